Source: an optimization exercise on an open RTL-to-GDS flow (aim: small area). Production flows keep margins and buffers that such runs may drop.
Where RTL was checked, it was by simulation tests only, not by an equivalence proof against the original.
The runs stand in the order in which they began. Some may have run side by side, so a run need not build on the results above it, and the first need not be the original design.
Some runs may be left out. An edit can pass the tests and still lose a function that they never use.
The RTL of run 1 was laid out without a check of its function.
The flow treats the clock pin as an ideal source, which a real chip does not have.

==> design.v <==
`timescale 1ns/1ps
module ride_fsm #(
  parameter int DEBOUNCE_CYCLES = 3,
  parameter int PERSIST_CYCLES  = 5,
  parameter int SHUTDOWN_TIMEOUT= 20
)(
  input  logic clk,
  input  logic rst_n,
  input  logic vibration_raw,
  input  logic queue_raw,
  input  logic brake_raw,
  input  logic restraint_raw,
  input  logic mask_vibration,
  input  logic mask_queue,
  input  logic mask_brake,
  input  logic mask_restraint,
  output logic [1:0] state,
  output logic alarm,
  output logic [2:0] fault_code
);
  typedef enum logic [1:0] {S_NORMAL=2'd0,S_WARNING=2'd1,S_FAULT=2'd2,S_SHUTDOWN=2'd3} state_t;
  state_t cur_state, nxt_state;
  logic vibration_db, queue_db, brake_db, restraint_db;
  integer cnt_vib, cnt_queue, cnt_brake, cnt_rest;
  always_ff @(posedge clk or negedge rst_n) begin
    if (!rst_n) begin
      vibration_db<=0; queue_db<=0; brake_db<=0; restraint_db<=0;
      cnt_vib<=0; cnt_queue<=0; cnt_brake<=0; cnt_rest<=0;
      cur_state<=S_NORMAL;
    end else begin
      if (vibration_raw==vibration_db) cnt_vib<=0;
      else if (cnt_vib+1>=DEBOUNCE_CYCLES) begin vibration_db<=vibration_raw; cnt_vib<=0; end
      else cnt_vib<=cnt_vib+1;
      if (queue_raw==queue_db) cnt_queue<=0;
      else if (cnt_queue+1>=DEBOUNCE_CYCLES) begin queue_db<=queue_raw; cnt_queue<=0; end
      else cnt_queue<=cnt_queue+1;
      if (brake_raw==brake_db) cnt_brake<=0;
      else if (cnt_brake+1>=DEBOUNCE_CYCLES) begin brake_db<=brake_raw; cnt_brake<=0; end
      else cnt_brake<=cnt_brake+1;
      if (restraint_raw==restraint_db) cnt_rest<=0;
      else if (cnt_rest+1>=DEBOUNCE_CYCLES) begin restraint_db<=restraint_raw; cnt_rest<=0; end
      else cnt_rest<=cnt_rest+1;
      cur_state<=nxt_state;
    end
  end
  logic vib,que,brk,res;
  always_comb begin
    vib = vibration_db & ~mask_vibration;
    que = queue_db & ~mask_queue;
    brk = brake_db & ~mask_brake;
    res = restraint_db & ~mask_restraint;
  end
  always_comb begin
    if (res)      fault_code=3'd1;
    else if (brk) fault_code=3'd2;
    else if (vib) fault_code=3'd3;
    else if (que) fault_code=3'd4;
    else          fault_code=3'd0;
  end
  logic any_flag;
  assign any_flag = res|brk|vib|que;
  integer persist_cnt;
  always_ff @(posedge clk or negedge rst_n) begin
    if (!rst_n) persist_cnt<=0;
    else if (cur_state==S_WARNING || cur_state==S_FAULT) begin
      if (any_flag) persist_cnt<=persist_cnt+1;
      else persist_cnt<=0;
    end else if (cur_state==S_NORMAL && any_flag) persist_cnt<=1;
    else persist_cnt<=0;
  end
  always_comb begin
    nxt_state=cur_state;
    unique case(cur_state)
      S_NORMAL:  if(any_flag) nxt_state=S_WARNING;
      S_WARNING: begin
        if(res||brk) nxt_state=S_FAULT;
        else if(persist_cnt>=PERSIST_CYCLES) nxt_state=S_FAULT;
        else if(!any_flag) nxt_state=S_NORMAL;
      end
      S_FAULT: begin
        if(persist_cnt>=SHUTDOWN_TIMEOUT || res) nxt_state=S_SHUTDOWN;
        else if(!any_flag) nxt_state=S_WARNING;
      end
      S_SHUTDOWN: nxt_state=S_SHUTDOWN;
    endcase
  end
  assign state=cur_state;
  assign alarm=(cur_state!=S_NORMAL);
endmodule
==> run.sh <==
#!/bin/bash
# synth_recipe.tcl (not shown) runs the flow's synth.tcl, then flattens the netlist and writes it again
# the make line also repeats each setting of config.mk as NAME=value (left out here)
make -C /OpenROAD-flow-scripts/flow DESIGN_CONFIG=/design/flow/config.mk WORK_HOME=/design/flow/orfs CLKGATE_MAP_FILE= SYNTH_SCRIPT=/design/flow/synth_recipe.tcl finish
==> config.mk <==
export PLATFORM = sky130hd
export DESIGN_NAME = ride_fsm
export DESIGN_NICKNAME = ride_fsm
export VERILOG_FILES = /design/flow/design.v
export SDC_FILE = /design/flow/constraint.sdc
export NUM_CORES = 4
export LEC_CHECK = 0
export CAP_MARGIN = 20
export CORE_MARGIN = 2
export CORE_UTILIZATION = 40
export SLEW_MARGIN = 20
==> constraint.sdc <==
create_clock -name core_clock -period 5.0 [get_ports {clk}]
set_input_delay 1.0000 -clock core_clock [delete_from_list [all_inputs] [get_ports {clk}]]
set_output_delay 1.0000 -clock core_clock [all_outputs]
set_load 0.01 [all_outputs]
==> impl_results.rst, run 1 <==
.. list-table::
   :header-rows: 1

   * - Metric
     - Value
   * - Post-Route Setup TNS
     - 0 ns
   * - GRT Overall Usage
     - between 10% and 20%
   * - Height of the chip
     - ~160 um
   * - Mean Syn Cell Area
     - between 8 and 9 sq um
   * - Post-cts repair resize count
     - 0
   * - Share of synthesized cell area in full adder, half adder and majority cells
     - under 10%
   * - Fin. Hold Viols
     - 0
   * - Insertion delay of the later-clocked pin in the worst-skew pair
     - 0.44 ns
   * - Syn_nets
     - 1190
   * - Reg-to-Reg Start
     - cnt_rest[0]$_DFF_PN0_
   * - Unrepaired setup endpoints after global routing
     - false
   * - Endpoint of the worst-slack reg-to-reg timing path
     - cnt_rest[5]$_DFF_PN0_
   * - Starting density of the core
     - 40.88%
   * - Async set-or-reset flop fraction in the synthesized netlist
     - 100.0%
   * - Biggest fanout along the worst timing path
     - 3
   * - Final global-route overflow total
     - 0
   * - Drt total wl
     - ~23000 um
   * - Number of remaining DRC errors
     - 0
   * - Count of final setup violators
     - 0
   * - Final nets
     - 1177
   * - Number of antenna violations at the first check in global routing
     - 0
   * - H-tree depth reported by CTS
     - 4
   * - Sequential element share of the synthesized area
     - about two fifths
   * - Synthesized-area fraction occupied by xor and xnor cells
     - 13.32%
   * - Clk slew on worst S/H paths
     - 0.06 ns
   * - Port buffer count
     - 15
   * - Synth-to-layout area growth
     - 9.538%
   * - Most frequently used flop master after synthesis
     - dfrtp_1
   * - HPWL after detailed placement
     - 15540 um
   * - Layout cells sized above 1
     - about 7%
   * - Register bit count reported by yosys
     - 166
   * - Buffer count from post-CTS setup fixing
     - 0
   * - Crit path launch
     - mask_brake
   * - Count of standard-cell rows
     - 58
   * - Capturing element type of the critical path
     - primary output
   * - Run status
     - no timing/DRC/antenna violations
   * - TritonCTS clock tree
     - done
   * - Number of antenna cells inserted
     - 0
   * - Clock Tree Buf Depth
     - 2
   * - Largest family of logic cells by synthesized area
     - simple AND/OR/NAND/NOR gates
   * - Worst slack at placement
     - 1.274 ns
   * - Final setup margin
     - 1.297 ns
   * - Critical path data required time
     - 4.00 ns
   * - Leading cell types by total area after synthesis
     - dfrtp_1 40%, xor2_1 6.7%, xnor2_1 6.6%
   * - CTS Root Buffer Type
     - clkbuf_16
   * - Clock buffer count from CTS
     - 17
   * - Relative slew slack
     - 36.52%
   * - Simple-Gate Fraction of Synth Area
     - 32.24%
   * - Die area
     - 27110 sq um
   * - Multiplexer share of the synthesized area
     - 1.757%
   * - Netlist cell types
     - between 70 and 80
   * - Pins over their slew limit
     - 0
   * - Weighted congestion reported at the end of routability-driven placement
     - just over 0.8
   * - Vias
     - 8223
   * - Hold Path Stages
     - 1
   * - Hold Crit Endpoint
     - cnt_vib[0]$_DFF_PN0_
   * - Final critical-path share of the clock period
     - 74.07%
   * - Placed standard-cell area
     - 10710 sq um
   * - Startpoint-to-endpoint class of the critical path
     - input pin to primary output
   * - Hold path startpoint
     - cnt_vib[0]$_DFF_PN0_
   * - Pin count of the biggest net entering global routing
     - 99
   * - Synthesized-area fraction occupied by ao, oa, aoi and oai cells
     - 6.811%
   * - Count of max-cap constraint violations
     - 0
   * - Slew at the pin closest to its max-slew limit
     - about 0.94 ns
   * - CTS Sinks
     - 166
   * - DR pass1 iterations
     - 5
   * - Startpoint types
     - input pin
   * - Ports
     - 16
   * - Biggest area consumer among synthesized cells
     - dfrtp_1
   * - Die X
     - roughly 160 um
   * - Global-route wire length before repair
     - a little under 40000 um
   * - Class of the most critical hold timing path
     - flip-flop to flip-flop
   * - Worst path arrival time
     - 2.70 ns
   * - Cell count after synthesis
     - 1164
   * - Timing-limited maximum frequency
     - approximately 270 MHz
   * - Number of enable flip-flop cells after synthesis
     - 0
   * - Depth of the worst register-to-register path
     - 10
   * - Number of vias per cell
     - about 5.5
   * - Clk_skew
     - 0.01563 ns
   * - Crit path time final
     - roughly 3.7 ns
   * - Area of the core region
     - 25250 sq um
   * - Area share of the largest cell type after synthesis
     - 40.24%
   * - Initial DRC count
     - 422
   * - Ranking of synthesized cells by instance count
     - 172 x nor2_1, 166 x dfrtp_1, 89 x nand2_1
   * - Mapped cell area
     - 10320 sq um
   * - Routed WL per cell
     - 15.10 um
   * - Final standard cell area without fillers
     - 11310 sq um
   * - Number of buffers inserted by hold repair at cts
     - 0
   * - Cell with the most instances after synthesis
     - nor2_1
   * - Antenna viol nets, final
     - 0
   * - Yosys warns
     - 1
   * - Number of global-route vias before repair
     - 8005
   * - Slack of the worst reg-to-reg path
     - about 1.6 ns
==> placed cells by master, fill, tap and decap left out, drive strengths merged, types with 31 or more instances in the layout <==
master  instances
xor2           79
and3           31
nor4           36
xnor2          78
nor2          188
nand3          80
dfrtp         166
nor3           55
nand2          90
nand4          56
inv            35
==> registers in the layout, indices dropped and copies added (netlist names) <==
name / flops
brake_db: 1
cnt_brake: 32
cnt_queue: 32
cnt_rest: 32
cnt_vib: 32
cur_state: 2
persist_cnt: 32
queue_db: 1
restraint_db: 1
vibration_db: 1
==> worst max-delay path: stages <==
cell and delay (ns):
clkdlybuf4s50_1 0.40, nor2b_1 0.47, inv_1 0.12, a21oi_1 0.17
clkdlybuf4s50_1 0.55
==> kinds of logic after synthesis <==
| family | Yosys count |
|---|---|
| flip-flops | 166 |
| multiplexers | 17 |
| adder cells (fa/ha/maj) | 16 |
| XOR/XNOR | 157 |
| AO/OA/AOI/OAI | 97 |
| AND/OR/NAND/NOR | 626 |
| buffers and inverters | 85 |
==> per-layer routing <==
metal / wire [um] / vias to the layer above / GRT usage, %
li1: - / 4104 / -
met1: 10840 / 3935 / 24.48
met2: 10390 / 148 / 28.36
met3: 890 / 36 / 3.491
met4: 421 / 0 / 5.850
met5: 0 / - / 0
==> worst max-delay path by stage <==
stage                                    to  slack [ns]  cells after the start
detailed placement            fault_code[1]        1.27                      5
finish                        fault_code[1]        1.30                      5
global route                  fault_code[1]        1.09                      5
CTS                           fault_code[1]        1.27                      5
global placement              fault_code[1]        1.27                      5
floorplan           cnt_queue[27]$_DFF_PN0_        2.21                     11
==> layout make-up <==
cell class | instances | area (sq um)
multi-input combinational | 913 | 5809
clock buffer | 18 | 429.2
inverter | 32 | 120.1
clock inverter | 13 | 173.9
tap | 330 | 412.9
timing repair buffer | 21 | 209.0
sequential | 166 | 4154
fill | 2450 | 13950
==> per-stage QoR <==
step           util, %  std cells  hold slack (ns)
2_1_floorplan        -       1164           0.4868
3_3_place_gp     42.39       1462           0.5214
3_5_place_dp     42.39       1462           0.5379
4_1_cts          44.78       1493           0.5485
5_1_grt          44.78       1493           0.5788
6_report         44.78       1493           0.5384
Power of run 1 is not shown: the default activity estimate is doubtful for this run.
==> run 2, diff against run 1 <==
==> design.v (replaced) <==
`timescale 1ns/1ps
module ride_fsm #(
  parameter int DEBOUNCE_CYCLES = 3,
  parameter int PERSIST_CYCLES  = 5,
  parameter int SHUTDOWN_TIMEOUT= 20
)(
  input  logic clk,
  input  logic rst_n,
  input  logic vibration_raw,
  input  logic queue_raw,
  input  logic brake_raw,
  input  logic restraint_raw,
  input  logic mask_vibration,
  input  logic mask_queue,
  input  logic mask_brake,
  input  logic mask_restraint,
  output logic [1:0] state,
  output logic alarm,
  output logic [2:0] fault_code
);
  logic [3:0] raw, db, r1, r2, nxt_db;
  assign raw = {queue_raw, vibration_raw, brake_raw, restraint_raw};
  always_comb
    for (int i = 0; i < 4; i++)
      nxt_db[i] = (raw[i] & r1[i] & r2[i]) | (db[i] & (raw[i] | r1[i] | r2[i]));
  always_ff @(posedge clk or negedge rst_n) begin
    if (!rst_n) begin
      db <= 4'b0;
      r1 <= 4'b0;
    end else begin
      db <= nxt_db;
      r1 <= raw;
    end
  end
  always_ff @(posedge clk) r2 <= r1;
  logic res, brk, vib, que, any_flag;
  assign res = db[0] & ~mask_restraint;
  assign brk = db[1] & ~mask_brake;
  assign vib = db[2] & ~mask_vibration;
  assign que = db[3] & ~mask_queue;
  assign any_flag = res | brk | vib | que;
  always_comb begin
    if (res)      fault_code = 3'd1;
    else if (brk) fault_code = 3'd2;
    else if (vib) fault_code = 3'd3;
    else if (que) fault_code = 3'd4;
    else          fault_code = 3'd0;
  end
  logic [1:0] cur_state, nxt_state;
  logic [4:0] pc;
  logic p_ge5, p_ge20;
  assign p_ge5  = pc[4];
  assign p_ge20 = pc[3] & ~pc[2] & ~pc[1] & ~pc[0];
  always_ff @(posedge clk) begin
    if (!any_flag)                 pc <= 5'd0;
    else if (cur_state == 2'd0)    pc <= 5'd1;
    else                           pc <= {pc[3:0], ~(pc[4] ^ pc[1])};
  end
  always_comb begin
    nxt_state = cur_state;
    case (cur_state)
      2'd0: if (any_flag) nxt_state = 2'd1;
      2'd1: begin
        if (res || brk)     nxt_state = 2'd2;
        else if (p_ge5)     nxt_state = 2'd2;
        else if (!any_flag) nxt_state = 2'd0;
      end
      2'd2: begin
        if (p_ge20 || res)  nxt_state = 2'd3;
        else if (!any_flag) nxt_state = 2'd1;
      end
      default: nxt_state = 2'd3;
    endcase
  end
  always_ff @(posedge clk or negedge rst_n)
    if (!rst_n) cur_state <= 2'd0;
    else        cur_state <= nxt_state;
  assign state = cur_state;
  assign alarm = (cur_state != 2'd0);
endmodule
--- a/config.mk
+++ b/config.mk
@@ -5,7 +5,8 @@
 export SDC_FILE = /design/flow/constraint.sdc
 export NUM_CORES = 4
 export LEC_CHECK = 0
+export ABC_AREA = 1
 export CAP_MARGIN = 20
 export CORE_MARGIN = 2
-export CORE_UTILIZATION = 40
+export CORE_UTILIZATION = 70
 export SLEW_MARGIN = 20
==> run 2 against run 1 <==
  * Wire length down 93%
  * Sequential cell count shrank 147
  * Global-route usage is 10 points higher
==> impl_results.rst, run 2 <==
.. list-table::
   :header-rows: 1

   * - Metric
     - Value
   * - Run status
     - no timing/DRC/antenna violations
   * - Register bank with the most flops
     - pc
   * - Global-route wire length before repair
     - 2559 um (-94%)
   * - Number of flip-flops under the largest register name
     - 5
   * - Final global-route overflow total
     - 0 (unchanged)
   * - H-tree depth reported by CTS
     - 1 (-3)
   * - Clk_skew
     - 0.001953 ns (-0.01368 ns)
   * - CTS Sinks
     - 19 (-89%)
   * - Antenna viol nets, final
     - 0 (unchanged)
   * - Insertion delay of the later-clocked pin in the worst-skew pair
     - 0.29 ns (-0.15 ns)
   * - Most common cell on crit path
     - clkdlybuf4s50_1
   * - Vias
     - 640 (-92%)
   * - Number of buffers inserted by hold repair at cts
     - 0 (unchanged)
   * - Number of enable flip-flop cells after synthesis
     - 0 (unchanged)
   * - Final critical-path share of the clock period
     - 69.09% (-5.0 points)
   * - Final standard cell area without fillers
     - 977.2 sq um (-91%)
   * - Post-cts repair resize count
     - 0 (unchanged)
   * - Biggest fanout along the worst timing path
     - 4 (+1)
   * - Starting density of the core
     - 72.45% (+32 points)
   * - Number of antenna violations at the first check in global routing
     - 0 (unchanged)
   * - Leading cell types in the layout, fill and taps excluded
     - 17 x inv_1, 15 x clkdlybuf4s50_1, 10 x nand3_1, 10 x dfrtp_1, 9 x dfxtp_1
   * - HPWL after detailed placement
     - 1236 um (-92%)
   * - Number of antenna cells inserted
     - 0 (unchanged)
   * - Routed WL per cell
     - 13.58 um (-10%)
   * - Count of final setup violators
     - 0 (unchanged)
   * - TritonCTS clock tree
     - done
   * - Ranking of synthesized cells by instance count
     - 17 x inv_1, 10 x dfrtp_1, 10 x nand3_1
   * - Biggest area consumer among synthesized cells
     - dfrtp_1
   * - Placed standard-cell area
     - 950.9 sq um (-91%)
   * - Fin. Hold Viols
     - 0 (unchanged)
   * - Final nets
     - 118 (-90%)
   * - DR pass1 iterations
     - 4 (-1)
   * - Relative slew slack
     - 69.69% (+33 points)
   * - Count of max-cap constraint violations
     - 0 (unchanged)
   * - Most common library cell in the layout ignoring fill and taps
     - inv_1
   * - GRT Overall Usage
     - 28.28% (+10 points)
   * - Worst path arrival time
     - 2.45 ns (-0.25 ns)
   * - Synth-to-layout area growth
     - 24.76%
   * - Mean Syn Cell Area
     - 8.901 sq um (+0.35%)
   * - Cell with the most instances after synthesis
     - inv_1
   * - Netlist cell types
     - 17 (-77%)
   * - Syn_nets
     - 98 (-92%)
   * - Sequential element share of the synthesized area
     - 54.95% (+15 points)
   * - Most frequently used flop master after synthesis
     - dfrtp_1
   * - Slew at the pin closest to its max-slew limit
     - 0.4532 ns (-0.4917 ns)
   * - Yosys warns
     - 1 (unchanged)
   * - Fillers
     - 57 (-98%)
   * - Drt total wl
     - 1643 um (-93%)
   * - Capturing element type of the critical path
     - primary output
   * - Hold path startpoint
     - r1[1]$_DFF_PN0_
   * - Mapped cell area
     - 783.3 sq um (-92%)
   * - Die area
     - 1403 sq um (-95%)
   * - Die X
     - 37.45 um (-77%)
   * - Weighted congestion reported at the end of routability-driven placement
     - 0.7765 (-5.5%)
   * - CTS Root Buffer Type
     - clkbuf_4
   * - Pins over their slew limit
     - 0 (unchanged)
   * - Number of vias per cell
     - 5.289 (-4.0%)
   * - Clock Tree Buf Depth
     - 2 (unchanged)
   * - Pin count of the biggest net entering global routing
     - 11 (-89%)
   * - Buffer count from post-CTS setup fixing
     - 0 (unchanged)
   * - Post-Route Setup TNS
     - 0 ns (unchanged)
   * - Critical path data required time
     - 4.00 ns (about the same)
   * - Cells along the critical path
     - clkdlybuf4s50_1 > nor2_4 > inv_1 > a21oi_1 > clkdlybuf4s50_1
   * - Cell count after synthesis
     - 88 (-92%)
   * - Startpoint types
     - input pin
   * - Startpoint-to-endpoint class of the critical path
     - input pin to primary output
   * - Port buffer count
     - 15 (unchanged)
   * - Number of remaining DRC errors
     - 0 (unchanged)
   * - Clock buffer count from CTS
     - 3 (-14)
   * - Area of the core region
     - 1081 sq um (-96%)
   * - Leading cell types by total area after synthesis
     - dfrtp_1 32%, dfxtp_1 23%, inv_1 8.1%
   * - Crit path launch
     - mask_vibration
   * - Ports
     - 16 (unchanged)
   * - Clk slew on worst S/H paths
     - 0.10 ns (+0.04 ns)
   * - Number of global-route vias before repair
     - 612 (-92%)
   * - Height of the chip
     - 37.45 um (-77%)
   * - Register bit count reported by yosys
     - 19 (-89%)
   * - Unrepaired setup endpoints after global routing
     - false
   * - Count of standard-cell rows
     - 12 (-79%)
   * - Timing-limited maximum frequency
     - 289.5 MHz (+7.2%)
   * - Area of the multi-input gates
     - 285.3 sq um (-95%)
   * - FF+latch area
     - 430.4 sq um (-90%)
   * - Class of the most critical hold timing path
     - flip-flop to flip-flop
   * - Reg-to-Reg Start
     - cur_state[0]$_DFFE_PN0P_
   * - Crit path time final
     - 3.455 ns (-0.2488 ns)
   * - Async set-or-reset flop fraction in the synthesized netlist
     - 52.63% (-47 points)
   * - Initial DRC count
     - 11 (-97%)
   * - Layout cells sized above 1
     - 12.15% (+5.2 points)
   * - Slowest stage delay, CP
     - 0.56 ns (about the same)
   * - Max stage delay cell, worst path
     - clkdlybuf4s50_1
   * - Area share of the largest cell type after synthesis
     - 31.95% (-8.3 points)
==> run 2: final timing paths <==
check	cells after the start	to	slack, ns
min in group asynchronous	1	r1[0]$_DFF_PN0_	1.02
worst max-delay path	5	fault_code[1]	1.55
worst min-delay path	0	r2[1]$_DFF_P_	0.41
max in group asynchronous	1	db[3]$_DFF_PN0_	3.68
worst max register to register	5	pc[0]$_SDFF_PN0_	3.89
worst min register to register	0	r2[1]$_DFF_P_	0.41
==> run 2: critical path: cells and delay by family <==
family / cells / cell delay (ns)
AO/OA/AOI/OAI: 1 / 0.15
buffers and inverters: 3 / 1.07
AND/OR/NAND/NOR: 1 / 0.23
==> run 2: kinds of logic after synthesis <==
kind of cell | synth area share (%)
compound gates | 5.750
buf+inv | 8.626
flops | 54.95
simple gates | 30.67
==> run 2: metrics by stage <==
| stage | hold slack [ns] | util [%] | cells | setup WS, ns |
|---|---|---|---|---|
| 6_report | 0.4141 | 90.39 | 121 | 1.545 |
| 5_1_grt | 0.4258 | 90.39 | 121 | 1.455 |
| 4_1_cts | 0.4127 | 90.39 | 121 | 1.549 |
| 3_5_place_dp | 0.3906 | 87.96 | 117 | 1.548 |
| 3_3_place_gp | 0.3712 | 87.96 | 117 | 1.561 |
| 2_1_floorplan | 0.3683 | - | 88 | 2.436 |
==> run 2: layout make-up <==
cell class / instances / area share (%)
Clock buffer: 4 / 2.689
Sequential cell: 19 / 44.05
Tap cell: 14 / 1.793
Multi-Input combinational cell: 51 / 29.19
Inverter: 18 / 6.914
Timing Repair Buffer: 15 / 15.36
==> run 2: routing by layer <==
layer / wire, um / global-route usage (%) / up-vias
met1: 652 / 28.80 / 283
met2: 827 / 49.12 / 30
met5: 0 / 0 / -
li1: - / - / 317
met4: 75 / 20.54 / 0
met3: 88 / 7.738 / 10
Power of run 2 is not shown: the default activity estimate is doubtful for this run.
==> run 3, diff against run 2 <==
--- a/config.mk
+++ b/config.mk
@@ -5,8 +5,7 @@
 export SDC_FILE = /design/flow/constraint.sdc
 export NUM_CORES = 4
 export LEC_CHECK = 0
-export ABC_AREA = 1
 export CAP_MARGIN = 20
-export CORE_MARGIN = 2
-export CORE_UTILIZATION = 70
+export CORE_AREA = 2.3 2.72 57.5 59.84
+export DIE_AREA = 0 0 59.8 62.56
 export SLEW_MARGIN = 20
==> run 3 against run 2 <==
  * Still clean on timing, DRC and antenna
  * Die area rose to 2.7 times the previous value
  * Sequential cell count did not move
  * Clock skew increased by 0.011 ns
  * Count of clock-buffer cells in the layout shrank 1
  * Non-clock buffer count unchanged
  * Final area decreased by 5.9%
  * Via count shrank 21%
  * Critical path depth decreased by 1
  * Wire length is 20% lower
  * Global-route usage down 21 points
  * Critical path type unchanged
  * Largest cell class unchanged
  * Highest routed layer unchanged
==> impl_results.rst, run 3 <==
.. list-table::
   :header-rows: 1

   * - Metric
     - Value
   * - FF+latch area
     - 430.4 sq um (unchanged)
   * - Buffer count from post-CTS setup fixing
     - 0 (unchanged)
   * - Number of global-route vias before repair
     - 455 (-26%)
   * - Final nets
     - 91 (-23%)
   * - Dpl cells
     - 110 (-6.0%)
   * - Class of the most critical hold timing path
     - flip-flop to flip-flop
   * - Layout cells sized above 1
     - 11.25% (-0.90 points)
   * - Worst path arrival time
     - 2.54 ns (+0.09 ns)
   * - Count of final setup violators
     - 0 (unchanged)
   * - Final non-filler cell total
     - 114 (-5.8%)
   * - H-tree depth reported by CTS
     - 1 (unchanged)
   * - Timing-limited maximum frequency
     - 282.6 MHz (-2.4%)
   * - Reg-to-Reg Start
     - db[0]$_DFF_PN0_
   * - Leading cell types by total area after synthesis
     - dfrtp_1 36%, dfxtp_1 26%, o21ai_0 5.7%
   * - Startpoint types
     - input pin
   * - CTS Sinks
     - 19 (unchanged)
   * - Post-cts repair resize count
     - 0 (unchanged)
   * - Starting density of the core
     - 22.18% (-50 points)
   * - Drt total wl
     - 1316 um (-20%)
   * - Slowest stage delay, CP
     - 0.60 ns (+0.04 ns)
   * - Biggest fanout along the worst timing path
     - 5 (+1)
   * - Clk slew on worst S/H paths
     - 0.11 ns (about the same)
   * - Global-route wire length before repair
     - 2056 um (-20%)
   * - Synth-to-layout area growth
     - 31.48%
   * - Netlist cell types
     - 19 (+2)
   * - Number of antenna cells inserted
     - 0 (unchanged)
   * - Endpoint of the worst-slack reg-to-reg timing path
     - pc[4]$_SDFF_PP0_
   * - Most frequently used flop master after synthesis
     - dfrtp_1
   * - Capturing element type of the critical path
     - primary output
   * - Sequential element share of the synthesized area
     - 61.54% (+6.6 points)
   * - Number of flip-flops under the largest register name
     - 5 (unchanged)
   * - Number of buffers inserted by hold repair at cts
     - 0 (unchanged)
   * - Leading cell types in the layout, fill and taps excluded
     - 15 x clkdlybuf4s50_1, 10 x dfrtp_1, 9 x dfxtp_1, 8 x o21ai_0, 6 x a21oi_1
   * - Die area
     - 3741 sq um (+170%)
   * - Hold Crit Endpoint
     - r2[2]$_DFF_P_
   * - Crit path time final
     - 3.539 ns (+0.08443 ns)
   * - Mean Syn Cell Area
     - 11.47 sq um (+29%)
   * - Register bank with the most flops
     - pc
   * - Syn_nets
     - 71 (-28%)
   * - Most common library cell in the layout ignoring fill and taps
     - clkdlybuf4s50_1
   * - Final critical-path share of the clock period
     - 70.78% (+1.7 points)
   * - GRT Overall Usage
     - 7.683% (-21 points)
   * - HPWL after detailed placement
     - 1031 um (-17%)
   * - Slack of the worst reg-to-reg path
     - 3.63 ns (-0.26 ns)
   * - Number of enable flip-flop cells after synthesis
     - 0 (unchanged)
   * - Post-layout utilization of the core
     - 29.17% (-61 points)
   * - Yosys warns
     - 1 (unchanged)
   * - Ports
     - 16 (unchanged)
   * - Post-Route Setup TNS
     - 0 ns (unchanged)
   * - Number of remaining DRC errors
     - 0 (unchanged)
   * - Run status
     - no timing/DRC/antenna violations
   * - Cell with the most instances after synthesis
     - dfrtp_1
   * - Die X
     - 59.80 um (+60%)
   * - Number of antenna violations at the first check in global routing
     - 0 (unchanged)
   * - Ranking of synthesized cells by instance count
     - 10 x dfrtp_1, 9 x dfxtp_1, 8 x o21ai_0
   * - Critical path data required time
     - 4.00 ns (about the same)
   * - Port buffer count
     - 15 (unchanged)
   * - DR pass1 iterations
     - 4 (unchanged)
   * - Weighted congestion reported at the end of routability-driven placement
     - 0.6744 (-13%)
   * - Initial DRC count
     - 11 (unchanged)
   * - Biggest area consumer among synthesized cells
     - dfrtp_1
   * - Cell count after synthesis
     - 61 (-31%)
   * - Number of vias per cell
     - 4.447 (-16%)
   * - Height of the chip
     - 62.56 um (+67%)
   * - Count of max-cap constraint violations
     - 0 (unchanged)
   * - Unrepaired setup endpoints after global routing
     - false
   * - Depth of the worst register-to-register path
     - 4 (-1)
   * - TritonCTS clock tree
     - done
   * - Cells along the critical path
     - clkdlybuf4s50_1 > and2b_4 > nor4_1 > clkdlybuf4s50_1
   * - Insertion delay of the later-clocked pin in the worst-skew pair
     - 0.30 ns (about the same)
   * - Fin. Hold Viols
     - 0 (unchanged)
   * - Pins over their slew limit
     - 0 (unchanged)
   * - Vias
     - 507 (-21%)
   * - Final global-route overflow total
     - 0 (unchanged)
   * - Clk_skew
     - 0.01286 ns (+0.01091 ns)
   * - Slew at the pin closest to its max-slew limit
     - 0.4713 ns (+0.01806 ns)
   * - Area of the multi-input gates
     - 250.2 sq um (-12%)
   * - Clock Tree Buf Depth
     - 2 (unchanged)
   * - Area share of the largest cell type after synthesis
     - 35.78% (+3.8 points)
   * - Async set-or-reset flop fraction in the synthesized netlist
     - 52.63% (unchanged)
   * - Antenna viol nets, final
     - 0 (unchanged)
   * - Fillers
     - 329 (+480%)
   * - Routed WL per cell
     - 11.54 um (-15%)
   * - Max stage delay cell, worst path
     - clkdlybuf4s50_1
   * - Startpoint-to-endpoint class of the critical path
     - input pin to primary output
   * - Hold Path Stages
     - 0 (unchanged)
   * - CTS Root Buffer Type
     - clkbuf_4
   * - Pin count of the biggest net entering global routing
     - 12 (+1)
   * - Clock buffer count from CTS
     - 3 (unchanged)
   * - Area of the core region
     - 3153 sq um (+190%)
   * - Hold path startpoint
     - r1[2]$_DFF_PN0_
   * - Mapped cell area
     - 699.4 sq um (-11%)
   * - Count of standard-cell rows
     - 21 (+9)
   * - Relative slew slack
     - 68.48% (-1.2 points)
   * - Register bit count reported by yosys
     - 19 (unchanged)
   * - Most common cell on crit path
     - clkdlybuf4s50_1
-- run 3: cell count changes after synthesis, moves of 2 or more --
cell / change
inv_1: -12
nand3_1: -10
nand2_1: -8
o21ai_0: +8
and2_1: +4
nor2_1: -4
nor3_1: -4
nand2_4: -3
nand2b_1: +3
a21oi_1: -2
nand2_2: -2
nand4_1: -2
nor2b_4: +2
-- run 3: layout make-up --
class / instances / share of cell area, %
clock buffer: 3 / 2.449
timing repair buffer: 15 / 16.33
tap: 34 / 4.626
clock inverter: 1 / 0.5442
inverter: 5 / 2.041
multi-input combinational: 37 / 27.21
sequential: 19 / 46.80
-- run 3: how the worst max path moves through the flow --
stage,start,to,depth (start not counted)
2_1_floorplan,mask_brake,fault_code[2],2
3_3_place_gp,mask_brake,fault_code[2],4
3_5_place_dp,mask_brake,fault_code[2],4
4_1_cts,mask_brake,fault_code[2],4
5_1_grt,mask_brake,fault_code[2],4
6_report,mask_brake,fault_code[2],4
-- run 3: kinds of logic (layout without fill, tap and decap cells) --
family,Yosys count,count (layout),synth area share [%]
AOI/OAI and AO/OA,17,17,13.60
xor gates and xnor gates,1,1,1.252
buffers and inverters,5,24,2.684
DFF,19,19,61.54
and+or+nand+nor,19,19,20.93
-- run 3: critical path, delay by kind of cell --
family | cells | cell delay, ns
buffers and inverters | 2 | 1.05
and+or+nand+nor | 2 | 0.49
-- run 3: through the flow --
step | hold WS [ns] | setup WS, ns | instance area (sq um)
finish | 0.3781 | 1.461 | 919.6
global route | 0.3987 | 1.395 | 919.6
CTS | 0.3826 | 1.474 | 919.6
detailed placement | 0.3543 | 1.474 | 892.1
global placement | 0.3503 | 1.514 | 892.1
floorplan | 0.3472 | 2.401 | 699.4
-- run 3: per-layer routing --
| metal | share of wire (%) | track usage [%] | vias to the layer above | wire length, um |
|---|---|---|---|---|
| met5 | 0 | 0 | - | 0 |
| met4 | 0.76 | 2.500 | 0 | 10 |
| met3 | 9.1 | 4.969 | 2 | 120 |
| met2 | 43 | 9.103 | 20 | 564 |
| met1 | 47 | 11.04 | 235 | 620 |
| li1 | - | - | 250 | - |
Power of run 3 is not shown: the default activity estimate is doubtful for this run.
==> run 4, diff against run 3 <==
==> flow/run.sh (new file) <==
#!/bin/bash
# Own layout flow: the standard synthesis, then every combinational cell
# set to the smallest drive of its family, then the standard layout with
# buf_1 as the port buffer cell. Each tool's output goes to a log of its own.
set -euo pipefail
W=$(pwd)
R=$W/orfs/results/$FLOW_PLATFORM/ride_fsm/base
bash standard.sh synth > synth.log 2>&1
openroad -no_init -exit flow/downsize.tcl > downsize.log 2>&1
touch "$R/1_synth.sdc"
bash standard.sh "BUFFER_PORTS_ARGS=-buffer_cell sky130_fd_sc_hd__buf_1" finish > layout.log 2>&1
==> flow/downsize.tcl (new file) <==
# Set each combinational cell of the synthesized netlist to the smallest-area
# cell of its family (same name up to the drive suffix).
set R [pwd]/orfs/results/$::env(FLOW_PLATFORM)/ride_fsm/base
read_db $R/1_synth.odb
set db [ord::get_db]
set dont {probe lpflow}
set n 0
foreach inst [[ord::get_db_block] getInsts] {
  set m [$inst getMaster]
  set name [$m getName]
  if {![regexp {^(sky130_fd_sc_hd__)([a-z0-9]+)_([0-9]+)$} $name -> pre base drv]} continue
  if {[string match "df*" $base] || [string match "sdf*" $base] || [string match "edf*" $base] || [string match "dl*" $base]} continue
  set best $m
  set barea [expr {[$m getWidth] * [$m getHeight]}]
  foreach d {0 1 2 3 4 6 8 12 16} {
    set alt [$db findMaster "${pre}${base}_$d"]
    if {$alt eq "NULL"} continue
    set a [expr {[$alt getWidth] * [$alt getHeight]}]
    if {$a < $barea} { set best $alt; set barea $a }
  }
  if {$best ne $m} {
    puts "[$inst getName]: $name -> [$best getName]"
    $inst swapMaster $best
    incr n
  }
}
puts "downsized $n cells"
write_db $R/1_synth.odb
==> standard.sh (new file) <==
#!/bin/bash
# synth_recipe.tcl (not shown) runs the flow's synth.tcl, then flattens the netlist and writes it again
# the make line also repeats each setting of config.mk as NAME=value (left out here)
make -C /OpenROAD-flow-scripts/flow DESIGN_CONFIG=/design/flow/config.mk WORK_HOME=/design/flow/orfs CLKGATE_MAP_FILE= SYNTH_SCRIPT=/design/flow/synth_recipe.tcl "${@:-finish}"
removed: run.sh
==> run 4 against run 3 <==
  * Still clean
  * Synthesized cell count is the same
  * Synthesized area shrank 5.0%
  * Sequential cell count is the same
  * First-iteration DRC count grew 73%
  * Final area shrank 14%
  * Utilization shrank 4.1 points
  * Global-route usage is essentially flat
  * Critical endpoint unchanged
  * Largest cell class unchanged
==> impl_results.rst, run 4 <==
.. list-table::
   :header-rows: 1

   * - Metric
     - Value
   * - Run status
     - no timing/DRC/antenna violations
   * - Most common library cell in the layout ignoring fill and taps
     - buf_1
   * - Cell count after synthesis
     - 61 (unchanged)
   * - Initial DRC count
     - 19 (+8)
   * - Depth of the worst register-to-register path
     - 4 (unchanged)
   * - Crit path time final
     - 2.765 ns (-0.7739 ns)
   * - Starting density of the core
     - 21.07% (-1.1 points)
   * - Clk slew on worst S/H paths
     - 0.11 ns (about the same)
   * - Fillers
     - 353 (+7.3%)
   * - Post-Route Setup TNS
     - 0 ns (unchanged)
   * - Syn_nets
     - 71 (unchanged)
   * - Worst path arrival time
     - 1.77 ns (-0.77 ns)
   * - Weighted congestion reported at the end of routability-driven placement
     - 0.7258 (+7.6%)
   * - CTS Sinks
     - 19 (unchanged)
   * - Height of the chip
     - 62.56 um (unchanged)
   * - DR pass1 iterations
     - 4 (unchanged)
   * - Number of antenna cells inserted
     - 0 (unchanged)
   * - Leading cell types in the layout, fill and taps excluded
     - 15 x buf_1, 10 x dfrtp_1, 9 x dfxtp_1, 8 x o21ai_0, 6 x a21oi_1
   * - Biggest fanout along the worst timing path
     - 5 (unchanged)
   * - Register bank with the most flops
     - pc
   * - Ports
     - 16 (unchanged)
   * - Insertion delay of the later-clocked pin in the worst-skew pair
     - 0.30 ns (about the same)
   * - Buffer count from post-CTS setup fixing
     - 0 (unchanged)
   * - Synth-to-layout area growth
     - 19.02%
   * - Capturing element type of the critical path
     - primary output
   * - Post-cts repair resize count
     - 0 (unchanged)
   * - Number of flip-flops under the largest register name
     - 5 (unchanged)
   * - Number of antenna violations at the first check in global routing
     - 0 (unchanged)
   * - Final global-route overflow total
     - 0 (unchanged)
   * - Layout cells sized above 1
     - 5.000% (-6.3 points)
   * - Global-route wire length before repair
     - 2125 um (+3.4%)
   * - Antenna viol nets, final
     - 0 (unchanged)
   * - Mapped cell area
     - 664.4 sq um (-5.0%)
   * - Unrepaired setup endpoints after global routing
     - false
   * - Count of final setup violators
     - 0 (unchanged)
   * - Port buffer count
     - 15 (unchanged)
   * - Clk_skew
     - 0.004368 ns (-0.008490 ns)
   * - Endpoint of the worst-slack reg-to-reg timing path
     - pc[1]$_SDFF_PP0_
   * - Relative slew slack
     - 49.88% (-19 points)
   * - Mean Syn Cell Area
     - 10.89 sq um (-5.0%)
   * - Count of standard-cell rows
     - 21 (unchanged)
   * - Clock buffer count from CTS
     - 3 (unchanged)
   * - Pins over their slew limit
     - 0 (unchanged)
   * - Critical path data required time
     - 4.00 ns (about the same)
   * - Slack of the worst reg-to-reg path
     - 3.25 ns (-0.38 ns)
   * - Crit path launch
     - mask_brake
   * - Vias
     - 492 (-3.0%)
   * - Die X
     - 59.80 um (unchanged)
   * - Number of buffers inserted by hold repair at cts
     - 0 (unchanged)
   * - Routed WL per cell
     - 10.65 um (-7.8%)
   * - Fin. Hold Viols
     - 0 (unchanged)
   * - Yosys warns
     - 1 (unchanged)
   * - Startpoint types
     - input pin
   * - Area of the core region
     - 3153 sq um (unchanged)
   * - Number of global-route vias before repair
     - 481 (+5.7%)
   * - Slew at the pin closest to its max-slew limit
     - 0.7414 ns (+0.2701 ns)
   * - Pin count of the biggest net entering global routing
     - 12 (unchanged)
   * - Startpoint-to-endpoint class of the critical path
     - input pin to primary output
   * - TritonCTS clock tree
     - done
   * - HPWL after detailed placement
     - 969.2 um (-6.0%)
   * - Timing-limited maximum frequency
     - 361.6 MHz (+28%)
   * - GRT Overall Usage
     - 7.705% (+0.022 points)
   * - Die area
     - 3741 sq um (unchanged)
   * - CTS Root Buffer Type
     - clkbuf_4
   * - Drt total wl
     - 1214 um (-7.8%)
   * - Reg-to-Reg Start
     - db[0]$_DFF_PN0_
   * - Count of max-cap constraint violations
     - 0 (unchanged)
   * - Class of the most critical hold timing path
     - flip-flop to flip-flop
   * - Final critical-path share of the clock period
     - 55.31% (-15 points)
   * - Final nets
     - 91 (unchanged)
   * - Number of remaining DRC errors
     - 0 (unchanged)
   * - Number of vias per cell
     - 4.316 (-3.0%)
   * - H-tree depth reported by CTS
     - 1 (unchanged)
   * - Clock Tree Buf Depth
     - 2 (unchanged)
   * - Worst setup path endpoint
     - fault_code[2]
run 4: how the worst min path moves through the flow:
stage | start | depth (start not counted) | end
after floorplan | r1[0]$_DFF_PN0_ | 0 | r2[0]$_DFF_P_
after global placement | r1[1]$_DFF_PN0_ | 0 | r2[1]$_DFF_P_
after detailed placement | r1[2]$_DFF_PN0_ | 0 | r2[2]$_DFF_P_
after CTS | r1[2]$_DFF_PN0_ | 0 | r2[2]$_DFF_P_
after global routing | r1[1]$_DFF_PN0_ | 0 | r2[1]$_DFF_P_
final | r1[1]$_DFF_PN0_ | 0 | r2[1]$_DFF_P_
run 4: area by class of cell:
cell class | count | area, sq um | share of cell area (%)
multi-input cells | 37 | 215.2 | 27.22
well taps | 34 | 42.54 | 5.380
clock inverters | 1 | 5.005 | 0.6329
inverters | 5 | 18.77 | 2.373
flip-flops and latches | 19 | 430.4 | 54.43
clock buffers | 3 | 22.52 | 2.848
repair buffers | 15 | 56.30 | 7.120
run 4: layer usage:
layer / routed length (um) / GRT usage (%)
met5: 0 / 0
met4: 22 / 4.167
met3: 81 / 3.727
met2: 550 / 10.73
met1: 560 / 9.585
run 4: stage by stage:
step                util, %  cells  instance area [sq um]  hold slack, ns  setup WS, ns
floorplan                 -     61                  664.4          0.3472         2.390
global placement      24.21    110                  763.2          0.3507         2.260
CTS                   25.08    114                  790.8          0.3815         2.225
detailed placement    24.21    110                  763.2          0.3552         2.225
global route          25.08    114                  790.8          0.3981         2.156
finish                25.08    114                  790.8          0.3751         2.235
run 4: critical path, stage by stage:
cell     delay [ns]
buf_1          0.06
and2b_1        0.21
nor4_1         0.29
buf_1          0.19
Power of run 4 is not shown: the default activity estimate is doubtful for this run.
==> run 5, diff against run 4 <==
--- a/config.mk
+++ b/config.mk
@@ -7,5 +7,7 @@
 export LEC_CHECK = 0
 export CAP_MARGIN = 20
 export CORE_AREA = 2.3 2.72 57.5 59.84
+export CTS_CLUSTER_DIAMETER = 100
+export CTS_CLUSTER_SIZE = 30
 export DIE_AREA = 0 0 59.8 62.56
 export SLEW_MARGIN = 20
==> run 5 against run 4 <==
  * Still clean on timing, DRC and antenna
  * First-iteration DRC count unchanged
  * Sequential share of layout area unchanged
  * Non-clock buffer count unchanged
  * Die area did not move
  * Worst setup slack unchanged
  * Wire length unchanged
  * Final cell count stayed put
  * Final area is the same
  * Count of clock-buffer cells in the layout unchanged
  * Largest cell class unchanged
==> impl_results.rst, run 5 <==
.. list-table::
   :header-rows: 1

   * - Metric
     - Value
   * - GRT Overall Usage
     - 7.705% (unchanged)
   * - TritonCTS clock tree
     - done
   * - Insertion delay of the later-clocked pin in the worst-skew pair
     - 0.30 ns (about the same)
   * - Port buffer count
     - 15 (unchanged)
   * - Endpoint of the worst-slack reg-to-reg timing path
     - pc[1]$_SDFF_PP0_
   * - Most common library cell in the layout ignoring fill and taps
     - buf_1
   * - Die area
     - 3741 sq um (unchanged)
   * - Critical path data required time
     - 4.00 ns (about the same)
   * - Fin. Hold Viols
     - 0 (unchanged)
   * - Reg-to-Reg Start
     - db[0]$_DFF_PN0_
   * - Syn_nets
     - 71 (unchanged)
   * - Area of the multi-input gates
     - 215.2 sq um (unchanged)
   * - Slowest stage delay, CP
     - 0.29 ns (about the same)
   * - CTS Sinks
     - 19 (unchanged)
   * - Starting density of the core
     - 21.07% (unchanged)
   * - Clk_skew
     - 0.004368 ns (unchanged)
   * - Clock Tree Buf Depth
     - 2 (unchanged)
   * - Drt total wl
     - 1214 um (unchanged)
   * - Startpoint types
     - input pin
   * - Run status
     - no timing/DRC/antenna violations
   * - Initial DRC count
     - 19 (unchanged)
   * - FF+latch area
     - 430.4 sq um (unchanged)
   * - Post-Route Setup TNS
     - 0 ns (unchanged)
   * - DR pass1 iterations
     - 4 (unchanged)
   * - Worst path arrival time
     - 1.77 ns (about the same)
   * - Max stage delay cell, worst path
     - nor4_1
   * - Global-route wire length before repair
     - 2125 um (unchanged)
   * - H-tree depth reported by CTS
     - 1 (unchanged)
   * - Number of vias per cell
     - 4.316 (unchanged)
   * - Final non-filler cell total
     - 114 (unchanged)
   * - Post-cts repair resize count
     - 0 (unchanged)
   * - Pin count of the biggest net entering global routing
     - 12 (unchanged)
   * - Final setup margin
     - 2.235 ns (unchanged)
   * - Slew at the pin closest to its max-slew limit
     - 0.7414 ns (unchanged)
   * - Hold path startpoint
     - r1[1]$_DFF_PN0_
   * - Layout cells sized above 1
     - 5.000% (unchanged)
   * - Count of final setup violators
     - 0 (unchanged)
   * - Worst path bufs/invs
     - 2 (unchanged)
   * - Vias
     - 492 (unchanged)
   * - Depth of the worst register-to-register path
     - 4 (unchanged)
   * - Crit path time final
     - 2.765 ns (unchanged)
   * - Area of the core region
     - 3153 sq um (unchanged)
   * - Timing-limited maximum frequency
     - 361.6 MHz (unchanged)
   * - Count of standard-cell rows
     - 21 (unchanged)
   * - Buffer count from post-CTS setup fixing
     - 0 (unchanged)
   * - Leading cell types in the layout, fill and taps excluded
     - 15 x buf_1, 10 x dfrtp_1, 9 x dfxtp_1, 8 x o21ai_0, 6 x a21oi_1
   * - Number of antenna violations at the first check in global routing
     - 0 (unchanged)
   * - Number of buffers inserted by hold repair at cts
     - 0 (unchanged)
   * - Capturing element type of the critical path
     - primary output
   * - Height of the chip
     - 62.56 um (unchanged)
   * - Number of flip-flops under the largest register name
     - 5 (unchanged)
   * - Cell count after synthesis
     - 61 (unchanged)
   * - Routed WL per cell
     - 10.65 um (unchanged)
   * - Yosys warns
     - 1 (unchanged)
   * - Ports
     - 16 (unchanged)
   * - Count of max-cap constraint violations
     - 0 (unchanged)
   * - CTS Root Buffer Type
     - clkbuf_4
   * - Number of remaining DRC errors
     - 0 (unchanged)
   * - HPWL after detailed placement
     - 969.2 um (unchanged)
   * - Kind of cell adding the most delay to the critical path
     - simple AND/OR/NAND/NOR gates
   * - Number of antenna cells inserted
     - 0 (unchanged)
   * - Final nets
     - 91 (unchanged)
   * - Placed standard-cell area
     - 763.2 sq um (unchanged)
   * - Most common cell on crit path
     - buf_1
   * - Number of global-route vias before repair
     - 481 (unchanged)
   * - Final standard cell area without fillers
     - 790.8 sq um (unchanged)
   * - Mapped cell area
     - 664.4 sq um (unchanged)
   * - Mean Syn Cell Area
     - 10.89 sq um (unchanged)
   * - Worst slack at placement
     - 2.225 ns (unchanged)
   * - Die X
     - 59.80 um (unchanged)
   * - Dpl cells
     - 110 (unchanged)
   * - Final global-route overflow total
     - 0 (unchanged)
   * - Antenna viol nets, final
     - 0 (unchanged)
   * - Register bank with the most flops
     - pc
   * - Clock buffer count from CTS
     - 3 (unchanged)
   * - Class of the most critical hold timing path
     - flip-flop to flip-flop
   * - Fillers
     - 353 (unchanged)
   * - Cells along the critical path
     - buf_1 > and2b_1 > nor4_1 > buf_1
   * - Hold Path Stages
     - 0 (unchanged)
   * - Pins over their slew limit
     - 0 (unchanged)
   * - Clk slew on worst S/H paths
     - 0.11 ns (about the same)
   * - Synth-to-layout area growth
     - 19.02% (unchanged)
   * - Startpoint-to-endpoint class of the critical path
     - input pin to primary output
   * - Final critical-path share of the clock period
     - 55.31% (unchanged)
   * - Relative slew slack
     - 49.88% (unchanged)
   * - Unrepaired setup endpoints after global routing
     - false
   * - Biggest fanout along the worst timing path
     - 5 (unchanged)
   * - Slack of the worst reg-to-reg path
     - 3.25 ns (about the same)
   * - Weighted congestion reported at the end of routability-driven placement
     - 0.7258 (unchanged)
   * - Hold Crit Endpoint
     - r2[1]$_DFF_P_
run 5: cell counts in the layout (fill, tap and decap cells not counted):
Identical to the previous run, type by type.
run 5: cell type report:
cell class	count	area share, %
clock inverters	1	0.6329
clock buffers	3	2.848
inverters	5	2.373
multi-input cells	37	27.22
well taps	34	5.380
flip-flops and latches	19	54.43
repair buffers	15	7.120
run 5: worst max path at each step:
stage | from | slack, ns | depth (start not counted) | end
detailed placement | mask_brake | 2.22 | 4 | fault_code[2]
finish | mask_brake | 2.23 | 4 | fault_code[2]
CTS | mask_brake | 2.22 | 4 | fault_code[2]
global placement | mask_brake | 2.26 | 4 | fault_code[2]
floorplan | mask_brake | 2.39 | 2 | fault_code[2]
global route | mask_brake | 2.16 | 4 | fault_code[2]
run 5: worst reg2reg max path, delay by kind of cell (launching register included):
kind / cells / cell delay (ns)
and+or+nand+nor: 4 / 1.24
DFF: 1 / 0.40
run 5: per-layer routing:
metal	up-vias	routed length (um)	global-route usage, %
met1	224	560	9.585
met4	0	22	4.167
met2	17	550	10.73
li1	247	-	-
met3	4	81	3.727
met5	-	0	0
run 5: through the flow:
step           hold slack [ns]  utilization [%]
6_report                0.3751            25.08
5_1_grt                 0.3981            25.08
4_1_cts                 0.3815            25.08
3_5_place_dp            0.3552            24.21
3_3_place_gp            0.3507            24.21
2_1_floorplan           0.3472                -
Power of run 5 is not shown: the default activity estimate is doubtful for this run.
==> run 6, diff against run 5 <==
==> flow/run.sh (replaced) <==
#!/bin/bash
# Own layout flow: the standard synthesis; every combinational cell set to
# the smallest drive of its family; the standard floorplan and placement
# with buf_1 as the port buffer cell; a clock tree of one clock buffer in place
# of TritonCTS; then the standard routing and finish.
# Each tool's output goes to a log of its own in this folder.
set -euo pipefail
W=$(pwd)
R=$W/orfs/results/$FLOW_PLATFORM/ride_fsm/base
PB="BUFFER_PORTS_ARGS=-buffer_cell sky130_fd_sc_hd__buf_1"
bash standard.sh synth > synth.log 2>&1
openroad -no_init -exit flow/downsize.tcl > downsize.log 2>&1
touch "$R/1_synth.sdc"
bash standard.sh "$PB" place > place.log 2>&1
RDIR=$R CLKBUF=sky130_fd_sc_hd__clkbuf_8 openroad -no_init -exit flow/mycts.tcl > cts.log 2>&1
bash standard.sh "$PB" finish > finish.log 2>&1
==> flow/mycts.tcl (new file) <==
# Clock tree of one buffer: all register clock pins on one clock buffer,
# placed at the centre of the registers, in place of TritonCTS.
set R $::env(RDIR)
read_db $R/3_place.odb
read_liberty $::env(FLOW_HOME)/platforms/$::env(FLOW_PLATFORM)/lib/sky130_fd_sc_hd__tt_025C_1v80.lib
read_sdc $R/3_place.sdc
source $::env(FLOW_HOME)/platforms/$::env(FLOW_PLATFORM)/setRC.tcl
set block [ord::get_db_block]
set clk [$block findNet clk]
set xs 0; set ys 0; set n 0
foreach it [$clk getITerms] {
  set bb [[$it getInst] getBBox]
  set xs [expr {$xs + ([$bb xMin]+[$bb xMax])/2}]
  set ys [expr {$ys + ([$bb yMin]+[$bb yMax])/2}]
  incr n
}
set dbu [$block getDbUnitsPerMicron]
set x [expr {double($xs)/$n/$dbu}]; set y [expr {double($ys)/$n/$dbu}]
puts "clock sinks $n, centre $x $y"
insert_buffer -buffer_cell $::env(CLKBUF) -net clk -location [list $x $y] -buffer_name clkbuf_0_clk -net_name clknet_0_clk
set bi NULL; foreach i [$block getInsts] { if {[string match clkbuf_0_clk* [$i getName]]} { set bi $i } }; foreach it [$bi getITerms] { set nn [$it getNet]; if {$nn ne "NULL"} { puts "[[$it getMTerm] getName] -> [$nn getName] ([llength [$nn getITerms]] iterms)"; $nn setSigType CLOCK } }

detailed_placement
check_placement -verbose
set_propagated_clock [all_clocks]
estimate_parasitics -placement
report_clock_skew
report_worst_slack -max
report_worst_slack -min
write_db $R/4_1_cts.odb
write_sdc -no_timestamp $R/4_cts.sdc
--- a/config.mk
+++ b/config.mk
@@ -7,7 +7,5 @@
 export LEC_CHECK = 0
 export CAP_MARGIN = 20
 export CORE_AREA = 2.3 2.72 57.5 59.84
-export CTS_CLUSTER_DIAMETER = 100
-export CTS_CLUSTER_SIZE = 30
 export DIE_AREA = 0 0 59.8 62.56
 export SLEW_MARGIN = 20
==> run 6 against run 5 <==
  * Final area down 1.7%
  * Clock skew fell by 0.0019 ns
  * Utilization fell by 0.44 points
  * Die area did not move
  * Largest cell class unchanged
  * First-iteration DRC count down 53%
  * Via count is 4.7% lower
  * Final cell count down 2.6%
  * Highest routed layer unchanged
  * Fmax about the same
  * Global-route usage is 1.2 points lower
  * Sequential share of layout area is 0.96 points higher
==> impl_results.rst, run 6 <==
.. list-table::
   :header-rows: 1

   * - Metric
     - Value
   * - Final nets
     - 89 (-2.2%)
   * - Crit path time final
     - 2.765 ns (-0.0002500 ns)
   * - Port buffer count
     - 15 (unchanged)
   * - Vias
     - 469 (-4.7%)
   * - Layout cells sized above 1
     - 1.299% (-3.7 points)
   * - HPWL after detailed placement
     - 969.2 um (unchanged)
   * - Weighted congestion reported at the end of routability-driven placement
     - 0.7258 (unchanged)
   * - Slowest stage delay, CP
     - 0.29 ns (about the same)
   * - Run status
     - no timing/DRC/antenna violations
   * - Met2 usage
     - 10.05% (-0.68 points)
   * - Mean Syn Cell Area
     - 10.89 sq um (unchanged)
   * - Number of flip-flops under the largest register name
     - 5 (unchanged)
   * - Starting density of the core
     - 21.07% (unchanged)
   * - DR pass1 iterations
     - 4 (unchanged)
   * - Depth of the worst register-to-register path
     - 4 (unchanged)
   * - Biggest fanout along the worst timing path
     - 5 (unchanged)
   * - Slack of the worst reg-to-reg path
     - 3.25 ns (about the same)
   * - Height of the chip
     - 62.56 um (unchanged)
   * - Count of final setup violators
     - 0 (unchanged)
   * - Count of max-cap constraint violations
     - 0 (unchanged)
   * - Count of standard-cell rows
     - 21 (unchanged)
   * - Fin. Hold Viols
     - 0 (unchanged)
   * - Drt total wl
     - 1166 um (-4.0%)
   * - Number of global-route vias before repair
     - 450 (-6.4%)
   * - Capturing element type of the critical path
     - primary output
   * - Yosys warns
     - 1 (unchanged)
   * - Cells along the critical path
     - buf_1 > and2b_1 > nor4_1 > buf_1
   * - Clk_skew
     - 0.002502 ns (-0.001866 ns)
   * - Insertion delay of the later-clocked pin in the worst-skew pair
     - 0.16 ns (-0.14 ns)
   * - Kind of cell adding the most delay to the critical path
     - simple AND/OR/NAND/NOR gates
   * - Die area
     - 3741 sq um (unchanged)
   * - Global-route wire length before repair
     - 2042 um (-3.9%)
   * - Final global-route overflow total
     - 0 (unchanged)
   * - Number of remaining DRC errors
     - 0 (unchanged)
   * - Slew at the pin closest to its max-slew limit
     - 0.7400 ns (-0.001387 ns)
   * - Max stage delay cell, worst path
     - nor4_1
   * - Met3 usage in global routing
     - 0.4141% (-3.3 points)
   * - Reg-to-Reg Start
     - db[0]$_DFF_PN0_
   * - Antenna viol nets, final
     - 0 (unchanged)
   * - Worst path arrival time
     - 1.76 ns (about the same)
   * - Ports
     - 16 (unchanged)
   * - Number of antenna violations at the first check in global routing
     - 0 (unchanged)
   * - Post-Route Setup TNS
     - 0 ns (unchanged)
   * - Register bank with the most flops
     - pc
   * - Most common library cell in the layout ignoring fill and taps
     - buf_1
   * - Endpoint of the worst-slack reg-to-reg timing path
     - pc[1]$_SDFF_PP0_
   * - Hold Path Stages
     - 0 (unchanged)
   * - Syn_nets
     - 71 (unchanged)
   * - Number of antenna cells inserted
     - 0 (unchanged)
   * - Unrepaired setup endpoints after global routing
     - false
   * - Hold Crit Endpoint
     - r2[2]$_DFF_P_
   * - Synth-to-layout area growth
     - 16.95%
   * - Mapped cell area
     - 664.4 sq um (unchanged)
   * - Global-route layer with the greatest usage
     - met1
   * - Pins over their slew limit
     - 0 (unchanged)
   * - Number of vias per cell
     - 4.225 (-2.1%)
   * - Critical path data required time
     - 4.00 ns (about the same)
   * - Final critical-path share of the clock period
     - 55.30% (about the same)
   * - Timing-limited maximum frequency
     - 361.7 MHz (about the same)
   * - Met1 Usage GRT
     - 10.23% (+0.65 points)
   * - Most common cell on crit path
     - buf_1
   * - Worst path bufs/invs
     - 2 (unchanged)
   * - Class of the most critical hold timing path
     - flip-flop to flip-flop
   * - Pin count of the biggest net entering global routing
     - 20 (+8)
   * - Routed WL per cell
     - 10.50 um (-1.4%)
   * - Leading cell types in the layout, fill and taps excluded
     - 15 x buf_1, 10 x dfrtp_1, 9 x dfxtp_1, 8 x o21ai_0, 6 x a21oi_1
   * - Hold path startpoint
     - r1[2]$_DFF_PN0_
   * - Relative slew slack
     - 49.97% (+0.094 points)
   * - Clk slew on worst S/H paths
     - 0.11 ns (about the same)
   * - Startpoint types
     - input pin
   * - Cell count after synthesis
     - 61 (unchanged)
   * - Startpoint-to-endpoint class of the critical path
     - input pin to primary output
   * - GRT Overall Usage
     - 6.545% (-1.2 points)
   * - Die X
     - 59.80 um (unchanged)
   * - Initial DRC count
     - 9 (-10)
   * - Area of the core region
     - 3153 sq um (unchanged)
==> run 6: per-layer routing <==
metal | part of all wire [%] | vias up
li1 | - | 241
met1 | 49 | 217
met2 | 44 | 9
met5 | 0 | -
met3 | 4.6 | 2
met4 | 1.8 | 0
==> run 6: worst reg2reg max path: stages (launching register included) <==
cell     delay, ns
dfrtp_1       0.41
nor2b_1       0.20
nor4b_1       0.69
nor2_1        0.16
and2_1        0.20
==> run 6: layout make-up <==
class / instances / area [sq um]
Multi-Input combinational cell: 37 / 215.2
Inverter: 5 / 18.77
Fill cell: 349 / 2376
Timing Repair Buffer: 15 / 56.30
Sequential cell: 19 / 430.4
Tap cell: 34 / 42.54
Clock buffer: 1 / 13.76
==> run 6: worst max-delay path by stage <==
stage	slack [ns]	to	depth (start not counted)	start
5_1_grt	2.16	fault_code[2]	4	mask_brake
6_report	2.24	fault_code[2]	4	mask_brake
2_1_floorplan	2.39	fault_code[2]	2	mask_brake
3_5_place_dp	2.22	fault_code[2]	4	mask_brake
3_3_place_gp	2.26	fault_code[2]	4	mask_brake
==> run 6: metrics by stage <==
stage | utilization (%) | std cells | hold slack, ns | cell area [sq um] | setup WS (ns)
after floorplan | - | 61 | 0.3472 | 664.4 | 2.390
after global placement | 24.21 | 110 | 0.3507 | 763.2 | 2.260
after detailed placement | 24.21 | 110 | 0.3552 | 763.2 | 2.225
after global routing | 24.64 | 111 | 0.3904 | 777.0 | 2.156
final | 24.64 | 111 | 0.3772 | 777.0 | 2.235
Power of run 6 is not shown: the default activity estimate is doubtful for this run.
==> run 7, diff against run 6 <==
==> flow/run.sh (replaced) <==
#!/bin/bash
# Own layout flow: the standard synthesis; its combinational logic
# re-mapped by ABC for area (registers kept, equivalence proved by Yosys);
# every combinational cell set to the smallest drive of its family; the standard flow's
# standard floorplan and placement with buf_1 as the port buffer cell; a clock
# tree of one clock buffer in place of TritonCTS; then the standard
# routing and finish. Each tool's output goes to a log of its own here.
set -euo pipefail
W=$(pwd)
R=$W/orfs/results/$FLOW_PLATFORM/ride_fsm/base
PB="BUFFER_PORTS_ARGS=-buffer_cell sky130_fd_sc_hd__buf_1"
bash standard.sh synth > synth.log 2>&1
bash flow/remap.sh $R > remap.log 2>&1
bash standard.sh synth > synth2.log 2>&1
openroad -no_init -exit flow/downsize.tcl > downsize.log 2>&1
touch "$R/1_synth.sdc"
bash standard.sh "$PB" place > place.log 2>&1
RDIR=$R CLKBUF=sky130_fd_sc_hd__clkbuf_8 openroad -no_init -exit flow/mycts.tcl > cts.log 2>&1
bash standard.sh "$PB" finish > finish.log 2>&1
==> flow/abc_a.script (new file) <==
strash
 &get -n
 &dc2
 &dch
 &nf -a -E 5
 &put
==> flow/abc_b.script (new file) <==
strash
 &get -n
 &fraig -x
 &put
 scorr
 dc2
 dretime
 strash
 &get -n
 &dch -f
 &nf {D}
 &put
==> flow/abc_c.script (new file) <==
strash
 ifraig
 scorr
 dc2
 strash
 dch -f
 map -a
==> flow/remap.sh (new file) <==
#!/bin/bash
# Re-map the combinational logic of the standard synthesis netlist with ABC,
# keeping every register cell (type and instance name) as it is. Tries a few
# ABC scripts, keeps the smallest netlist that Yosys proves equivalent to the
# standard one, and writes it back as the synthesis netlist.
set -euo pipefail
R=$1
W=$(pwd)
LIB=$FLOW_HOME/platforms/$FLOW_PLATFORM/lib/sky130_fd_sc_hd__tt_025C_1v80.lib
DU=$(sed -n '/^export DONT_USE_CELLS/,/^$/p' $FLOW_HOME/platforms/$FLOW_PLATFORM/config.mk | grep -oE 'sky130_fd_sc_hd__[a-z0-9_]+' | sed 's/^/-dont_use /' | tr '\n' ' ')
cp $R/1_2_yosys.v $W/std_1_2_yosys.v
best=""; besta=""
for s in default a b c; do
  if [[ $s == default ]]; then scr=""; else scr="-script $W/flow/abc_$s.script"; fi
  yosys -p "
read_liberty -ignore_miss_func $LIB
read_verilog $W/std_1_2_yosys.v
hierarchy -top $FLOW_TOP
setattr -mod -set keep_hierarchy 1 sky130_fd_sc_hd__df*
flatten
opt_clean
abc -liberty $LIB $DU $scr
opt_clean -purge
rename -hide w:*.*
tee -o $W/remap_$s.stat stat -liberty $LIB
blackbox sky130_fd_sc_hd__df*
write_verilog -noattr -noexpr -nohex -nodec $W/remap_$s.v
" > $W/remap_$s.log 2>&1 || continue
  yosys -p "
read_liberty -ignore_miss_func $LIB
read_verilog $W/std_1_2_yosys.v; rename $FLOW_TOP gold
read_verilog $W/remap_$s.v; rename $FLOW_TOP gate
hierarchy -check
flatten gold gate
async2sync
rename -hide w:_*
opt_clean
equiv_make gold gate eq
hierarchy -top eq
equiv_simple -seq 2
equiv_induct
equiv_status -assert
" > $W/remap_eq_$s.log 2>&1 || { echo "$s: not proven equivalent"; continue; }
  a=$(grep -E "Chip area for module" $W/remap_$s.stat | awk '{print $NF}')
  echo "$s: area $a"
  if [[ -z $besta ]] || awk -v a=$a -v b=$besta 'BEGIN{exit !(a<b)}'; then best=$s; besta=$a; fi
done
sa=$(yosys -p "read_liberty -ignore_miss_func $LIB; read_verilog $W/std_1_2_yosys.v; hierarchy -top $FLOW_TOP; tee -o $W/std.stat stat -liberty $LIB" > /dev/null 2>&1; grep -E "Chip area for module" $W/std.stat | awk '{print $NF}')
echo "standard: area $sa; best: $best $besta"
if [[ -n $best ]] && awk -v a=$besta -v b=$sa 'BEGIN{exit !(a<b)}'; then
  cp $W/remap_$best.v $R/1_2_yosys.v
  rm -f $R/1_synth.odb $R/1_synth.sdc
  echo "using $best"
fi
==> run 7 against run 6 <==
  * Final cell count is 3.6% lower
  * Utilization down 0.71 points
  * Worst setup slack improved by 0.15 ns
  * Largest cell class unchanged
==> impl_results.rst, run 7 <==
.. list-table::
   :header-rows: 1

   * - Metric
     - Value
   * - Class of the most critical hold timing path
     - flip-flop to flip-flop
   * - Routed WL per cell
     - 10.83 um (+3.1%)
   * - Worst slack at placement
     - 2.381 ns (+0.1560 ns)
   * - Worst Hold Margin
     - 0.4028 ns (+0.02554 ns)
   * - Worst path arrival time
     - 1.62 ns (-0.14 ns)
   * - Most common library cell in the layout ignoring fill and taps
     - buf_1
   * - Slack of the worst reg-to-reg path
     - 3.76 ns (+0.51 ns)
   * - Critical path data required time
     - 4.00 ns (about the same)
   * - DR pass1 iterations
     - 2 (-2)
   * - Fin. Hold Viols
     - 0 (unchanged)
   * - Area of the core region
     - 3153 sq um (unchanged)
   * - Vias
     - 468 (-0.21%)
   * - Count of final setup violators
     - 0 (unchanged)
   * - HPWL after detailed placement
     - 979.7 um (+1.1%)
   * - Run status
     - no timing/DRC/antenna violations
   * - Initial DRC count
     - 41 (+32)
   * - Reg-to-Reg Start
     - db[0]$_DFF_PN0_
   * - Synth-to-layout area growth
     - 17.54%
   * - Mean Syn Cell Area
     - 11.26 sq um (+3.4%)
   * - Register bank with the most flops
     - pc
   * - Hold Path Stages
     - 0 (unchanged)
   * - Hold path startpoint
     - r1[2]$_DFF_PN0_
   * - Crit path time final
     - 2.616 ns (-0.1495 ns)
   * - Depth of the worst register-to-register path
     - 3 (-1)
   * - Number of antenna violations at the first check in global routing
     - 0 (unchanged)
   * - Number of global-route vias before repair
     - 473 (+5.1%)
   * - Weighted congestion reported at the end of routability-driven placement
     - 0.7950 (+9.5%)
   * - Number of remaining DRC errors
     - 0 (unchanged)
   * - Starting density of the core
     - 20.36% (-0.71 points)
   * - Final critical-path share of the clock period
     - 52.31% (-3.0 points)
   * - Die X
     - 59.80 um (unchanged)
   * - Port buffer count
     - 15 (unchanged)
   * - Final global-route overflow total
     - 0 (unchanged)
   * - Die area
     - 3741 sq um (unchanged)
   * - Timing-limited maximum frequency
     - 382.3 MHz (+5.7%)
   * - Relative slew slack
     - 62.74% (+13 points)
   * - Slew at the pin closest to its max-slew limit
     - 0.5588 ns (-0.1812 ns)
   * - Number of antenna cells inserted
     - 0 (unchanged)
   * - Antenna viol nets, final
     - 0 (unchanged)
   * - Drt total wl
     - 1159 um (-0.60%)
   * - Startpoint-to-endpoint class of the critical path
     - input pin to primary output
   * - Final setup margin
     - 2.384 ns (+0.1495 ns)
   * - Ports
     - 16 (unchanged)
   * - Layout cells sized above 1
     - 1.370% (+0.071 points)
   * - Pin count of the biggest net entering global routing
     - 20 (unchanged)
   * - Number of flip-flops under the largest register name
     - 5 (unchanged)
   * - Mapped cell area
     - 641.9 sq um (-3.4%)
   * - Fillers
     - 347 (-0.57%)
   * - Post-Route Setup TNS
     - 0 ns (unchanged)
   * - GRT Overall Usage
     - 6.402% (-0.14 points)
   * - Unrepaired setup endpoints after global routing
     - false
   * - Count of standard-cell rows
     - 21 (unchanged)
   * - Yosys warns
     - 1 (unchanged)
   * - Number of vias per cell
     - 4.374 (+3.5%)
   * - Cell count after synthesis
     - 57 (-6.6%)
   * - Endpoint of the worst-slack reg-to-reg timing path
     - cur_state[0]$_DFFE_PN0P_
   * - Leading cell types in the layout, fill and taps excluded
     - 15 x buf_1, 10 x dfrtp_1, 9 x dfxtp_1, 6 x nor2_1, 5 x nor3_1
   * - Count of max-cap constraint violations
     - 0 (unchanged)
   * - Clk_skew
     - 0.002125 ns (-0.0003774 ns)
   * - Startpoint types
     - input pin
   * - Capturing element type of the critical path
     - primary output
   * - Final nets
     - 85 (-4.5%)
   * - Post-layout utilization of the core
     - 23.93% (-0.71 points)
   * - Height of the chip
     - 62.56 um (unchanged)
   * - Global-route wire length before repair
     - 2035 um (-0.34%)
   * - Syn_nets
     - 67 (-5.6%)
   * - Hold Crit Endpoint
     - r2[2]$_DFF_P_
   * - Pins over their slew limit
     - 0 (unchanged)
   * - Insertion delay of the later-clocked pin in the worst-skew pair
     - 0.16 ns (about the same)
   * - Clk slew on worst S/H paths
     - 0.10 ns (about the same)
   * - Biggest fanout along the worst timing path
     - 4 (-1)
==> run 7: through the flow <==
stage                     instance area (sq um)  instances
after floorplan                           641.9         57
after global placement                    740.7        106
after detailed placement                  740.7        106
after global routing                      754.5        107
final                                     754.5        107
==> run 7: per-layer routing <==
metal  global-route usage (%)  routed length, um
met5                        0                  0
met4                   0.5556                 14
met3                    1.242                 78
met2                    11.28                551
met1                    8.216                515
==> run 7: critical path, stage by stage <==
cell,delay [ns]
buf_1,0.07
nand2b_1,0.19
o21ai_0,0.19
buf_1,0.17
==> run 7: worst max path at each step <==
stage	startpoint	end	slack, ns	cells after the start
after floorplan	mask_vibration	fault_code[0]	2.53	2
after detailed placement	mask_vibration	fault_code[0]	2.38	4
after global routing	mask_vibration	fault_code[2]	2.33	5
after global placement	mask_vibration	fault_code[0]	2.39	4
final	mask_vibration	fault_code[0]	2.38	4
==> run 7: layout make-up <==
type,count,area (sq um),share of cell area (%)
timing repair buffer,15,56.30,7.463
sequential,19,430.4,57.05
multi-input combinational,37,207.7,27.53
inverter,1,3.754,0.4975
tap,34,42.54,5.638
clock buffer,1,13.76,1.824
Power of run 7 is not shown: the default activity estimate is doubtful for this run.
==> run 8, diff against run 7 <==
--- a/design.v
+++ b/design.v
@@ -18,21 +18,22 @@
   output logic alarm,
   output logic [2:0] fault_code
 );
-  logic [3:0] raw, db, r1, r2, nxt_db;
+  logic [3:0] raw, db, ndb, r1, r2, nxt_ndb;
   assign raw = {queue_raw, vibration_raw, brake_raw, restraint_raw};
   always_comb
     for (int i = 0; i < 4; i++)
-      nxt_db[i] = (raw[i] & r1[i] & r2[i]) | (db[i] & (raw[i] | r1[i] | r2[i]));
+      nxt_ndb[i] = ~(raw[i] & r1[i] & r2[i]) & (ndb[i] | ~(raw[i] | r1[i] | r2[i]));
   always_ff @(posedge clk or negedge rst_n) begin
     if (!rst_n) begin
-      db <= 4'b0;
+      ndb <= 4'b1111;
       r1 <= 4'b0;
     end else begin
-      db <= nxt_db;
+      ndb <= nxt_ndb;
       r1 <= raw;
     end
   end
   always_ff @(posedge clk) r2 <= r1;
+  assign db = ~ndb;
   logic res, brk, vib, que, any_flag;
   assign res = db[0] & ~mask_restraint;
   assign brk = db[1] & ~mask_brake;
@@ -47,15 +48,18 @@
     else          fault_code = 3'd0;
   end
   logic [1:0] cur_state, nxt_state;
-  logic [4:0] pc;
+  logic [4:0] pc, pq, nxt_pc;
+  localparam logic [4:0] PINV = 5'b01010;
+  assign pc = pq ^ PINV;
   logic p_ge5, p_ge20;
   assign p_ge5  = pc[4];
   assign p_ge20 = pc[3] & ~pc[2] & ~pc[1] & ~pc[0];
-  always_ff @(posedge clk) begin
-    if (!any_flag)                 pc <= 5'd0;
-    else if (cur_state == 2'd0)    pc <= 5'd1;
-    else                           pc <= {pc[3:0], ~(pc[4] ^ pc[1])};
+  always_comb begin
+    if (!any_flag)                 nxt_pc = 5'd0;
+    else if (cur_state == 2'd0)    nxt_pc = 5'd1;
+    else                           nxt_pc = {pc[3:0], ~(pc[4] ^ pc[1])};
   end
+  always_ff @(posedge clk) pq <= nxt_pc ^ PINV;
   always_comb begin
     nxt_state = cur_state;
     case (cur_state)
==> flow/remap.sh (replaced) <==
#!/bin/bash
# Re-map the combinational logic of the standard synthesis netlist with ABC,
# keeping every register cell (type and instance name) as it is. Each round
# re-maps the current netlist with each ABC script below and keeps the
# smallest result that Yosys proves equivalent to the standard netlist; it
# stops when a round finds nothing smaller. The result replaces the
# synthesis netlist.
set -uo pipefail
R=$1
W=$(pwd)
D=$W/remap
mkdir -p $D
LIB=$FLOW_HOME/platforms/$FLOW_PLATFORM/lib/sky130_fd_sc_hd__tt_025C_1v80.lib
DU=$(sed -n '/^export DONT_USE_CELLS/,/^$/p' $FLOW_HOME/platforms/$FLOW_PLATFORM/config.mk | grep -oE 'sky130_fd_sc_hd__[a-z0-9_]+' | sed 's/^/-dont_use /' | tr '\n' ' ')
SCRIPTS=(
"default"
"strash; &get -n; &fraig -x; &put; scorr; dc2; dretime; strash; &get -n; &dch -f; &nf {D}; &put"
"strash; ifraig; scorr; dc2; strash; dch -f; map -a"
"strash; &get -n; &dc2; &dch; &nf -a -E 5; &put"
"strash; dch -f; map -a; strash; dch -f; map -a; strash; dch -f; map -a"
"strash; &get -n; &dch -f; &nf -a -F 10 -A 10 -E 10; &put"
"strash; &get -n; &dc2; &dc2; &dch -f; &nf -a -R 10000; &put"
"strash; dc2; resub -K 8; dch -f; map -a"
"strash; &get -n; &dch -f; &nf -a; &put; strash; &get -n; &dch -f; &nf -a; &put"
"strash; dch; amap"
"strash; &get -n; &b; &dch -f; &nf -a -p; &put"
"strash; &get -n; &dch -f; &if -K 4 -a; &put; strash; dch -f; map -a"
"strash; &get -n; &if -K 6 -a; &mfs; &st; &dch -f; &nf -a; &put"
)
area() {
  yosys -p "read_liberty -ignore_miss_func $LIB; read_verilog $1; hierarchy -top $FLOW_TOP; tee -o $1.stat stat -liberty $LIB" > $1.stat.log 2>&1
  grep -E "Chip area for module" $1.stat | awk '{print $NF}'
}
equiv() {
  yosys -p "
read_liberty -ignore_miss_func $LIB
read_verilog $D/std.v; rename $FLOW_TOP gold
read_verilog $1; rename $FLOW_TOP gate
hierarchy -check
flatten gold gate
async2sync
rename -hide w:_*
opt_clean
equiv_make gold gate eq
hierarchy -top eq
equiv_simple -seq 2
equiv_induct
equiv_status -assert
" > $1.eq.log 2>&1
}
cp $R/1_2_yosys.v $D/std.v
cp $D/std.v $D/cur.v
cura=$(area $D/cur.v)
echo "standard: area $cura"
for r in 1 2 3 4 5 6; do
  besta=$cura; best=""
  for i in "${!SCRIPTS[@]}"; do
    s=${SCRIPTS[$i]}
    c=$D/r${r}_s$i.v
    if [[ $s == default ]]; then scr=""; else echo "$s" | tr ';' '\n' > $D/s$i.abc; scr="-script $D/s$i.abc"; fi
    yosys -p "
read_liberty -ignore_miss_func $LIB
read_verilog $D/cur.v
hierarchy -top $FLOW_TOP
setattr -mod -set keep_hierarchy 1 sky130_fd_sc_hd__df*
flatten
opt_clean
abc -liberty $LIB $DU $scr
opt_clean -purge
rename -hide w:*.*
blackbox sky130_fd_sc_hd__df*
write_verilog -noattr -noexpr -nohex -nodec $c
" > $c.log 2>&1 || continue
    a=$(area $c)
    [[ -n $a ]] || continue
    if awk -v a=$a -v b=$besta 'BEGIN{exit !(a<b)}'; then
      if equiv $c; then besta=$a; best=$c; else echo "round $r script $i: not proven equivalent"; fi
    fi
  done
  [[ -n $best ]] || break
  cp $best $D/cur.v; cura=$besta
  echo "round $r: $(basename $best) area $cura"
done
if ! cmp -s $D/cur.v $D/std.v; then
  equiv $D/cur.v || { echo "final netlist not proven equivalent; keeping the standard one"; exit 0; }
  cp $D/cur.v $R/1_2_yosys.v
  rm -f $R/1_synth.odb $R/1_synth.sdc
  echo "using the re-mapped netlist, area $cura"
fi
removed: flow/abc_a.script
removed: flow/abc_b.script
removed: flow/abc_c.script
==> run 8 against run 7 <==
  * Count of clock-buffer cells in the layout did not move
  * Critical endpoint is now fault_code[1]
  * Non-clock buffer count did not move
  * Critical path type unchanged
  * Register-to-register slack got worse by 0.34 ns
==> impl_results.rst, run 8 <==
.. list-table::
   :header-rows: 1

   * - Metric
     - Value
   * - Reg-to-Reg Start
     - ndb[2]$_DFF_PN1_
   * - Slowest stage delay, CP
     - 0.25 ns (+0.06 ns)
   * - Crit path time final
     - 2.670 ns (+0.05409 ns)
   * - Count of final setup violators
     - 0 (unchanged)
   * - Timing-limited maximum frequency
     - 374.6 MHz (-2.0%)
   * - Yosys warns
     - 1 (unchanged)
   * - HPWL after detailed placement
     - 905.3 um (-7.6%)
   * - Most common library cell in the layout ignoring fill and taps
     - buf_1
   * - Run status
     - no timing/DRC/antenna violations
   * - Hold path startpoint
     - pq[2]$_SDFF_PP0_
   * - Clk slew on worst S/H paths
     - 0.11 ns (about the same)
   * - Number of flip-flops under the largest register name
     - 5 (unchanged)
   * - Die X
     - 59.80 um (unchanged)
   * - Number of antenna cells inserted
     - 0 (unchanged)
   * - Max stage delay cell, worst path
     - o22ai_1
   * - Startpoint types
     - input pin
   * - Critical path data required time
     - 4.00 ns (about the same)
   * - Count of max-cap constraint violations
     - 0 (unchanged)
   * - Die area
     - 3741 sq um (unchanged)
   * - Unrepaired setup endpoints after global routing
     - false
   * - Number of antenna violations at the first check in global routing
     - 0 (unchanged)
   * - Capturing element type of the critical path
     - primary output
   * - Kind of cell adding the most delay to the critical path
     - buffers and inverters
   * - Mapped cell area
     - 626.9 sq um (-2.3%)
   * - Startpoint-to-endpoint class of the critical path
     - input pin to primary output
   * - Relative slew slack
     - 53.12% (-9.6 points)
   * - Fin. Hold Viols
     - 0 (unchanged)
   * - Weighted congestion reported at the end of routability-driven placement
     - 0.6483 (-18%)
   * - Slack of the worst reg-to-reg path
     - 3.42 ns (-0.34 ns)
   * - Worst slack at placement
     - 2.331 ns (-0.05010 ns)
   * - Clk_skew
     - 0.001604 ns (-0.0005206 ns)
   * - Area of the core region
     - 3153 sq um (unchanged)
   * - Endpoint of the worst-slack reg-to-reg timing path
     - cur_state[0]$_DFFE_PN0P_
   * - Number of global-route vias before repair
     - 412 (-13%)
   * - Register bank with the most flops
     - pq
   * - Pins over their slew limit
     - 0 (unchanged)
   * - Depth of the worst register-to-register path
     - 4 (+1)
   * - Worst path bufs/invs
     - 2 (unchanged)
   * - Area of the multi-input gates
     - 183.9 sq um (-11%)
   * - Final critical-path share of the clock period
     - 53.39% (+1.1 points)
   * - Insertion delay of the later-clocked pin in the worst-skew pair
     - 0.16 ns (about the same)
   * - Slew at the pin closest to its max-slew limit
     - 0.6978 ns (+0.1390 ns)
   * - GRT Overall Usage
     - 5.705% (-0.70 points)
   * - Hold Crit Endpoint
     - pq[3]$_DFF_P_
   * - Ports
     - 16 (unchanged)
   * - Port buffer count
     - 15 (unchanged)
   * - Vias
     - 472 (+0.85%)
   * - Pin count of the biggest net entering global routing
     - 20 (unchanged)
   * - Class of the most critical hold timing path
     - flip-flop to flip-flop
   * - Final nets
     - 84 (-1.2%)
   * - Synth-to-layout area growth
     - 17.96%
   * - Final global-route overflow total
     - 0 (unchanged)
   * - Mean Syn Cell Area
     - 11.19 sq um (-0.60%)
   * - Layout cells sized above 1
     - 6.944% (+5.6 points)
   * - Syn_nets
     - 66 (-1.5%)
   * - Biggest fanout along the worst timing path
     - 3 (-1)
   * - Antenna viol nets, final
     - 0 (unchanged)
   * - DR pass1 iterations
     - 4 (+2)
   * - Global-route wire length before repair
     - 1780 um (-13%)
   * - Drt total wl
     - 1120 um (-3.4%)
   * - Leading cell types in the layout, fill and taps excluded
     - 15 x buf_1, 10 x nor2_1, 9 x dfxtp_1, 8 x nor3_1, 6 x dfrtp_1
   * - Cell count after synthesis
     - 56 (-1.8%)
   * - FF+latch area
     - 435.4 sq um (+1.2%)
   * - Count of standard-cell rows
     - 21 (unchanged)
   * - Cells along the critical path
     - buf_1 > o22ai_1 > nor2b_1 > buf_1
   * - Most common cell on crit path
     - buf_1
   * - Worst path arrival time
     - 1.67 ns (+0.05 ns)
   * - Starting density of the core
     - 19.88% (-0.48 points)
   * - Final setup margin
     - 2.330 ns (-0.05409 ns)
   * - Number of vias per cell
     - 4.453 (+1.8%)
   * - Routed WL per cell
     - 10.57 um (-2.5%)
   * - Post-Route Setup TNS
     - 0 ns (unchanged)
   * - Fillers
     - 351 (+1.2%)
   * - Height of the chip
     - 62.56 um (unchanged)
   * - Hold Path Stages
     - 1 (+1)
   * - Number of remaining DRC errors
     - 0 (unchanged)
   * - Initial DRC count
     - 5 (-88%)
-- run 8: metrics by stage --
stage	util (%)	instance area, sq um	hold WS (ns)	std cells
floorplan	-	626.9	0.3576	56
global placement	23.02	725.7	0.3660	105
detailed placement	23.02	725.7	0.3694	105
global route	23.45	739.5	0.4113	106
finish	23.45	739.5	0.3905	106
-- run 8: worst max-delay path by stage --
stage / start / to / slack, ns / cells after the start
after global routing: mask_vibration / fault_code[1] / 2.25 / 4
after global placement: mask_vibration / fault_code[1] / 2.33 / 4
after floorplan: mask_restraint / fault_code[2] / 2.53 / 2
final: mask_vibration / fault_code[1] / 2.33 / 4
after detailed placement: mask_vibration / fault_code[1] / 2.33 / 4
-- run 8: worst reg2reg max path, cell delays in order, from the launching register on --
cell     delay (ns)
dfstp_2        0.56
o22ai_1        0.12
nor3_1         0.56
nor3b_1        0.11
o22ai_1        0.16
-- run 8: layout make-up --
type	count	area share, %
flip-flops and latches	19	58.88
multi-input cells	35	24.87
well taps	34	5.753
inverters	2	1.015
clock buffers	1	1.861
repair buffers	15	7.614
-- run 8: routing by layer --
layer  track usage [%]  part of all wire, %  routed length, um
met2             9.239                   49                544
met1             8.366                   45                509
met4            0.5556                 0.89                 10
met3            0.6211                  4.9                 55
met5                 0                    0                  0
Power of run 8 is not shown: the default activity estimate is doubtful for this run.
==> run 9, diff against run 8 <==
--- a/design.v
+++ b/design.v
@@ -18,22 +18,26 @@
   output logic alarm,
   output logic [2:0] fault_code
 );
-  logic [3:0] raw, db, ndb, r1, r2, nxt_ndb;
+  localparam logic [3:0] DBINV = 4'b1111;
+  localparam logic [3:0] R1INV = 4'b0000;
+  logic [3:0] raw, db, r1, r2, dbq, r1q, r2q, nxt_db;
   assign raw = {queue_raw, vibration_raw, brake_raw, restraint_raw};
+  assign db = dbq ^ DBINV;
+  assign r1 = r1q ^ R1INV;
+  assign r2 = r2q ^ R1INV;
   always_comb
     for (int i = 0; i < 4; i++)
-      nxt_ndb[i] = ~(raw[i] & r1[i] & r2[i]) & (ndb[i] | ~(raw[i] | r1[i] | r2[i]));
+      nxt_db[i] = (raw[i] & r1[i] & r2[i]) | (db[i] & (raw[i] | r1[i] | r2[i]));
   always_ff @(posedge clk or negedge rst_n) begin
     if (!rst_n) begin
-      ndb <= 4'b1111;
-      r1 <= 4'b0;
+      dbq <= 4'b1111;
+      r1q <= 4'b0000;
     end else begin
-      ndb <= nxt_ndb;
-      r1 <= raw;
+      dbq <= nxt_db ^ DBINV;
+      r1q <= raw ^ R1INV;
     end
   end
-  always_ff @(posedge clk) r2 <= r1;
-  assign db = ~ndb;
+  always_ff @(posedge clk) r2q <= r1q;
   logic res, brk, vib, que, any_flag;
   assign res = db[0] & ~mask_restraint;
   assign brk = db[1] & ~mask_brake;
@@ -48,17 +52,14 @@
     else          fault_code = 3'd0;
   end
   logic [1:0] cur_state, nxt_state;
+  localparam logic [4:0] PINV = 5'b10101;
   logic [4:0] pc, pq, nxt_pc;
-  localparam logic [4:0] PINV = 5'b01010;
   assign pc = pq ^ PINV;
   logic p_ge5, p_ge20;
-  assign p_ge5  = pc[4];
-  assign p_ge20 = pc[3] & ~pc[2] & ~pc[1] & ~pc[0];
-  always_comb begin
-    if (!any_flag)                 nxt_pc = 5'd0;
-    else if (cur_state == 2'd0)    nxt_pc = 5'd1;
-    else                           nxt_pc = {pc[3:0], ~(pc[4] ^ pc[1])};
-  end
+  assign p_ge5  = pc[1];
+  assign p_ge20 = pc[3] & pc[2] & pc[0];
+  localparam logic [4:0] PCLR = 5'b01100;
+  assign nxt_pc = any_flag ? {pc[3:0], ~(pc[4] ^ pc[2])} : PCLR;
   always_ff @(posedge clk) pq <= nxt_pc ^ PINV;
   always_comb begin
     nxt_state = cur_state;
==> run 9 against run 8 <==
  * Still clean
  * First-iteration DRC count grew to 4.4 times the previous value
  * Final cell count grew 0.94%
  * Count of clock-buffer cells in the layout is the same
  * Synthesized area shrank 1.0%
  * Clock skew shrank 0.00088 ns
  * Sequential cell count is the same
  * Via count shrank 6.1%
  * Global-route usage grew 0.46 points
  * Largest cell class unchanged
  * Highest routed layer is now met3
==> impl_results.rst, run 9 <==
.. list-table::
   :header-rows: 1

   * - Metric
     - Value
   * - Startpoint types
     - input pin
   * - Most common cell on crit path
     - buf_1
   * - Starting density of the core
     - 19.68% (-0.20 points)
   * - GRT Overall Usage
     - 6.170% (+0.46 points)
   * - Kind of cell adding the most delay to the critical path
     - buffers and inverters
   * - Worst path arrival time
     - 1.75 ns (+0.08 ns)
   * - Routed WL per cell
     - 10.34 um (-2.2%)
   * - Run status
     - no timing/DRC/antenna violations
   * - Crit path time final
     - 2.753 ns (+0.08299 ns)
   * - DR pass1 iterations
     - 4 (unchanged)
   * - Post-Route Setup TNS
     - 0 ns (unchanged)
   * - Antenna viol nets, final
     - 0 (unchanged)
   * - Die area
     - 3741 sq um (unchanged)
   * - Global-route wire length before repair
     - 1890 um (+6.2%)
   * - Die X
     - 59.80 um (unchanged)
   * - Unrepaired setup endpoints after global routing
     - false
   * - Pin count of the biggest net entering global routing
     - 20 (unchanged)
   * - Insertion delay of the later-clocked pin in the worst-skew pair
     - 0.16 ns (about the same)
   * - Ports
     - 16 (unchanged)
   * - Initial DRC count
     - 22 (+17)
   * - Layout cells sized above 1
     - 8.219% (+1.3 points)
   * - Final setup margin
     - 2.247 ns (-0.08299 ns)
   * - Height of the chip
     - 62.56 um (unchanged)
   * - FF+latch area
     - 435.4 sq um (unchanged)
   * - Number of cells on the critical path
     - 5 (+1)
   * - Number of remaining DRC errors
     - 0 (unchanged)
   * - Number of vias per cell
     - 4.140 (-7.0%)
   * - HPWL after detailed placement
     - 897.5 um (-0.86%)
   * - Startpoint-to-endpoint class of the critical path
     - input pin to primary output
   * - Weighted congestion reported at the end of routability-driven placement
     - 0.7513 (+16%)
   * - Syn_nets
     - 67 (+1.5%)
   * - Critical path data required time
     - 4.00 ns (about the same)
   * - Clk slew on worst S/H paths
     - 0.11 ns (about the same)
   * - Area of the multi-input gates
     - 177.7 sq um (-3.4%)
   * - Number of antenna cells inserted
     - 0 (unchanged)
   * - Biggest fanout along the worst timing path
     - 4 (+1)
   * - Cells along the critical path
     - buf_1 > nor2_1 > clkinv_1 > o31ai_1 > buf_1
   * - Synth-to-layout area growth
     - 18.15%
   * - Cell count after synthesis
     - 57 (+1.8%)
   * - Number of antenna violations at the first check in global routing
     - 0 (unchanged)
   * - Final critical-path share of the clock period
     - 55.05% (+1.7 points)
   * - Final global-route overflow total
     - 0 (unchanged)
   * - Hold Path Stages
     - 0 (-1)
   * - Drt total wl
     - 1106 um (-1.3%)
   * - Post-layout utilization of the core
     - 23.25% (-0.20 points)
   * - Slew at the pin closest to its max-slew limit
     - 0.5675 ns (-0.1303 ns)
   * - Fillers
     - 339 (-3.4%)
   * - Timing-limited maximum frequency
     - 363.3 MHz (-3.0%)
   * - Vias
     - 443 (-6.1%)
   * - Class of the most critical hold timing path
     - flip-flop to flip-flop
   * - Count of final setup violators
     - 0 (unchanged)
   * - Port buffer count
     - 15 (unchanged)
   * - Max stage delay cell, worst path
     - nor2_1
   * - Mean Syn Cell Area
     - 10.89 sq um (-2.7%)
   * - Count of standard-cell rows
     - 21 (unchanged)
   * - Depth of the worst register-to-register path
     - 7 (+3)
   * - Clk_skew
     - 0.0007262 ns (-0.0008782 ns)
   * - Pins over their slew limit
     - 0 (unchanged)
   * - Fin. Hold Viols
     - 0 (unchanged)
   * - Relative slew slack
     - 62.17% (+9.0 points)
   * - Number of global-route vias before repair
     - 427 (+3.6%)
   * - Capturing element type of the critical path
     - primary output
   * - Mapped cell area
     - 620.6 sq um (-1.0%)
   * - Register bank with the most flops
     - pq
   * - Area of the core region
     - 3153 sq um (unchanged)
   * - Final nets
     - 85 (+1.2%)
   * - Leading cell types in the layout, fill and taps excluded
     - 15 x buf_1, 12 x nor2_1, 9 x dfxtp_1, 7 x nand2_1, 6 x dfrtp_1
   * - Slowest stage delay, CP
     - 0.24 ns (about the same)
   * - Most common library cell in the layout ignoring fill and taps
     - buf_1
   * - Yosys warns
     - 1 (unchanged)
   * - Count of max-cap constraint violations
     - 0 (unchanged)
   * - Worst path bufs/invs
     - 3 (+1)
   * - Number of flip-flops under the largest register name
     - 5 (unchanged)
   * - Worst slack at placement
     - 2.235 ns (-0.09610 ns)
-- run 9: changes by cell type in the layout (fill, tap and decap cells not counted) --
| cell | previous run | this run |
|---|---|---|
| nor2_1 | 10 | 12 |
| a31oi_1 | 4 | 5 |
| nor3b_1 | 1 | 0 |
| o31ai_1 | 0 | 2 |
| o22ai_1 | 2 | 0 |
| nor4_1 | 2 | 0 |
| o32ai_1 | 1 | 0 |
| a21oi_1 | 2 | 1 |
| nor2b_1 | 1 | 0 |
| or2_2 | 0 | 1 |
| nand2_1 | 2 | 7 |
| o211ai_1 | 0 | 1 |
| nor3_1 | 8 | 5 |
-- run 9: layout make-up --
type	instances	share of cell area, %
Timing Repair Buffer	15	7.679
Multi-Input combinational cell	36	24.23
Tap cell	34	5.802
Sequential cell	19	59.39
Inverter	2	1.024
Clock buffer	1	1.877
-- run 9: path summary, 6_finish.rpt --
path,from,endpoint,slack (ns)
setup reg to reg,dbq[0]$_DFF_PN1_,cur_state[1]$_DFFE_PN0P_,3.50
setup / recovery,mask_restraint,fault_code[0],2.25
max in group asynchronous,rst_n,dbq[0]$_DFF_PN1_,3.84
hold reg to reg,r1q[0]$_DFF_PN0_,r2q[0]$_DFF_P_,0.41
min in group asynchronous,rst_n,cur_state[1]$_DFFE_PN0P_,0.79
hold / removal,r1q[0]$_DFF_PN0_,r2q[0]$_DFF_P_,0.41
-- run 9: metrics by stage --
stage               hold WS (ns)  cell area [sq um]  std cells
floorplan                 0.3667              620.6         57
global placement          0.3763              719.4        106
detailed placement        0.3833              719.4        106
global route              0.4228              733.2        107
finish                    0.4080              733.2        107
-- run 9: metal layers --
layer | vias up | part of all wire (%) | GRT usage (%)
met4 | 0 | 0 | 0.2778
met5 | - | 0 | 0
met3 | 0 | 4.8 | 0.8282
met1 | 210 | 43 | 8.668
li1 | 226 | - | -
met2 | 7 | 52 | 10.46
Power of run 9 is not shown: the default activity estimate is doubtful for this run.
==> run 10, diff against run 9 <==
--- a/flow/run.sh
+++ b/flow/run.sh
@@ -15,5 +15,5 @@
 openroad -no_init -exit flow/downsize.tcl > downsize.log 2>&1
 touch "$R/1_synth.sdc"
 bash standard.sh "$PB" place > place.log 2>&1
-RDIR=$R CLKBUF=sky130_fd_sc_hd__clkbuf_8 openroad -no_init -exit flow/mycts.tcl > cts.log 2>&1
+RDIR=$R CLKBUF=sky130_fd_sc_hd__buf_6 openroad -no_init -exit flow/mycts.tcl > cts.log 2>&1
 bash standard.sh "$PB" finish > finish.log 2>&1
==> run 10 against run 9 <==
  * Still clean
  * Final cell count unchanged
  * Global-route usage is essentially flat
  * Synthesized cell count unchanged
  * Clock skew hardly changed
  * Non-clock buffer count unchanged
  * Die area is the same
  * Critical path type unchanged
==> impl_results.rst, run 10 <==
.. list-table::
   :header-rows: 1

   * - Metric
     - Value
   * - Pin count of the biggest net entering global routing
     - 20 (unchanged)
   * - Timing-limited maximum frequency
     - 363.0 MHz (about the same)
   * - Count of standard-cell rows
     - 21 (unchanged)
   * - Slowest stage delay, CP
     - 0.24 ns (about the same)
   * - Antenna viol nets, final
     - 0 (unchanged)
   * - Critical path data required time
     - 4.00 ns (about the same)
   * - Clk slew on worst S/H paths
     - 0.12 ns (about the same)
   * - Cell count after synthesis
     - 57 (unchanged)
   * - Fin. Hold Viols
     - 0 (unchanged)
   * - Synth-to-layout area growth
     - 17.74%
   * - Worst slack at placement
     - 2.235 ns (unchanged)
   * - Crit path launch
     - mask_restraint
   * - Dpl cells
     - 106 (unchanged)
   * - Cells along the critical path
     - buf_1 > nor2_1 > clkinv_1 > o31ai_1 > buf_1
   * - HPWL after detailed placement
     - 897.5 um (unchanged)
   * - Clk_skew
     - 0.0006904 ns (-0.00003588 ns)
   * - Global-route wire length before repair
     - 1897 um (+0.37%)
   * - GRT Overall Usage
     - 6.211% (+0.041 points)
   * - Count of max-cap constraint violations
     - 0 (unchanged)
   * - Number of global-route vias before repair
     - 426 (-0.23%)
   * - DR pass1 iterations
     - 4 (unchanged)
   * - Final setup margin
     - 2.245 ns (-0.002230 ns)
   * - Yosys warns
     - 1 (unchanged)
   * - Crit path time final
     - 2.755 ns (+0.002230 ns)
   * - Startpoint types
     - input pin
   * - Placed standard-cell area
     - 719.4 sq um (unchanged)
   * - Relative slew slack
     - 62.20% (about the same)
   * - Port buffer count
     - 15 (unchanged)
   * - Worst path bufs/invs
     - 3 (unchanged)
   * - Mapped cell area
     - 620.6 sq um (unchanged)
   * - Class of the most critical hold timing path
     - flip-flop to flip-flop
   * - Starting density of the core
     - 19.68% (unchanged)
   * - Final nets
     - 85 (unchanged)
   * - Leading cell types in the layout, fill and taps excluded
     - 15 x buf_1, 12 x nor2_1, 9 x dfxtp_1, 7 x nand2_1, 6 x dfrtp_1
   * - Mean Syn Cell Area
     - 10.89 sq um (unchanged)
   * - Final critical-path share of the clock period
     - 55.10% (about the same)
   * - Most common cell on crit path
     - buf_1
   * - Capturing element type of the critical path
     - primary output
   * - Die area
     - 3741 sq um (unchanged)
   * - Number of antenna violations at the first check in global routing
     - 0 (unchanged)
   * - Hold path startpoint
     - r1q[0]$_DFF_PN0_
   * - Reg-to-Reg Start
     - dbq[0]$_DFF_PN1_
   * - Weighted congestion reported at the end of routability-driven placement
     - 0.7513 (unchanged)
   * - Drt total wl
     - 1107 um (about the same)
   * - Biggest fanout along the worst timing path
     - 4 (unchanged)
   * - Unrepaired setup endpoints after global routing
     - false
   * - Number of antenna cells inserted
     - 0 (unchanged)
   * - Pins over their slew limit
     - 0 (unchanged)
   * - Syn_nets
     - 67 (unchanged)
   * - Worst path arrival time
     - 1.75 ns (about the same)
   * - Ports
     - 16 (unchanged)
   * - Initial DRC count
     - 22 (unchanged)
   * - Routed WL per cell
     - 10.35 um (about the same)
   * - Slew at the pin closest to its max-slew limit
     - 0.5671 ns (-0.0004272 ns)
   * - Register bank with the most flops
     - pq
   * - Run status
     - no timing/DRC/antenna violations
   * - Slack of the worst reg-to-reg path
     - 3.50 ns (about the same)
   * - Layout cells sized above 1
     - 8.219% (unchanged)
   * - Most common library cell in the layout ignoring fill and taps
     - buf_1
   * - Count of final setup violators
     - 0 (unchanged)
   * - Post-Route Setup TNS
     - 0 ns (unchanged)
   * - Number of remaining DRC errors
     - 0 (unchanged)
   * - Final global-route overflow total
     - 0 (unchanged)
   * - Kind of cell adding the most delay to the critical path
     - buffers and inverters
   * - Insertion delay of the later-clocked pin in the worst-skew pair
     - 0.14 ns (-0.02 ns)
   * - Max stage delay cell, worst path
     - nor2_1
   * - Number of vias per cell
     - 4.168 (+0.68%)
   * - Final non-filler cell total
     - 107 (unchanged)
   * - Height of the chip
     - 62.56 um (unchanged)
   * - Vias
     - 446 (+0.68%)
   * - Final standard cell area without fillers
     - 730.7 sq um (-0.34%)
   * - Startpoint-to-endpoint class of the critical path
     - input pin to primary output
   * - Number of flip-flops under the largest register name
     - 5 (unchanged)
   * - Die X
     - 59.80 um (unchanged)
   * - Area of the core region
     - 3153 sq um (unchanged)
run 10: changes by cell type in the layout (fill, tap and decap cells not counted), sizes merged:
cell | previous run | this run
clkbuf | 1 | 0
buf | 15 | 16
run 10: per-stage QoR:
| step | hold WS [ns] | util, % |
|---|---|---|
| 6_report | 0.4103 | 23.17 |
| 5_1_grt | 0.4239 | 23.17 |
| 3_5_place_dp | 0.3833 | 22.82 |
| 3_3_place_gp | 0.3763 | 22.82 |
| 2_1_floorplan | 0.3667 | - |
run 10: layer usage:
layer | up-vias | global-route usage, % | routed length (um)
met4 | 0 | 0.5556 | 10
li1 | 227 | - | -
met3 | 2 | 0.8282 | 48
met2 | 7 | 10.46 | 565
met1 | 210 | 8.668 | 482
met5 | - | 0 | 0
run 10: worst paths after layout:
check	cells after the start	to
setup / recovery	5	fault_code[0]
hold / removal	0	r2q[0]$_DFF_P_
setup reg to reg	7	cur_state[1]$_DFFE_PN0P_
hold reg to reg	0	r2q[0]$_DFF_P_
max in group asynchronous	1	dbq[0]$_DFF_PN1_
min in group asynchronous	1	cur_state[1]$_DFFE_PN0P_
run 10: cell type report:
type | count | area, sq um
tap | 34 | 42.54
multi-input combinational | 36 | 177.7
inverter | 2 | 7.507
sequential | 19 | 435.4
timing repair buffer | 15 | 56.30
fill | 340 | 2422
clock buffer | 1 | 11.26
Power of run 10 is not shown: the default activity estimate is doubtful for this run.

-- afterwards: timing with drivers on the ports --
Ports are ideal in the flow. The routed layouts listed here were re-timed in OpenROAD.
Step 1: set_driving_cell puts a clkbuf_16 on clk and a buf_2 on each other input, an assumption about the parent block.
Step 2 adds t to the input delays and takes it off the output delays; t is the mean of the earliest and latest rising clock arrival at the registers after step 1. Input paths then give back, and output paths get back, about the clock's delay inside the block.
a / b / c = ideal / step 1 / step 2; a / b = the first two.
| run | shift t [ns] | setup slack, ns | pins driven straight from the clock port |
|---|---|---|---|
| run 1 | 0.481 | 1.297 / 1.276 / 1.276 | 1 |
| run 2 | 0.304 | 1.545 / 1.523 / 1.523 | 1 |
| run 3 | 0.309 | 1.461 / 1.435 / 1.435 | 1 |
| run 4 | 0.315 | 2.235 / 2.211 / 2.211 | 1 |
| run 5 | 0.315 | 2.235 / 2.211 / 2.211 | 1 |
| run 6 | 0.185 | 2.235 / 2.211 / 2.211 | 1 |
| run 7 | 0.181 | 2.384 / 2.364 / 2.364 | 1 |
| run 8 | 0.183 | 2.330 / 2.307 / 2.307 | 1 |
| run 9 | 0.182 | 2.247 / 2.228 / 2.228 | 1 |
| run 10 | 0.162 | 2.245 / 2.226 / 2.226 | 1 |
After both steps setup and hold are still met in every run listed. For run 3, which loses most, drivers alone change the setup slack by -0.026 ns; drivers and shift together by -0.026 ns.
